From an optimization exercise on the open Yosys and OpenROAD flow, aimed at small area and a short achievable clock period; shortcuts taken in it are not production practice.
The RTL was checked by simulation tests, not by an equivalence proof against the original design.
Order is by start time. A run may have started before the one above it ended, and the first run may already hold edits.
The series may have gaps, and a smaller design here may also do less where the tests do not look.
Power figures rest on the tool's default switching activity, not on a simulated workload.

==> flow/config.mk <==
export PLATFORM = sky130hd
export DESIGN_NAME = mips_core
export DESIGN_NICKNAME = mips_core
export VERILOG_FILES = /design/flow/design.v
export SDC_FILE = /design/flow/constraint.sdc
export NUM_CORES = 4
export LEC_CHECK = 0
export CAP_MARGIN = 20
export CORE_MARGIN = 2
export CORE_UTILIZATION = 40
export SLEW_MARGIN = 20
==> flow/constraint.sdc <==
create_clock -name core_clock -period 7.0 [get_ports {clk}]
set_input_delay 1.4000 -clock core_clock [delete_from_list [all_inputs] [get_ports {clk}]]
set_output_delay 1.4000 -clock core_clock [all_outputs]
set_load 0.01 [all_outputs]
==> flow/design.v <==
module adder (out, in1, in2);
    input [31:0] in1 , in2;
    output [31:0] out;
    assign out = in1 + in2;
endmodule
module mux (out, in1 , in2, sel);
    input sel;
    input [31:0] in1,in2;
    output reg [31:0] out;
    always@(sel or in1 or in2)
    case (sel)
      0: out = in1;
      1: out = in2;
    endcase
endmodule
module miniMux (out, in1 , in2, sel);
    input sel;
    input [4:0] in1,in2;
    output reg [4:0] out;
    always@(sel or in1 or in2)
    case (sel)
      0: out = in1;
      1: out = in2;
    endcase
endmodule
module sign_extend(out, in);
    input [15:0] in;
    output reg [31:0] out;
    integer i;
    always@(in)
    begin
      for(i = 16 ; i < 32 ; i = i+1)
      begin
        out[i] = in[15];
      end
      out[15:0] = in;
    end
endmodule
module alu(out, zeroFlag, in1, in2, shamt, aluControl);
    input[31: 0] in1, in2;
    input[4: 0] shamt;
    input[3: 0] aluControl;
    output reg[31: 0] out;
    output reg zeroFlag;
    always @(in1, in2, shamt, aluControl)
    begin
        out = 0;
        zeroFlag = (in1 == in2);
        case (aluControl) 
        4'b 0000: out = in1 & in2  ;  
        4'b 0001: out = in1 | in2  ;   
        4'b 0010: out = in1 + in2  ;  
        4'b 0110: out = in1 - in2  ;  
        4'b 1000: begin out = in1 - in2; if (in1 == in2)   begin zeroFlag = 1;
                    end
                else  zeroFlag = 0; end    
        4'b 0111: out = ($signed(in1) < $signed(in2)) ? 1 : 0  ;  
        4'b 1111: out =  in2 << shamt;   
        4'b 1110: out = in2 >> shamt;     
        4'b 1011: begin out = in1 - in2; if (in1 == in2)   begin zeroFlag = 0;
                    end
                else zeroFlag = 1; end  
        default: out = 0;
        endcase 
    end 
endmodule
module alu_control(funct, AluOp, outp);
    input [5:0] funct;
    input [2:0] AluOp;
    output [3:0] outp;
    reg [3:0] outp;
    always @(funct or AluOp)
    begin
        case (AluOp)
        3'b000: outp = 4'b0010 ; 
        3'b001: outp = 4'b1000 ; 
        3'b010 : if (funct ==  6'b100000) begin  
                    outp=4'b0010 ;
                end
            else if ( funct== 6'b100010) begin  
                    outp=4'b0110 ;
                end
            else if ( funct==6'b100100) begin  
                    outp=4'b0000;
                end
            else if( funct== 6'b100101) begin  
                    outp=4'b0001;
               end
            else  if( funct==6'b101010) begin  
                 outp=4'b0111;  
                end
          else   if( funct==6'b 000000) begin     
                 outp= 4'b 1111; 
               end
         else if ( funct==6'b 000010) begin  
                outp= 4'b 1110;  
                end
         else outp = 4'b 0010;  
         3'b011: outp = 4'b1011 ;    
         3'b100: outp = 4'b0000 ;    
         3'b101: outp = 4'b0001 ;    
        default: outp = 4'b0010;
        endcase
    end
endmodule
module Control (RegDest, Branch, MemRead, MemtoReg, ALUOp, MemWrite, ALUSrc, RegWrite, OpCode);
output reg RegDest;
output reg Branch;
output reg MemRead;
output reg MemtoReg;
output reg MemWrite;
output reg ALUSrc;
output reg RegWrite;
output reg [2:0] ALUOp;
input [5:0] OpCode;
always @(OpCode)
begin
case(OpCode)
6'b000000 : begin RegDest= 1; Branch=0; MemRead=0; MemtoReg=0; MemWrite=0; ALUSrc=0; RegWrite=1; ALUOp=3'b010; end  
6'b001000 : begin RegDest= 0; Branch=0; MemRead=0; MemtoReg=0; MemWrite=0; ALUSrc=1; RegWrite=1; ALUOp=3'b000; end  
6'b100011 : begin RegDest= 0; Branch=0; MemRead=1; MemtoReg=1; MemWrite=0; ALUSrc=1; RegWrite=1; ALUOp=3'b000; end  
6'b101011 : begin RegDest= 0; Branch=0; MemRead=0; MemtoReg=1; MemWrite=1; ALUSrc=1; RegWrite=0; ALUOp=3'b000; end  
6'b001100 : begin RegDest= 0; Branch=0; MemRead=0; MemtoReg=0; MemWrite=0; ALUSrc=1; RegWrite=1; ALUOp=3'b100; end  
6'b001101 : begin RegDest= 0; Branch=0; MemRead=0; MemtoReg=0; MemWrite=0; ALUSrc=1; RegWrite=1; ALUOp=3'b101; end  
6'b000100 : begin RegDest= 0; Branch=1; MemRead=0; MemtoReg=0; MemWrite=0; ALUSrc=0; RegWrite=0; ALUOp=3'b001; end  
6'b000101 : begin RegDest= 0; Branch=1; MemRead=0; MemtoReg=0; MemWrite=0; ALUSrc=0; RegWrite=0; ALUOp=3'b011; end  
default   : begin RegDest= 0; Branch=0; MemRead=0; MemtoReg=0; MemWrite=0; ALUSrc=0; RegWrite=0; ALUOp=3'b000; end  
endcase
end
endmodule
module IDIFreg (instout, pcout, instruction, pc, reset, clock);
output reg[31:0] instout, pcout;
input  [31:0] instruction,pc;
input reset, clock;
always@(posedge clock)
begin
if (reset) instout<=32'b0; else instout<=instruction;
pcout<=pc;
end
endmodule
module IDEXreg ( pcOut, reg1Out, reg2Out, offsetOut, rtOut, rdOut, RegDestOut, ALUOpOut, ALUSrcOut, BranchOut, MemReadOut, MemWriteOut, RegWriteOut,MemtoRegOut, pc, reg1, reg2, offset, rt, rd, RegDest, ALUOp, ALUSrc, Branch, MemRead, MemWrite, RegWrite,MemtoReg, reset, clock);
output reg [31:0] pcOut, reg1Out, reg2Out, offsetOut;
output reg [4:0] rtOut, rdOut;
output reg [2:0] ALUOpOut;
output reg RegDestOut, ALUSrcOut, BranchOut, MemReadOut, MemWriteOut, RegWriteOut,MemtoRegOut; 
input [31:0] pc, reg1, reg2, offset;
input [4:0] rt, rd;
input [2:0] ALUOp;
input RegDest, ALUSrc, Branch, MemRead, MemWrite, RegWrite,MemtoReg, reset, clock; 
always@(posedge clock)
begin
pcOut<=pc;
reg1Out<=reg1;
reg2Out<=reg2;
offsetOut<=offset;
rtOut<=rt;
rdOut<=rd;
ALUOpOut<=ALUOp;
RegDestOut<=RegDest;
ALUSrcOut<=ALUSrc;
MemtoRegOut<=MemtoReg;
if (reset) begin
BranchOut<=0;
MemReadOut<=0;
MemWriteOut<=0;
RegWriteOut<=0;
end else begin
BranchOut<=Branch;
MemReadOut<=MemRead;
MemWriteOut<=MemWrite;
RegWriteOut<=RegWrite;
end
end
endmodule
module EXMEMreg (brachAdrOut, zeroOut, ALUresOut, RegValueOut, writeRegOut,BranchOut, MemReadOut, MemWriteOut, RegWriteOut,MemtoRegOut,brachAdr, zero, ALUres, RegValue, writeReg,Branch, MemRead, MemWrite, RegWrite,MemtoReg, reset, clock);
output reg[31:0] brachAdrOut, ALUresOut, RegValueOut; 
output reg[4:0] writeRegOut; 
output reg zeroOut,BranchOut, MemReadOut, MemWriteOut, RegWriteOut,MemtoRegOut;
input [31:0] brachAdr, ALUres, RegValue; 
input [4:0] writeReg; 
input zero,Branch, MemRead, MemWrite, RegWrite,MemtoReg, reset, clock;
always@(posedge clock)
begin
brachAdrOut<=brachAdr;
ALUresOut<=ALUres;
RegValueOut<=RegValue;
writeRegOut<=writeReg;
zeroOut<=zero;
MemtoRegOut<=MemtoReg;
if (reset) begin
BranchOut<=0;
MemReadOut<=0;
MemWriteOut<=0;
RegWriteOut<=0;
end else begin
BranchOut<=Branch;
MemReadOut<=MemRead;
MemWriteOut<=MemWrite;
RegWriteOut<=RegWrite;
end
end
endmodule
module MEMWBreg(ALUresOut, writeRegOut, RegWriteOut,MemtoRegOut, ALUres, writeReg, RegWrite,MemtoReg, reset, clock);
output  reg[31:0] ALUresOut;
output  reg[4:0] writeRegOut;
output  reg RegWriteOut,MemtoRegOut;
input [31:0] ALUres;
input [4:0] writeReg;
input RegWrite,MemtoReg, reset, clock;
always@(posedge clock)
begin
ALUresOut<=ALUres;
writeRegOut<=writeReg;
MemtoRegOut<=MemtoReg;
if (reset) RegWriteOut<=0; else RegWriteOut<=RegWrite;
end
endmodule
module register_file(clk, rs, rt, rd, regWrite, writeData, readData1, readData2);
input regWrite, clk;
input [4:0] rs, rt, rd;
input [31:0] writeData;
output reg [31:0] readData1, readData2;
reg [31:0] registers [31:0];
always @(*)
begin
     readData1 = (rs==0)? 32'b0:registers[rs];
     readData2 = (rt==0)? 32'b0:registers[rt];   
end
always @(posedge clk)
begin
    if(regWrite)
        registers[rd] <= writeData;
end
endmodule
module fetch(pc, pc_out, pcSrc, reset, clk, pc_branched );
input wire clk, reset, pcSrc; 
input wire [31:0] pc_branched;
wire [31:0] pcOut_mux, mux_pc;
wire [31:0] input_4 = 32'd4;
output reg [31:0] pc;
output wire [31:0] pc_out; 
always@(posedge clk) if (reset) pc <= 0; else pc <= mux_pc;
assign pc_out = pcOut_mux;
mux mux(mux_pc,pcOut_mux, pc_branched, pcSrc);
adder add(pcOut_mux, pc, input_4);
endmodule
module decode (clk, reset, pc, instructionIn, WriteReg, WriteData, RegWriteIn, RegDest, Branch, MemRead, MemtoReg, ALUOp, 
	MemWrite,ALUSrc,RegWriteOut, pcOut, readData1, readData2, signExtendOut, instruction2016, instruction1511);
input clk, reset, RegWriteIn;
input [31:0] pc, instructionIn, WriteData;
input [4:0] WriteReg;
output RegDest, Branch, MemRead, MemtoReg, MemWrite, ALUSrc, RegWriteOut;
output [2:0] ALUOp;
output [31:0] pcOut, readData1, readData2, signExtendOut;
output [4:0] instruction2016, instruction1511;
wire [31:0] instruction;
IDIFreg if_id(instruction, pcOut, instructionIn, pc, reset, clk);
Control ctrl(RegDest, Branch, MemRead, MemtoReg, ALUOp, MemWrite, ALUSrc, RegWriteOut, instruction[31:26]);
register_file rf(clk, instruction[25:21], instruction[20:16], WriteReg, RegWriteIn, WriteData, readData1, readData2);
sign_extend se(signExtendOut, instruction[15:0]);
assign instruction2016= instruction[20:16];
assign instruction1511= instruction[15:11];
endmodule
module ex (brachAdr,zero, ALUres, reg21, writeReg,BranchOut, MemReadOut, MemWriteOut, RegWriteOut,MemtoRegOut,pc, reg1, reg2, offset, rt, rs, RegDest, ALUOp, ALUSrc, Branch, MemRead, MemWrite, RegWrite,MemtoReg, reset, clock);
output [31:0] brachAdr,ALUres,reg21;
output [4:0] writeReg;
output zero,BranchOut, MemReadOut, MemWriteOut, RegWriteOut,MemtoRegOut;
input [31:0] pc, reg1, reg2, offset;
input [4:0] rt, rs;
input [2:0] ALUOp;
input RegDest, ALUSrc, Branch, MemRead, MemWrite, RegWrite,MemtoReg, reset, clock;
wire [4:0] rt1, rs1;
wire [5:0] func;
wire [2:0] ALUOp1;
wire [3:0] aluControl;
wire [31:0] mulof,aluin,immin,pc1, reg11, reg21, offset1;
wire RegDest1, ALUSrc1;
IDEXreg regesters(pc1, reg11, reg21, offset1, rt1, rs1, RegDest1, ALUOp1, ALUSrc1, BranchOut, MemReadOut, MemWriteOut, RegWriteOut,MemtoRegOut,pc, reg1, reg2, offset, rt, rs, RegDest, ALUOp, ALUSrc, Branch, MemRead, MemWrite, RegWrite,MemtoReg, reset, clock);
assign mulof=offset1*4;
adder addBrachAdress(brachAdr,pc1,mulof);
assign immin = ALUOp1[2] ? {16'b0, offset1[15:0]} : offset1;
mux m1(aluin,reg21,immin,ALUSrc1);
assign func=offset1[5:0];
alu_control c1(func, ALUOp1, aluControl);
alu alu1(ALUres, zero, reg11, aluin, offset1[10:6], aluControl);
miniMux m2(writeReg,rt1,rs1,RegDest1);
endmodule
module memory(ALUres_out, writeData_out, memRead_out, memWrite_out, rd_out, WB_out, branch, branchAddr_out, branch_in, memWrite, memRead, regWrite, memToReg, branchAddr, zero, ALUres, writeData, rd, reset, clk);
input branch_in, memWrite, memRead, regWrite, memToReg, zero, reset, clk;
input [31:0] branchAddr, ALUres, writeData;
input [4:0] rd;
output wire [31:0] ALUres_out, branchAddr_out, writeData_out;
output wire [4:0] rd_out;
output wire [1:0] WB_out;
output wire branch, memWrite_out, memRead_out;
wire branch_out, PCSrc_out, memToReg_out, zero_out, regWrite_out;
assign WB_out = {regWrite_out, memToReg_out};
EXMEMreg mem(branchAddr_out, zero_out, ALUres_out, writeData_out, rd_out, branch_out, memRead_out, memWrite_out, regWrite_out,memToReg_out,
                branchAddr, zero, ALUres, writeData, rd, branch_in, memRead, memWrite, regWrite, memToReg, reset, clk);
assign branch = zero_out & branch_out;
endmodule
module writeback(writeData, rd_out, regWrite, ALUres, readData, rd, regWrite_out, memToReg, reset, clk);
input clk, reset, regWrite, memToReg;
input [31:0] readData, ALUres;
input [4:0] rd;
wire [31:0] ALUres_out;
wire memToReg_out;
output wire [4:0] rd_out;
output wire regWrite_out;
output wire [31:0] writeData;
MEMWBreg wb(ALUres_out, rd_out, regWrite_out, memToReg_out, ALUres, rd, regWrite, memToReg, reset, clk);
mux m (writeData, ALUres_out, readData, memToReg_out);
endmodule
module mips_core(clk, rst, imem_addr, imem_rdata, dmem_addr, dmem_wdata, dmem_we, dmem_re, dmem_rdata);
input clk, rst;
output [31:0] imem_addr;
input [31:0] imem_rdata;
output [31:0] dmem_addr, dmem_wdata;
output dmem_we, dmem_re;
input [31:0] dmem_rdata;
wire[31:0] pc_out_fetch, pc_out_IDIF, pc_branched,writeData,pc_out_to_ex,readData1, readData2,signExtendOut,branchAddr,
    ALUres, writeData_to_mem, ALUres_out_toWB;
wire[4:0] WriteReg,instruction2016, instruction1511,rd_out_toWB, writeReg_to_mem;
wire [2:0] ALUOp;
wire [1:0] WB_out;
wire pcSrc, RegDest, Branch, MemRead, MemtoReg, MemWrite, ALUSrc, RegWriteOut_toEx, zero, branch_out_to_mem, memRead_to_mem,
    memWrite_to_mem, RegWriteOut_toMem, memToReg, regWrite_wb_to_decode;
fetch fet(imem_addr, pc_out_fetch, pcSrc, rst, clk, pc_branched);
decode dec(clk, rst, pc_out_fetch, imem_rdata, WriteReg, writeData, regWrite_wb_to_decode, RegDest, Branch, MemRead, MemtoReg, ALUOp, 
	MemWrite,ALUSrc,RegWriteOut_toEx, pc_out_to_ex, readData1, readData2, signExtendOut, instruction2016, instruction1511);
ex ex(branchAddr,zero, ALUres, writeData_to_mem, writeReg_to_mem,branch_out_to_mem, memRead_to_mem, memWrite_to_mem, 
RegWriteOut_toMem,memToReg,pc_out_to_ex, readData1, readData2, signExtendOut, instruction2016, instruction1511, RegDest, ALUOp, ALUSrc, Branch, 
MemRead, MemWrite, RegWriteOut_toEx,MemtoReg, rst, clk);
memory mem(dmem_addr, dmem_wdata, dmem_re, dmem_we, rd_out_toWB, WB_out, pcSrc, pc_branched, branch_out_to_mem, memWrite_to_mem, 
memRead_to_mem, RegWriteOut_toMem, memToReg, branchAddr, zero, ALUres, writeData_to_mem, writeReg_to_mem, rst, clk);
writeback wb(writeData, WriteReg, WB_out[1], dmem_addr, dmem_rdata, rd_out_toWB, regWrite_wb_to_decode, WB_out[0], rst, clk);
endmodule
==> flow/run.sh <==
#!/bin/bash
# synth_recipe.tcl (not shown) runs the flow's synth.tcl, then flattens the netlist and writes it again
# the make line also repeats each setting of config.mk as NAME=value (left out here)
make -C /OpenROAD-flow-scripts/flow DESIGN_CONFIG=/design/flow/config.mk WORK_HOME=/design/flow/orfs CLKGATE_MAP_FILE= SYNTH_SCRIPT=/design/flow/synth_recipe.tcl finish
==> impl_results.md, run 1 <==
- Outcome: finished clean
- Worst-Margin Slew: 1.181 ns
- GRT Total Usage: 26.71%
- WL/cell: 32.81 um
- GR Overflow Total: 0
- Root buf cell: clkbuf_16
- Ys Warns: 12
- Type of the worst min-delay path: flop to flop
- Tot Pwr: 22.05 mW
- Area of placed instances: 70930 sq um
- Hold slack: around 0.32 ns
- Post-synth EDFFs: 1024
- Final setup fails: 0
- Area leader, netlist: edfxtp_1
- I/O pin total: 164
- Multi-input gate area: 27100 sq um
- Post-synth top area share: 46.11%
- Dominant synthesized flop cell: edfxtp_1
- Clk slew on worst S/H paths: roughly 0.07 ns
- Worst-Skew Late Latency: 0.80 ns
- Fin crit share: 71.82%
- RSZ-0062 raised after global routing: false
- Synth-to-Final Area Change: 13.44%
- Number of global-route vias before repair: 43.72k
- DR vias/cell: 6.371
- Postcts setup bufs: 0
- CTS tree: yes
- Most common cell in the netlist: edfxtp_1
- Post-synthesis cell count: 4605
- Worst clock skew: roughly 0.042 ns
- PortBufs: 163
- Max_slew headroom: 20.53%
- Register area share after synthesis: 57.19%
- Critical-path cell list: buf_4 -> mux2_2 -> inv_1 -> ha_1 -> nand3_1 -> o31ai_1 -> a41o_1 -> nor4b_1 -> o41a_1 -> mux2i_1 -> o311ai_1
- Number of fill cells in the layout: between 10k and 15k
- Min Tclk post-route: 5.028 ns
- Crit Path Max Fanout: 47
- Clock Sinks: 1393
- Core area: about 170000 sq um
- Largest net degree at the start of global routing: between 100 and 150
- DR vias: 44.60k
- Mean post-synth cell area: 14.48 sq um
- Post-cts gate resize count: 0
- Die Area: 170000 sq um
- Post-DP HPWL: 138.6 mm
- H-tree Lvls: 4
- Final nets: 4882
- 1st-iter DRT viols: about 5.7k
- Ratio of cells with drive above 1 in the final layout: 20.92%
- Core Rows: 149
- Delay of the slowest critical-path stage: 0.78 ns
- PwrDens: approximately 290 nW/um^2
- DR DRC count: 0
- First-pass GRT wire length: 323.7 mm
- Path type of the worst setup path: flop to flop
- Hold Path Stages: 0
- # hold bufs at CTS: 0
- Distinct cells, synth: between 80 and 90
- Total routed wirelength: approximately 230 mm
- FF+latch count, synth: 1393
- Deepest clock path buffer count: 3
- FF-to-FF path depth: 11
- Worst path required time: 7.65 ns
- Arr. time, crit path: approximately 5.7 ns
- Max Freq: slightly below 200 MHz
- Mapped Area: about 67000 sq um
- Nature of the critical path endpoint: flop
- Slew Limit Fails: 0
- Die W: about 410 um
- Startpoint types: flop
- GP Congestion: 0.9785
- CTS Buf Count: 147
- Sum Neg Setup Slack: 0 ns
- Initial core utilization: 40.37%
- Initial antenna violation count: 20
- Synth cell count leaders: 1024 x edfxtp_1, 445 x mux4_2, 369 x dfxtp_1
- Max VDD drop: 0.0002559 V
- Die Y: 412.3 um
- MaxCap Viol Count: 0
- Async set or reset register ratio after synthesis: 0%
- Flip-flop and latch area: 38180 sq um
- ANT nets after route: 0
- Slowest stage cell, crit path: dfxtp_2
- Final hold vios: 0
- Top cells by area, synth: edfxtp_1 46%, mux4_2 15%, dfxtp_1 11%
- Final Cell Area: roughly 76000 sq um
- P_leak: 25.19 nW
- DR pass1 iterations: 5
## registers in the layout (all words and copies together), names as in the netlist, 3 cells and up
name	cells
ex.regesters.reg2Out	32
ex.regesters.reg1Out	32
dec.rf.registers	1024
ex.regesters.rtOut	5
mem.mem.brachAdrOut	32
ex.regesters.pcOut	32
ex.regesters.ALUOpOut	3
dec.if_id.instout	32
mem.mem.ALUresOut	32
ex.regesters.rdOut	4
fet.pc	32
wb.wb.ALUresOut	32
mem.mem.RegValueOut	32
mem.mem.writeRegOut	5
ex.regesters.offsetOut	12
dec.if_id.pcout	32
wb.wb.writeRegOut	5
## per-layer routing
layer,track usage (%),wire length [um]
met1,35.64,90630
met2,42.10,106200
met3,6.130,22510
met4,11.01,10270
met5,0,57
## critical path: cells and delay by family, from the launching register on
family | cells | cell delay, ns
fa+ha+maj | 1 | 0.37
compound gates | 4 | 1.52
mux | 2 | 0.63
simple gates | 2 | 0.84
flops | 1 | 0.78
buf+inv | 2 | 0.71
## cell families (layout without fill, tap and decap cells)
family | after synthesis | in the layout | share of synthesized area (%)
mux | 887 | 887 | 21.97
fa+ha+maj | 129 | 129 | 2.454
buf+inv | 443 | 646 | 2.616
flops | 1393 | 1393 | 57.19
other cells | 0 | 3 | 0
simple gates | 830 | 830 | 5.873
compound gates | 854 | 854 | 8.988
xor+xnor | 69 | 69 | 0.9063
## cells in the final DEF, fill, tap and decap left out, drive strengths merged, types with 10 or more instances in the layout
cell,count
a211o,33
a211oi,83
a21o,25
a21oi,181
a221o,17
a221oi,76
a31oi,13
and2,10
and3,18
buf,102
clkbuf,197
clkdlybuf4s50,162
clkinv,61
dfxtp,369
edfxtp,1024
ha,126
inv,117
mux2,149
mux2i,292
mux4,446
nand2,158
nand2b,39
nand3,55
nand4,14
nor2,309
nor2b,62
nor3,96
nor4,11
o211ai,47
o21ai,99
o21bai,20
o221ai,63
o22ai,87
or3,15
xnor2,48
xor2,21
## layout make-up
type	count	area share (%)
Sequential cell	1393	50.48
Multi-Input combinational cell	2769	35.83
Clock buffer	197	5.408
Tap cell	2189	3.621
Timing Repair Buffer	264	3.305
Clock inverter	73	0.7857
Inverter	112	0.5558
Antenna cell	3	0.009925
## path summary, 6_finish.rpt
| kind | startpoint | end | slack, ns |
|---|---|---|---|
| worst max-delay path | ex.regesters.ALUSrcOut | mem.mem.ALUresOut[28] | 1.97 |
| worst min-delay path | dec.if_id.pcout[18] | ex.regesters.pcOut[18] | 0.32 |
| worst max register to register | ex.regesters.ALUSrcOut | mem.mem.ALUresOut[28] | 1.97 |
| worst min register to register | dec.if_id.pcout[18] | ex.regesters.pcOut[18] | 0.32 |
## report_power, final
part	internal, mW	switching, mW	leakage, nW
Sequential	10.0	0.480	12.3
Clock	4.31	3.32	2.30
Combinational	1.29	2.64	10.6
## stage by stage
stage | setup WS (ns) | util [%] | std cells
4_1_cts | 2.195 | 45.78 | 6997
5_1_grt | 1.814 | 45.79 | 6997
6_report | 1.972 | 45.79 | 7000
3_5_place_dp | 2.222 | 42.94 | 6727
2_1_floorplan | 2.819 | - | 4605
3_3_place_gp | 2.229 | 42.94 | 6727
==> inputs of run 2 (changes only) <==
==> flow/design.v (replaced) <==
module mips_core(clk, rst, imem_addr, imem_rdata, dmem_addr, dmem_wdata, dmem_we, dmem_re, dmem_rdata);
input clk, rst;
output [31:0] imem_addr;
input [31:0] imem_rdata;
output [31:0] dmem_addr, dmem_wdata;
output dmem_we, dmem_re;
input [31:0] dmem_rdata;
integer k;
genvar i;
reg  [31:2] pc;
wire [31:2] pc_inc = pc + 30'd1;
reg  [31:0] m_res;
reg         m_take;
always @(posedge clk)
    if (rst) pc <= 30'd0;
    else if (m_take) pc <= m_res[31:2];
    else pc <= pc_inc;
assign imem_addr = {pc, 2'b00};
reg [31:0] d_ins;
reg [31:2] d_pc4;
reg        d_v;
reg [31:1] d_rs_oh, d_rt_oh;
always @(posedge clk)
    for (k = 1; k < 32; k = k + 1) begin
        d_rs_oh[k] <= imem_rdata[25:21] == k;
        d_rt_oh[k] <= imem_rdata[20:16] == k;
    end
always @(posedge clk) begin
    d_ins <= imem_rdata;
    d_pc4 <= pc_inc;
    d_v   <= ~rst;
end
wire [5:0] op    = d_ins[31:26];
wire [4:0] rs    = d_ins[25:21];
wire [4:0] rt    = d_ins[20:16];
wire [4:0] rd    = d_ins[15:11];
wire [4:0] shamt = d_ins[10:6];
wire [5:0] funct = d_ins[5:0];
wire [15:0] imm  = d_ins[15:0];
wire is_r    = op == 6'b000000;
wire is_addi = op == 6'b001000;
wire is_andi = op == 6'b001100;
wire is_ori  = op == 6'b001101;
wire is_lw   = op == 6'b100011;
wire is_sw   = op == 6'b101011;
wire is_beq  = op == 6'b000100;
wire is_bne  = op == 6'b000101;
wire is_br   = is_beq | is_bne;
wire f_sub = funct == 6'b100010;
wire f_and = funct == 6'b100100;
wire f_or  = funct == 6'b100101;
wire f_slt = funct == 6'b101010;
wire f_sll = funct == 6'b000000;
wire f_srl = funct == 6'b000010;
wire r_and = is_r & f_and;
wire r_or  = is_r & f_or;
wire r_slt = is_r & f_slt;
wire r_sub = is_r & f_sub;
wire r_sh  = is_r & (f_sll | f_srl);
wire r_srl = is_r & f_srl;
wire sel_and = r_and | is_andi;
wire sel_or  = r_or  | is_ori;
wire sel_add = ~(sel_and | sel_or | r_slt | r_sh);
wire inv_b   = r_sub | r_slt;
wire use_imm = is_addi | is_andi | is_ori | is_lw | is_sw;
wire zext    = is_andi | is_ori;
wire regwrite = is_r | is_addi | is_andi | is_ori | is_lw;
wire [4:0] wreg = is_r ? rd : rt;
reg  [31:0] w_res;
reg  [4:0]  w_wr;
reg         w_rw, w_lw;
wire [31:0] wd = w_lw ? dmem_rdata : w_res;
wire [31:0] rs_acc [0:31];
wire [31:0] rt_acc [0:31];
assign rs_acc[0] = 32'd0;
assign rt_acc[0] = 32'd0;
generate for (i = 1; i < 32; i = i + 1) begin : g_rf
    reg [31:0] q;
    always @(posedge clk)
        if (w_rw && w_wr == i) q <= wd;
    assign rs_acc[i] = rs_acc[i-1] | ({32{d_rs_oh[i]}} & q);
    assign rt_acc[i] = rt_acc[i-1] | ({32{d_rt_oh[i]}} & q);
end endgenerate
wire [31:0] rs_val = rs_acc[31];
wire [31:0] rt_val = rt_acc[31];
wire [31:0] sext = {{16{imm[15]}}, imm};
wire [31:0] immx = zext ? {16'd0, imm} : sext;
wire [31:0] opa = is_br ? {d_pc4, 2'b00} : rs_val;
wire [31:0] opb = is_br ? {sext[29:0], 2'b00} :
                  use_imm ? immx :
                  inv_b ? ~rt_val : rt_val;
wire [31:0] opd = is_br ? (rs_val ^ rt_val) : rt_val;
wire [4:0]  shn = r_srl ? (5'd0 - shamt) : shamt;
reg [31:0] e_a, e_b, e_d;
reg [4:0]  e_sh, e_wr;
reg        e_srl, e_cin, e_add, e_and, e_or, e_slt, e_shf;
reg        e_rw, e_lw, e_sw, e_beq, e_bne;
always @(posedge clk) begin
    e_a   <= opa;
    e_b   <= opb;
    e_d   <= opd;
    e_sh  <= shn;
    e_wr  <= wreg;
    e_srl <= r_srl;
    e_cin <= inv_b;
    e_add <= sel_add;
    e_and <= sel_and;
    e_or  <= sel_or;
    e_slt <= r_slt;
    e_shf <= r_sh;
    if (rst) begin
        e_rw <= 1'b0; e_lw <= 1'b0; e_sw <= 1'b0; e_beq <= 1'b0; e_bne <= 1'b0;
    end else begin
        e_rw  <= d_v & regwrite;
        e_lw  <= d_v & is_lw;
        e_sw  <= d_v & is_sw;
        e_beq <= d_v & is_beq;
        e_bne <= d_v & is_bne;
    end
end
wire [32:0] sum1 = {e_a, 1'b1} + {e_b, e_cin};
wire [31:0] sum = sum1[32:1];
wire lt = (e_a[31] == e_b[31]) ? e_a[31] : sum[31];
reg [31:0] rot;
always @(*) begin
    rot = e_b;
    if (e_sh[0]) rot = {rot[30:0], rot[31]};
    if (e_sh[1]) rot = {rot[29:0], rot[31:30]};
    if (e_sh[2]) rot = {rot[27:0], rot[31:28]};
    if (e_sh[3]) rot = {rot[23:0], rot[31:24]};
    if (e_sh[4]) rot = {rot[15:0], rot[31:16]};
end
reg [31:0] mask;
always @(*)
    for (k = 0; k < 32; k = k + 1)
        mask[k] = e_srl ? (e_sh == 5'd0 || k < e_sh) : (k >= e_sh);
wire [31:0] res = ({32{e_add}} & sum) |
                  ({32{e_and}} & (e_a & e_b)) |
                  ({32{e_or}}  & (e_a | e_b)) |
                  {31'd0, e_slt & lt} |
                  ({32{e_shf}} & rot & mask);
wire eq = ~|e_d;
wire take = (e_beq & eq) | (e_bne & ~eq);
reg [31:0] m_sd;
reg [4:0]  m_wr;
reg        m_rw, m_lw, m_sw;
always @(posedge clk) begin
    m_res <= res;
    m_sd  <= e_d;
    m_wr  <= e_wr;
    if (rst) begin
        m_rw <= 1'b0; m_lw <= 1'b0; m_sw <= 1'b0; m_take <= 1'b0;
    end else begin
        m_rw <= e_rw; m_lw <= e_lw; m_sw <= e_sw; m_take <= take;
    end
end
assign dmem_addr  = m_res;
assign dmem_wdata = m_sd;
assign dmem_we    = m_sw;
assign dmem_re    = m_lw;
always @(posedge clk) begin
    w_res <= m_res;
    w_wr  <= m_wr;
    w_lw  <= m_lw;
    w_rw  <= rst ? 1'b0 : m_rw;
end
endmodule
--- a/flow/config.mk
+++ b/flow/config.mk
@@ -7,5 +7,7 @@
 export LEC_CHECK = 0
 export CAP_MARGIN = 20
 export CORE_MARGIN = 2
-export CORE_UTILIZATION = 40
+export CORE_UTILIZATION = 50
+export PLACE_DENSITY = 0.55
+export SETUP_SLACK_MARGIN = 4.3
 export SLEW_MARGIN = 20
==> run 2 against run 1 <==
Core utilization is 13 points higher. Sequential power is essentially flat. Cell count down 12%. Highest routed layer unchanged.
==> impl_results.md, run 2 <==
- Post-synthesis cell count: between 4k and 5k
- Gr busiest metal: met2
- Ratio of cells with drive above 1 in the final layout: between 10% and 20%
- RSZ-0062 raised after global routing: true
- Critical-path cell list: buf_6 -> a22o_1 -> a221oi_1 -> nand3_1 -> or4_1 -> nand2_1 -> xnor2_1
- Ys Warns: 1
- GR Overflow Total: 0
- PwrDens: between 300 and 400 nW/um^2
- Final nets: 4704
- Die Area: 116600 sq um
- GRT Total Usage: 44.84%
- FF+latch count, synth: 1372
- Worst-Margin Slew: 1.183 ns
- Post-DP HPWL: 140.2 mm
- Main combinational cell family by area after synthesis: compound AO/OA/AOI/OAI gates
- Max VDD drop: 0.0002381 V
- Mean post-synth cell area: 13.05 sq um
- P_leak: ~23 nW
- Max_slew headroom: a little over a fifth
- Most common cell after layout, fill and taps aside: edfxtp_1
- Post-synth EDFFs: 992
- Worst Setup SP: d_rs_oh[18]
- Delay of the slowest critical-path stage: 0.79 ns
- Hold slack: between 0.3 and 0.4 ns
- Worst path required time: 7.69 ns
- GP Congestion: about 0.96
- Path type of the worst setup path: flop to flop
- Final hold vios: 0
- Number of global-route vias before repair: 43.70k
- WL/cell: ~43 um
- Top cells by area, synth: edfxtp_1 52%, dfxtp_1 13%, a22oi_1 8.4%
- Slowest stage cell, crit path: or4_1
- Number of flip-flops in the largest register: 992
- Final setup fails: 0
- Clk slew on worst S/H paths: 0.06 ns
- Deepest clock path buffer count: 3
- Distinct cells, synth: 73
- Startpoint types: flop
- MaxCap Viol Count: 0
- Commonest non-fill, non-tap cells in the layout: 992 x edfxtp_1, 638 x a22oi_1, 241 x nor2_1
- Xor/xnor cell area share of the yosys netlist: 1.893%
- Area of placed instances: 60480 sq um
- Critical hold path startpoint: e_wr[3]
- # hold bufs at CTS: 0
- Worst clock skew: about 0.03 ns
- Largest Register: g_rf.q
- Die W: 341.4 um
- Post-synth top area share: 52.34%
- Met3 usage: 17.14%
- Synth-to-Final Area Change: 16.72%
- Compound-Gate Fraction of Synth Area: 16.86%
- DR pass1 iterations: 10
- Outcome: finished clean
- ANT nets after route: 0
- DR vias: 46.16k
- Min Tclk post-route: 2.777 ns
- Reg2reg start: d_rs_oh[18]
- DR DRC count: 0
- Worst-Skew Late Latency: between 0.7 and 0.8 ns
- Post-synthesis mux area share: between 2 and 3%
- H-tree Lvls: 4
- Max Freq: 360.1 MHz
- Slew Limit Fails: 0
- Sum Neg Setup Slack: 0 ns
- Routing usage on met2: 66.01%
- Dominant synthesized flop cell: edfxtp_1
- Tot Pwr: 21.54 mW
- Initial core utilization: 50.52%
- DR vias/cell: 7.460
- CTS Buf Count: 143
- Synth cell count leaders: 992 x edfxtp_1, 638 x a22oi_1, 380 x dfxtp_1
- Mapped Area: 56920 sq um
- Placed Cells: slightly below 6k
- Type of the worst min-delay path: flop to flop
- CTS tree: yes
- Arr. time, crit path: 3.47 ns
- Core Rows: 123
- Fin crit share: approximately two fifths
- Largest net degree at the start of global routing: 72
- 1st-iter DRT viols: 8707
- PortBufs: 161
- Crit Path Max Fanout: 25
- Async set or reset register ratio after synthesis: 0%
- I/O pin total: between 150 and 200
- Final Cell Area: 66430 sq um
- Total routed wirelength: about 270 mm
- Area leader, netlist: edfxtp_1
- Root buf cell: clkbuf_16
- Die Y: 341.4 um
- Met1 usage: between 50% and 60%
- Non-Filler Instances: 6187
- Synth Area in Simple Gates: 8.707%
- Clock Sinks: 1372
- Most common cell in the netlist: edfxtp_1
- Adder-cell share of the synthesized area: 1.486%
- Initial antenna violation count: 4
- First-pass GRT wire length: ~360 mm
- Core area: 112700 sq um
- Nature of the critical path endpoint: flop
- Register area share after synthesis: 65.70%
run 2: changes by cell type after synthesis, sizes merged, moves of 68 or more:
cell	before	now
a211oi	83	8
a21oi	181	96
a22o	8	132
a22oi	9	638
buf	121	53
mux2	149	39
mux2i	292	44
mux4	446	32
nand2	158	241
nand3	55	225
o22ai	87	7
run 2: per-layer routing:
metal  up-vias  part of all wire, %
met5         -               0.0079
met2      4559                   42
met3      1202                   16
met4         4                  7.9
li1      17780                    -
met1     22610                   34
run 2: repair_timing:
| action | 4_1_cts | 5_1_grt |
|---|---|---|
| buffers inserted | 55 | 26 |
| resized for setup | 581 | 110 |
| pin swaps | 21 | 30 |
| setup endpoints to repair | 276 | 147 |
| hold endpoints to repair | 0 | 0 |
run 2: worst paths after layout:
path / endpoint / slack (ns) / depth (start not counted)
worst max register to register: e_d[21] / 4.22 / 7
worst min register to register: m_wr[3] / 0.33 / 0
worst min-delay path: m_wr[3] / 0.33 / 0
worst max-delay path: e_d[21] / 4.22 / 7
run 2: cell type report:
| cell class | count | area [sq um] |
|---|---|---|
| sequential | 1372 | 37720 |
| inverter | 86 | 337.8 |
| clock inverter | 80 | 903.4 |
| multi-input combinational | 2614 | 18770 |
| tap | 1500 | 1877 |
| fill | 9081 | 46220 |
| timing repair buffer | 354 | 2945 |
| antenna | 4 | 10.01 |
| clock buffer | 177 | 3872 |
run 2: worst max-delay path, delay by kind of cell, from the launching register on:
kind,cells,cell delay (ns)
AND/OR/NAND/NOR,3,1.11
AO/OA/AOI/OAI,2,0.56
flip-flops,1,0.50
buffers and inverters,1,0.37
XOR/XNOR,1,0.13
run 2: kinds of logic (layout without fill, tap and decap cells):
| logic type | count (synthesis) | after routing |
|---|---|---|
| flops | 1372 | 1372 |
| buf+inv | 375 | 697 |
| xor+xnor | 123 | 123 |
| fa+ha+maj | 67 | 67 |
| simple gates | 1034 | 1034 |
| compound gates | 1273 | 1273 |
| other cells | 1 | 6 |
| mux | 115 | 115 |
run 2: power breakdown:
| group | switching (mW) | leakage (nW) | internal, mW |
|---|---|---|---|
| registers | 0.382 | 12.1 | 10.0 |
| clock network | 3.33 | 2.33 | 4.54 |
| logic | 2.29 | 8.51 | 0.997 |
run 2: per-stage QoR:
step | setup WS, ns | utilization, %
3_5_place_dp | 3.829 | 53.69
5_1_grt | 4.196 | 58.96
3_3_place_gp | 3.691 | 53.66
4_1_cts | 4.116 | 58.45
2_1_floorplan | 4.408 | -
6_report | 4.223 | 58.97
==> inputs of run 3 (changes only) <==
--- a/flow/config.mk
+++ b/flow/config.mk
@@ -8,6 +8,8 @@
 export CAP_MARGIN = 20
 export CORE_MARGIN = 2
 export CORE_UTILIZATION = 50
+export CTS_CLUSTER_DIAMETER = 80
+export CTS_CLUSTER_SIZE = 20
 export PLACE_DENSITY = 0.55
 export SETUP_SLACK_MARGIN = 4.3
 export SLEW_MARGIN = 20
==> run 3 against run 2 <==
Still clean on timing, DRC and antenna. Power is 13% lower. Via count is 0.25% lower. Global-route usage is 0.30 points lower. Flip-flop and latch count stayed put. Sequential share of layout area is 2.0 points higher.
==> impl_results.md, run 3 <==
- Type of the worst min-delay path: flop to flop
- RSZ-0062 raised after global routing: true
- Slew Limit Fails: 0
- Critical-path cell list: buf_12 -> a22o_1 -> a221oi_1 -> nand3_1 -> or4_1 -> xor2_1 -> nand2_1 -> a21oi_1
- Final hold vios: 0
- Synth Area in Simple Gates: under 10%
- Reg2reg start: d_rt_oh[18]
- Worst path required time: approximately 7.6 ns
- Top cells by area, synth: edfxtp_1 52%, dfxtp_1 13%, a22oi_1 8.4%
- Post-synth top area share: 52.34%
- GP Congestion: 0.9610
- H-tree Lvls: 3
- Arr. time, crit path: roughly 3.3 ns
- Worst clock skew: 0.04518 ns
- Worst path depth: 8
- Largest Register: g_rf.q
- CTS Buf Count: 82
- Distinct cells, synth: between 70 and 80
- I/O pin total: 164
- WL/cell: about 44 um
- Post-synthesis mux area share: 2.812%
- First-pass GRT wire length: 355.5 mm
- Nature of the critical path endpoint: flop
- Xor/xnor cell area share of the yosys netlist: under 10%
- 1st-iter DRT viols: just under 9k
- Number of flip-flops in the largest register: roughly 990
- Startpoint types: flop
- Crit Path Max Fanout: 21
- Placed Cells: 5845
- Path type of the worst setup path: flop to flop
- Final nets: approximately 4.7k
- Main combinational cell family by area after synthesis: compound AO/OA/AOI/OAI gates
- Post-synthesis cell count: about 4.4k
- Commonest non-fill, non-tap cells in the layout: 992 x edfxtp_1, 638 x a22oi_1, 241 x nor2_1
- Ys Warns: 1
- Critical hold path startpoint: e_wr[0]
- PwrDens: 291.0 nW/um^2
- Initial antenna violation count: 5
- DR DRC count: 0
- GR Overflow Total: 0
- Synth cell count leaders: 992 x edfxtp_1, 638 x a22oi_1, 380 x dfxtp_1
- Fin crit share: 39.18%
- DR vias/cell: 7.591
- Max Freq: 364.6 MHz
- Register area share after synthesis: between 60% and 70%
- Clk slew on worst S/H paths: 0.09 ns
- Number of fill cells in the layout: 9309
- Area of placed instances: 60480 sq um
- PortBufs: 161
- Core Rows: 123
- Buf/Inv on CP: 1
- DR vias: about 46k
- Flip-flop and latch area: 37720 sq um
- ANT nets after route: 0
- FF+latch count, synth: roughly 1.4k
- Core area: 112700 sq um
- Post-synth EDFFs: 992
- Multi-input gate area: 18800 sq um
- Crit path max-delay family: simple AND/OR/NAND/NOR gates
- Post-DP HPWL: 140.2 mm
- Deepest clock path buffer count: 3
- Dominant synthesized flop cell: edfxtp_1
- Worst Setup SP: d_rt_oh[18]
- Async set or reset register ratio after synthesis: 0%
- Synth-to-Final Area Change: 12.85%
- Clock Sinks: around 1.4k
- Mean post-synth cell area: 13.05 sq um
- Worst-Margin Slew: 1.147 ns
- Die W: 341.4 um
- Ratio of cells with drive above 1 in the final layout: 16.28%
- Hold slack: 0.3353 ns
- Most common cell after layout, fill and taps aside: edfxtp_1
- Outcome: finished clean
- Min Tclk post-route: roughly 2.7 ns
- DR pass1 iterations: 9
- CTS tree: yes
- Largest net degree at the start of global routing: just over 70
- Max_slew headroom: 23.55%
- Sum Neg Setup Slack: 0 ns
- Final Cell Area: 64230 sq um
- Die Y: 341.4 um
- FF-to-FF path depth: 8
- Adder-cell share of the synthesized area: 1.486%
- Die Area: 116600 sq um
- Slowest stage cell, crit path: or4_1
- GRT Total Usage: 44.54%
- Compound-Gate Fraction of Synth Area: 16.86%
- Mapped Area: 56920 sq um
- Most common cell in the netlist: edfxtp_1
- Max VDD drop: about 0.00026 V
- Number of global-route vias before repair: 43.09k
- Delay of the slowest critical-path stage: ~0.67 ns
- Final setup fails: 0
- Non-Filler Instances: 6065
- P_leak: 21.78 nW
- Worst-Skew Late Latency: 0.73 ns
- Area leader, netlist: edfxtp_1
- Root buf cell: clkbuf_16
- Initial core utilization: 50.52%
- Hold Path Stages: 0
- MaxCap Viol Count: 0
- Total routed wirelength: between 200 and 300 mm
run 3: cell count changes in the layout (fill, tap and decap cells not counted), moves of 15 or more:
cell / change
clkdlybuf4s15_1: +16
clkinv_2: -21
bufinv_16: -16
clkinv_1: -25
clkbuf_16: -64
buf_6: -15
buf_2: -34
clkdlybuf4s15_2: +21
run 3: where the power goes:
group,internal [mW],switching [mW]
sequential,9.99,0.372
clock,2.24,2.82
combinational,0.970,2.29
total,13.2,5.49
run 3: what timing repair did:
item                       4_1_cts  5_1_grt
hold buffers                     0        0
gates resized for setup        468      141
buffers inserted                60       31
setup endpoints to repair      279      181
pin swaps                       20       37
run 3: worst register-to-register path: cells and delay by family, from the launching register on:
kind                      cells  cell delay, ns
and+or+nand+nor               3            0.87
AOI/OAI and AO/OA             3            0.69
DFF                           1            0.49
buffers and inverters         1            0.31
xor gates and xnor gates      1            0.21
run 3: cell families after synthesis:
logic type      count (synthesis)
fa+ha+maj                      67
other cells                     1
xor+xnor                      123
flops                        1372
mux                           115
buf+inv                       375
simple gates                 1034
compound gates               1273
run 3: final timing paths:
kind / to / slack (ns)
worst max register to register: e_b[25] / 4.26
worst max-delay path: e_b[25] / 4.26
worst min-delay path: m_wr[0] / 0.34
worst min register to register: m_wr[0] / 0.34
run 3: through the flow:
step | power (mW) | setup slack, ns | util (%)
2_1_floorplan | 11.83 | 4.408 | -
3_3_place_gp | 13.40 | 3.691 | 53.66
3_5_place_dp | 13.41 | 3.829 | 53.69
4_1_cts | 18.43 | 4.184 | 56.57
5_1_grt | 19.10 | 4.211 | 57.00
6_report | 18.69 | 4.257 | 57.02
run 3: layout make-up:
| class | instances | area share, % |
|---|---|---|
| well taps | 1500 | 2.922 |
| clock inverters | 16 | 0.2747 |
| inverters | 86 | 0.5260 |
| diodes | 7 | 0.02727 |
| multi-input cells | 2614 | 29.27 |
| clock buffers | 106 | 3.417 |
| repair buffers | 364 | 4.843 |
| flip-flops and latches | 1372 | 58.73 |
run 3: layer usage:
layer	vias up	wire [um]	global-route usage, %
met1	22740	90420	55.91
met5	-	322	1.307
met3	1141	40940	16.21
met2	4554	113800	66.02
li1	17600	-	-
met4	11	19790	26.52
==> inputs of run 4 (changes only) <==
==> flow/flow/run.sh (new file) <==
#!/bin/bash
# The standard layout (standard.sh, with the standard synthesis), with two
# changes to what ORFS does by default:
#  - ports are buffered with buf_2 cells instead of the delay cells that
#    buffer_ports otherwise picks (every port still gets its own buffer);
#  - clock tree synthesis inserts no dummy load cells.
# Each tool's output goes to the logs under orfs/logs; make's own output to
# flow_make.log in this folder.
set -euo pipefail
export BUFFER_PORTS_ARGS="-buffer_cell sky130_fd_sc_hd__buf_2"
export CTS_ARGS="-sink_clustering_enable -repair_clock_nets -dont_use_dummy_load -sink_clustering_size 20 -sink_clustering_max_diameter 80"
bash standard.sh > flow_make.log 2>&1
==> flow/standard.sh (new file) <==
#!/bin/bash
# synth_recipe.tcl (not shown) runs the flow's synth.tcl, then flattens the netlist and writes it again
# the make line also repeats each setting of config.mk as NAME=value (left out here)
make -C /OpenROAD-flow-scripts/flow DESIGN_CONFIG=/design/flow/config.mk WORK_HOME=/design/flow/orfs CLKGATE_MAP_FILE= SYNTH_SCRIPT=/design/flow/synth_recipe.tcl "${@:-finish}"
removed: flow/run.sh
==> run 4 against run 3 <==
Area after synthesis unchanged. Die area unchanged. Synthesized cell count unchanged. Still clean. Via count decreased by 2.1%. Global-route usage decreased by 0.37 points. Non-clock buffer count decreased by 46. Critical path type unchanged. Largest cell class unchanged. Flip-flop and latch count unchanged. Sequential share of layout area increased by 1.1 points. Maximum frequency decreased by 4.9%. First-iteration DRC count decreased by 0.10%.
==> impl_results.md, run 4 <==
- Outcome: finished clean
- Deepest clock path buffer count: 3
- Synth cell count leaders: 992 x edfxtp_1, 638 x a22oi_1, 380 x dfxtp_1
- Final setup fails: 0
- CTS Buf Count: 80
- Switching pwr: 5.246 mW
- Synth-to-Final Area Change: 10.49%
- MaxCap Viol Count: 0
- Commonest non-fill, non-tap cells in the layout: 992 x edfxtp_1, 638 x a22oi_1, 266 x dfxtp_1
- Largest net degree at the start of global routing: just over 70
- Register area share after synthesis: 65.70%
- Fin crit share: 41.21%
- Mapped Area: between 50000 and 60000 sq um
- Sequential power share: 57.1%
- 1st-iter DRT viols: 8917
- Crit Path Max Fanout: 7
- Die W: 341.4 um
- Die Y: 341.4 um
- P_leak: 21.39 nW
- Arr. time, crit path: about 3.4 ns
- # hold bufs at CTS: 0
- Cell Int Power: 12.85 mW
- Path type of the worst setup path: flop to flop
- Final nets: 4605
- Clock Sinks: 1372
- Post-DP HPWL: 142.6 mm
- Number of global-route vias before repair: 42.73k
- Synth Area in Simple Gates: 8.707%
- Distinct cells, synth: 73
- Sum Neg Setup Slack: 0 ns
- Final hold vios: 0
- Adder-cell share of the synthesized area: 1.486%
- Startpoint types: flop
- Final Cell Area: 62890 sq um
- DR DRC count: 0
- Root buf cell: clkbuf_16
- Max_slew headroom: ~17%
- Worst clock skew: about 0.068 ns
- Post-synth top area share: about 52%
- First-pass GRT wire length: 352.5 mm
- Number of flip-flops in the largest register: between 900 and 1k
- Ys Warns: 1
- Ratio of cells with drive above 1 in the final layout: roughly 16%
- H-tree Lvls: 3
- Clk slew on worst S/H paths: 0.09 ns
- CTS tree: yes
- Xor/xnor cell area share of the yosys netlist: between 1.5 and 2%
- Slew Limit Fails: 0
- PwrDens: 287.7 nW/um^2
- Area leader, netlist: edfxtp_1
- GR Overflow Total: 0
- Reg2Reg Setup Slack: 4.12 ns
- Async set or reset register ratio after synthesis: 0%
- Post-synthesis cell count: 4360
- DR pass1 iterations: 10
- Compound-Gate Fraction of Synth Area: 16.86%
- WL/cell: 44.10 um
- DR vias: 45.05k
- Total routed wirelength: 263.4 mm
- Nature of the critical path endpoint: flop
- Worst path required time: 7.53 ns
- I/O pin total: 164
- Largest Register: g_rf.q
- RSZ-0062 raised after global routing: true
- Core Rows: 123
- Clock Power Share: 25.8%
- ANT nets after route: 0
- Worst-Margin Slew: 1.243 ns
- Max VDD drop: 0.0001694 V
- GRT Total Usage: 44.17%
- Initial antenna violation count: 8
- DR vias/cell: 7.544
- Worst-Skew Late Latency: 0.71 ns
- Max Freq: between 300 and 400 MHz
- Comb pwr share: 17.1%
- Min Tclk post-route: 2.885 ns
- Post-synthesis mux area share: about 2.8%
- Most common cell in the netlist: edfxtp_1
- Most common cell after layout, fill and taps aside: edfxtp_1
- Dominant synthesized flop cell: edfxtp_1
- Area of placed instances: 59670 sq um
- Initial core utilization: 50.52%
- Core area: 112700 sq um
- GP Congestion: about 0.96
- PortBufs: 161
- Switching power share of the total: 29.00%
- FF+latch count, synth: 1372
- Mean post-synth cell area: 13.05 sq um
- Top cells by area, synth: edfxtp_1 52%, dfxtp_1 13%, a22oi_1 8.4%
- Post-synth EDFFs: 992
- Die Area: 116600 sq um
- Main combinational cell family by area after synthesis: compound AO/OA/AOI/OAI gates
- Type of the worst min-delay path: flop to flop
[run 4: cell types whose count changed in the layout (fill, tap and decap cells not counted), moves of 16 or more]
cell	previous run	this run
dfxtp_1	226	266
clkdlybuf4s50_1	64	0
clkdlybuf4s15_1	16	0
buf_2	45	161
dfxtp_4	52	26
clkbuf_1	21	0
buf_4	163	113
clkdlybuf4s15_2	21	0
[run 4: repair_timing]
item / in CTS / in global routing
endpoints found under the setup margin: 179 / 110
pin swaps: 13 / 27
gates cloned: 0 / 1
resized for setup: 103 / 129
endpoints found under the hold margin: 0 / 0
setup buffers: 16 / 27
[run 4: metal layers]
metal	track usage, %	vias up	wire, um
met1	56.35	22140	90040
met5	0	-	33
met3	15.04	1139	41200
met4	24.98	4	20050
met2	65.97	4329	112000
li1	-	17450	-
[run 4: area by class of cell]
class                   count  area [sq um]
clock buffers              80          2002
diodes                      2         5.005
well taps                1500          1877
repair buffers            318          2256
multi-input cells        2614         18810
fillers                  9458         49760
inverters                  86         331.6
flip-flops and latches   1372         37600
[run 4: path summary, 6_finish.rpt]
kind	startpoint	to	cells after the start
setup / recovery	e_b[0]	m_res[0]	11
hold / removal	e_wr[0]	m_wr[0]	0
setup reg to reg	e_b[0]	m_res[0]	11
hold reg to reg	e_wr[0]	m_wr[0]	0
[run 4: cell families after synthesis]
logic type	after synthesis
AO/OA/AOI/OAI	1273
AND/OR/NAND/NOR	1034
other	1
flip-flops	1372
multiplexers	115
buffers and inverters	375
adder cells (fa/ha/maj)	67
XOR/XNOR	123
[run 4: stage by stage]
step / instances / util [%] / total power [mW] / setup slack (ns) / hold WS (ns)
2_1_floorplan: 4361 / - / 11.83 / 4.408 / 0.3096
3_3_place_gp: 5846 / 52.97 / 13.23 / 3.872 / 0.3149
3_5_place_dp: 5846 / 52.97 / 13.24 / 3.840 / 0.3132
4_1_cts: 5942 / 55.17 / 17.79 / 4.160 / 0.3363
5_1_grt: 5970 / 55.82 / 18.50 / 4.036 / 0.3427
6_report: 5972 / 55.83 / 18.09 / 4.115 / 0.3337
[run 4: power groups by stage]
stage                     registers (mW)  clock network (mW)  logic [mW]
final                               10.3                4.67        3.09
after global routing                10.4                4.93        3.21
after CTS                           10.3                4.66        2.80
after detailed placement            10.5                   0        2.74
after global placement              10.5                   0        2.73
after floorplan                     10.3                   0        1.52
[run 4: worst max-delay path: stages, from the launching register on]
cell and delay, ns:
dfxtp_4 0.40, fa_1 0.30, a21oi_4 0.10, o211a_4 0.28, nor4_4 0.35, o21ai_4 0.15
a211oi_4 0.23, buf_4 0.16, nand3_4 0.09, a31oi_4 0.25, a211oi_2 0.10, a311o_1 0.32
==> inputs of run 5 (changes only) <==
==> flow/run.sh (new file) <==
#!/bin/bash
# synth_recipe.tcl (not shown) runs the flow's synth.tcl, then flattens the netlist and writes it again
# the make line also repeats each setting of config.mk as NAME=value (left out here)
make -C /OpenROAD-flow-scripts/flow DESIGN_CONFIG=/design/flow/config.mk WORK_HOME=/design/flow/orfs CLKGATE_MAP_FILE= SYNTH_SCRIPT=/design/flow/synth_recipe.tcl finish
--- a/flow/config.mk
+++ b/flow/config.mk
@@ -11,5 +11,5 @@
 export CTS_CLUSTER_DIAMETER = 80
 export CTS_CLUSTER_SIZE = 20
 export PLACE_DENSITY = 0.55
-export SETUP_SLACK_MARGIN = 4.3
+export SETUP_SLACK_MARGIN = 4.2
 export SLEW_MARGIN = 20
removed: flow/flow/run.sh
removed: flow/standard.sh
==> run 5 against run 4 <==
Still clean. Power up 2.2%. Clock power rose by 8.4%. Sequential share of layout area is 0.49 points lower. Setup slack improved by 0.042 ns. Via count grew 1.6%. Clock-buffer cell count grew 26. Critical path depth is 4 lower. Cell count increased by 0.35%. Sequential power about the same. Die area stayed put. Clock skew decreased by 0.025 ns.
==> impl_results.md, run 5 <==
- Outcome: finished clean
- # hold bufs at CTS: 0
- Comb pwr share: 16.6%
- Min Tclk post-route: roughly 2.8 ns
- Clock Sinks: 1372
- Most common cell in the netlist: edfxtp_1
- Synth cell count leaders: 992 x edfxtp_1, 638 x a22oi_1, 380 x dfxtp_1
- Post-synth EDFFs: 992
- WL/cell: 44.04 um
- GR Overflow Total: 0
- Initial core utilization: 50.52%
- Max_slew headroom: 23.32%
- Max Freq: around 350 MHz
- Nature of the critical path endpoint: flop
- Worst-Skew Late Latency: around 0.73 ns
- Startpoint types: flop
- Sequential power share: 56.1%
- Ratio of cells with drive above 1 in the final layout: 11.88%
- H-tree Lvls: 3
- I/O pin total: 164
- Largest Register: g_rf.q
- Slew Limit Fails: 0
- Dominant synthesized flop cell: edfxtp_1
- Fin crit share: between 40 and 50%
- Placed Cells: 5845
- GP Congestion: roughly 0.96
- Initial antenna violation count: 5
- Area leader, netlist: edfxtp_1
- Final setup fails: 0
- Worst clock skew: 0.04228 ns
- Met3 usage: 15.59%
- Routing usage on met2: 65.80%
- Top cells by area, synth: edfxtp_1 52%, dfxtp_1 13%, a22oi_1 8.4%
- Final hold vios: 0
- Post-DP HPWL: 140.2 mm
- Die Y: roughly 340 um
- Synth-to-Final Area Change: 11.56%
- Path type of the worst setup path: flop to flop
- Max VDD drop: 0.0002579 V
- PwrDens: 291.3 nW/um^2
- Most common cell after layout, fill and taps aside: edfxtp_1
- PortBufs: between 150 and 200
- CTS tree: yes
- Switching pwr: 5.411 mW
- Hold slack: about 0.34 ns
- 1st-iter DRT viols: slightly below 9k
- Type of the worst min-delay path: flop to flop
- Arr. time, crit path: between 3 and 4 ns
- RSZ-0062 raised after global routing: true
- Deepest clock path buffer count: 3
- Mapped Area: 56920 sq um
- FF+latch count, synth: 1372
- Non-Filler Instances: roughly 6.0k
- Die W: 341.4 um
- Ys Warns: 1
- Final nets: 4581
- Clock Power Share: 27.4%
- Root buf cell: clkbuf_16
- Worst path required time: 7.61 ns
- DR vias/cell: 7.640
- Cell Int Power: around 13 mW
- DR vias: 45.78k
- Crit Path Max Fanout: 23
- DR pass1 iterations: 10
- Commonest non-fill, non-tap cells in the layout: 992 x edfxtp_1, 638 x a22oi_1, 248 x dfxtp_1
- First-pass GRT wire length: approximately 350 mm
- Largest net degree at the start of global routing: 72
- Register area share after synthesis: 65.70%
- Met1 usage: a little under three fifths
- GRT Total Usage: 44.33%
- Die Area: 116600 sq um
- Number of global-route vias before repair: 42.70k
- Core area: 112700 sq um
- Clk slew on worst S/H paths: around 0.09 ns
- MaxCap Viol Count: 0
- Gr busiest metal: met2
- Number of flip-flops in the largest register: ~1000
- ANT nets after route: 0
- Async set or reset register ratio after synthesis: 0%
- CTS Buf Count: 82
- DR DRC count: 0
- Mean post-synth cell area: ~13 sq um
- Core Rows: 123
- P_leak: 21.54 nW
- Post-synth top area share: 52.34%
- Sum Neg Setup Slack: 0 ns
- Total routed wirelength: 263.9 mm
- Number of fill cells in the layout: between 9k and 10k
- Distinct cells, synth: 73
- Switching power share of the total: between 20% and 30%
- Post-synthesis cell count: 4360
- Worst-Margin Slew: 1.150 ns
run 5: cell counts after synthesis:
No cell type changed its count.
run 5: cells by family after synthesis:
group / share of synthesized area [%]
compound gates: 16.86
other cells: 0.006589
buf+inv: 2.535
flops: 65.70
fa+ha+maj: 1.486
mux: 2.812
xor+xnor: 1.893
simple gates: 8.707
run 5: critical path: stages (launching register included):
cell,delay (ns)
dfxtp_2,0.50
buf_4,0.43
a22o_1,0.30
a221oi_1,0.25
nand3_1,0.10
or4_1,0.75
nand2_1,0.20
xnor2_2,0.16
run 5: final timing paths:
path | slack, ns | to | cells after the start | start
max | 4.16 | e_d[17] | 7 | d_rs_oh[24]
min | 0.34 | m_wr[3] | 0 | e_wr[3]
max reg2reg | 4.16 | e_d[17] | 7 | d_rs_oh[24]
min reg2reg | 0.34 | m_wr[3] | 0 | e_wr[3]
run 5: per-stage QoR:
step,total power [mW],worst slack [ns],util (%),instance area [sq um]
2_1_floorplan,11.83,4.408,-,56920
3_3_place_gp,13.40,3.691,53.66,60450
3_5_place_dp,13.41,3.829,53.69,60480
4_1_cts,18.29,4.184,56.08,63170
5_1_grt,18.91,4.096,56.35,63480
6_report,18.50,4.157,56.36,63500
run 5: area by class of cell:
class	count	area (sq um)	share of cell area [%]
multi-input combinational	2614	18600	29.30
clock buffer	106	2195	3.456
clock inverter	16	176.4	0.2778
antenna	7	17.52	0.02759
tap	1500	1877	2.956
timing repair buffer	292	2648	4.170
inverter	86	327.8	0.5163
sequential	1372	37650	59.30
run 5: layer usage:
layer | vias up | share of wire, %
met2 | 4743 | 42
met3 | 1307 | 16
met5 | - | 0.086
met1 | 22280 | 34
met4 | 6 | 8.0
li1 | 17450 | -
run 5: power groups by stage:
| stage | clock network (mW) | registers, mW | logic (mW) |
|---|---|---|---|
| 5_1_grt | 5.34 | 10.4 | 3.18 |
| 4_1_cts | 5.05 | 10.4 | 2.87 |
| 3_3_place_gp | 0 | 10.5 | 2.88 |
| 2_1_floorplan | 0 | 10.3 | 1.52 |
| 3_5_place_dp | 0 | 10.5 | 2.90 |
| 6_report | 5.06 | 10.4 | 3.07 |
run 5: what timing repair did:
| item | 4_1_cts | 5_1_grt |
|---|---|---|
| resized for setup | 233 | 78 |
| setup buffers | 12 | 7 |
| setup endpoints to repair | 191 | 111 |
| pin swaps | 11 | 10 |
==> inputs of run 6 (changes only) <==
==> flow/flow/run.sh (new file) <==
#!/bin/bash
# The standard layout (standard.sh, with the standard synthesis), except that
# ports are buffered with buf_2 cells instead of the delay cells that
# buffer_ports otherwise picks (every port still gets its own buffer).
# Each ORFS step writes its full log under orfs/logs; make's own output goes
# to flow_make.log in this folder.
set -euo pipefail
export BUFFER_PORTS_ARGS="-buffer_cell sky130_fd_sc_hd__buf_2"
bash standard.sh > flow_make.log 2>&1
==> flow/standard.sh (new file) <==
#!/bin/bash
# synth_recipe.tcl (not shown) runs the flow's synth.tcl, then flattens the netlist and writes it again
# the make line also repeats each setting of config.mk as NAME=value (left out here)
make -C /OpenROAD-flow-scripts/flow DESIGN_CONFIG=/design/flow/config.mk WORK_HOME=/design/flow/orfs CLKGATE_MAP_FILE= SYNTH_SCRIPT=/design/flow/synth_recipe.tcl "${@:-finish}"
removed: flow/run.sh
==> run 6 against run 5 <==
First-iteration DRC count shrank 0.96%. Setup slack worse by 0.034 ns. Routed wire length fell by 0.95%. Clock skew fell by 0.00088 ns. Non-clock buffer count up 18. Hold slack about the same. Clock power fell by 3%. Via count shrank 1.5%. Cell count grew 0.28%. Largest cell class unchanged. Highest routed layer is now met4.
==> impl_results.md, run 6 <==
- Outcome: finished clean
- Worst clock skew: 0.04140 ns
- Largest net degree at the start of global routing: 72
- CTS tree: yes
- Clock Sinks: 1372
- Worst-Skew Late Latency: 0.71 ns
- DR DRC count: 0
- Post-synthesis cell count: 4360
- Synth-to-Final Area Change: 10.15%
- Core area: between 100000 and 150000 sq um
- WL/cell: about 43 um
- Cell Int Power: 12.93 mW
- Min Tclk post-route: 2.877 ns
- Synth cell count leaders: 992 x edfxtp_1, 638 x a22oi_1, 380 x dfxtp_1
- I/O pin total: ~160
- Final nets: between 4k and 5k
- Mean post-synth cell area: around 13 sq um
- Arr. time, crit path: 3.46 ns
- GP Congestion: about 0.96
- Clk slew on worst S/H paths: 0.08 ns
- Register area share after synthesis: between 60% and 70%
- MaxCap Viol Count: 0
- Number of global-route vias before repair: between 40k and 50k
- PwrDens: 290.6 nW/um^2
- GR Overflow Total: 0
- Area leader, netlist: edfxtp_1
- Slew Limit Fails: 0
- Ys Warns: 1
- Ratio of cells with drive above 1 in the final layout: 14.61%
- Distinct cells, synth: 73
- Comb pwr share: between 15 and 20%
- PortBufs: 161
- Top cells by area, synth: edfxtp_1 52%, dfxtp_1 13%, a22oi_1 8.4%
- Switching pwr: about 5.3 mW
- Clock Power Share: a little over a quarter
- Post-DP HPWL: 142.6 mm
- Die W: 341.4 um
- Final hold vios: 0
- Max_slew headroom: approximately 20%
- Dominant synthesized flop cell: edfxtp_1
- Mapped Area: 56920 sq um
- Commonest non-fill, non-tap cells in the layout: 992 x edfxtp_1, 638 x a22oi_1, 291 x dfxtp_1
- Fin crit share: between 40 and 50%
- Sequential power share: 56.6%
- Sum Neg Setup Slack: 0 ns
- # hold bufs at CTS: 0
- DR top layer: met4
- ANT nets after route: 0
- FF+latch count, synth: 1372
- Initial antenna violation count: 4
- Switching power share of the total: 29.03%
- Worst path required time: 7.58 ns
- Type of the worst min-delay path: flop to flop
- RSZ-0062 raised after global routing: true
- Largest Register: g_rf.q
- Post-synth EDFFs: 992
- DR pass1 iterations: 9
- Met3 routed WL: 39.25 mm
- Most common cell after layout, fill and taps aside: edfxtp_1
- DR vias: 45.11k
- Final setup fails: 0
- First-pass GRT wire length: ~350 mm
- Area of placed instances: 59670 sq um
- Initial core utilization: 50.52%
- 1st-iter DRT viols: slightly below 9k
- Die Y: 341.4 um
- WL met2: 112.4 mm
- Path type of the worst setup path: flop to flop
- Worst-Margin Slew: 1.205 ns
- Max VDD drop: about 0.00017 V
- Max Freq: 347.6 MHz
- P_leak: 21.42 nW
- Most common cell in the netlist: edfxtp_1
- Post-route setup slack: 4.123 ns
- DR vias/cell: 7.505
- M1 WL: 91.54 mm
- Async set or reset register ratio after synthesis: 0%
- DP Worst Slack: around 3.8 ns
- Total routed wirelength: 261.4 mm
- Crit Path Max Fanout: 32
- Nature of the critical path endpoint: flop
- Die Area: roughly 120000 sq um
- CTS Buf Count: 80
- H-tree Lvls: 3
- Startpoint types: flop
- Number of flip-flops in the largest register: approximately 1000
- Final Cell Area: 62700 sq um
- GRT Total Usage: a little over two fifths
- Core Rows: 123
- Post-synth top area share: 52.34%
- Root buf cell: clkbuf_16
- Deepest clock path buffer count: 3
[run 6: final timing paths]
check	from	endpoint	slack [ns]	depth (start not counted)
hold / removal	e_wr[0]	m_wr[0]	0.34	0
setup / recovery	d_rs_oh[28]	e_a[24]	4.12	7
hold reg to reg	e_wr[0]	m_wr[0]	0.34	0
setup reg to reg	d_rs_oh[28]	e_a[24]	4.12	7
[run 6: routing by layer]
metal / GRT usage, % / vias up
li1: - / 17490
met1: 56.15 / 22360
met2: 65.13 / 4230
met3: 15.77 / 1028
met4: 24.79 / 0
met5: 0.2451 / -
[run 6: worst max-delay path, cell delays in order (launching register included)]
cell	delay, ns
dfxtp_2	0.32
buf_4	0.38
a22o_1	0.36
a221oi_1	0.30
nand3_1	0.17
or4_1	0.78
nor2_1	0.27
nor2_1	0.06
[run 6: repair_timing]
action,4_1_cts,5_1_grt
setup endpoints to repair,64,126
resized for setup,46,76
pin swaps,9,16
buffers inserted,9,27
[run 6: area by class of cell]
| cell class | count | area (sq um) |
|---|---|---|
| Fill cell | 9495 | 49960 |
| Sequential cell | 1372 | 37540 |
| Multi-Input combinational cell | 2614 | 18590 |
| Clock buffer | 109 | 2153 |
| Timing Repair Buffer | 310 | 2073 |
| Tap cell | 1500 | 1877 |
| Inverter | 86 | 329.1 |
| Clock inverter | 13 | 113.9 |
| Antenna cell | 6 | 15.01 |
[run 6: stage by stage]
stage                     std cells  total power [mW]  hold WS (ns)  utilization (%)
after global routing           6004             18.68        0.3448            55.64
after detailed placement       5846             13.24        0.3132            52.97
after floorplan                4361             11.83        0.3096                -
after global placement         5846             13.23        0.3149            52.97
final                          6010             18.22        0.3360            55.65
after CTS                      5977             18.02        0.3389            55.19
[run 6: cells by family after synthesis]
group,count (synthesis),share of synthesized area [%]
AOI/OAI and AO/OA,1273,16.86
xor gates and xnor gates,123,1.893
adders and majority gates,67,1.486
buffers and inverters,375,2.535
DFF,1372,65.70
muxes,115,2.812
other,1,0.006589
and+or+nand+nor,1034,8.707
[run 6: power groups by stage]
| stage | Combinational [mW] | Clock, mW | Sequential (mW) |
|---|---|---|---|
| after CTS | 2.78 | 4.92 | 10.3 |
| after global placement | 2.73 | 0 | 10.5 |
| final | 2.98 | 4.92 | 10.3 |
| after floorplan | 1.52 | 0 | 10.3 |
| after detailed placement | 2.74 | 0 | 10.5 |
| after global routing | 3.12 | 5.21 | 10.3 |
==> inputs of run 7 (changes only) <==
==> flow/run.sh (new file) <==
#!/bin/bash
# synth_recipe.tcl (not shown) runs the flow's synth.tcl, then flattens the netlist and writes it again
# the make line also repeats each setting of config.mk as NAME=value (left out here)
make -C /OpenROAD-flow-scripts/flow DESIGN_CONFIG=/design/flow/config.mk WORK_HOME=/design/flow/orfs CLKGATE_MAP_FILE= SYNTH_SCRIPT=/design/flow/synth_recipe.tcl finish
--- a/flow/config.mk
+++ b/flow/config.mk
@@ -11,5 +11,5 @@
 export CTS_CLUSTER_DIAMETER = 80
 export CTS_CLUSTER_SIZE = 20
 export PLACE_DENSITY = 0.55
-export SETUP_SLACK_MARGIN = 4.2
+export SETUP_SLACK_MARGIN = 4.4
 export SLEW_MARGIN = 20
removed: flow/flow/run.sh
removed: flow/standard.sh
==> run 7 against run 6 <==
Still clean. Register-to-register slack gained 0.16 ns. Hold slack lost 0.0032 ns. Routed wire length grew 1.8%. Cell count grew 1.4%. Combinational power grew 15%. Flip-flop and latch count is the same. Maximum frequency grew 5.9%. Synthesized cell count is the same. Via count grew 1.9%. Non-clock buffer count grew 87. First-iteration DRC count grew 4.4%. Sequential power is essentially flat. Critical path type unchanged.
==> impl_results.md, run 7 <==
- Most common cell in the netlist: edfxtp_1
- Initial antenna violation count: 2
- Total routed wirelength: roughly 270 mm
- Distinct cells, synth: 73
- Sum Neg Setup Slack: 0 ns
- DP Worst Slack: 3.829 ns
- Die Y: roughly 340 um
- Crit Path Max Fanout: 4
- Hold slack: 0.3327 ns
- Final setup fails: 0
- Final hold vios: 0
- Dominant synthesized flop cell: edfxtp_1
- Compound-Gate Fraction of Synth Area: roughly 17%
- Initial core utilization: between 50 and 60%
- Post-synth top area share: 52.34%
- Flip-flop and latch area: approximately 38000 sq um
- DR vias: 45.95k
- Post-synthesis cell count: ~4.4k
- FF+latch count, synth: ~1.4k
- Number of flip-flops in the largest register: between 900 and 1k
- DR vias/cell: 7.536
- Switching pwr: ~5.5 mW
- Largest Register: g_rf.q
- Worst clock skew: 0.04283 ns
- Startpoint types: flop
- Synth Area in Simple Gates: between 8 and 9%
- DR pass1 iterations: 9
- Comb pwr share: a little under a fifth
- Xor/xnor cell area share of the yosys netlist: 1.893%
- Outcome: finished clean
- Nature of the critical path endpoint: flop
- First-pass GRT wire length: 356.2 mm
- Clock Sinks: 1372
- CTS Buf Count: 82
- Register area share after synthesis: ~66%
- WL/cell: 43.65 um
- GR Overflow Total: 0
- I/O pin total: 164
- Async set or reset register ratio after synthesis: 0%
- Die Area: roughly 120000 sq um
- Main combinational cell family by area after synthesis: compound AO/OA/AOI/OAI gates
- Final nets: between 4k and 5k
- Path type of the worst setup path: flop to flop
- Largest net degree at the start of global routing: slightly above 70
- Adder-cell share of the synthesized area: 1.486%
- Type of the worst min-delay path: flop to flop
- GP Congestion: a little under 1
- Min Tclk post-route: ~2.7 ns
- Ratio of cells with drive above 1 in the final layout: between 10% and 20%
- Mean post-synth cell area: 13.05 sq um
- Switching power share of the total: approximately 29%
- Max_slew headroom: between 20 and 25%
- Mapped Area: 56920 sq um
- Root buf cell: clkbuf_16
- DR DRC count: 0
- Max Freq: 367.9 MHz
- Worst-Margin Slew: 1.165 ns
- Post-synthesis mux area share: 2.812%
- Sequential power share: 55.0%
- Number of global-route vias before repair: 43.25k
- Post-DP HPWL: 140.2 mm
- 1st-iter DRT viols: 9236
- Post-route setup slack: 4.282 ns
- Slew Limit Fails: 0
- H-tree Lvls: 3
- Area leader, netlist: edfxtp_1
- # hold bufs at CTS: 0
- MaxCap Viol Count: 0
- CTS tree: yes
- Fin crit share: 38.83%
- Deepest clock path buffer count: 3
- Worst path required time: approximately 7.6 ns
- Die W: 341.4 um
- Most common cell after layout, fill and taps aside: edfxtp_1
- Cell Int Power: around 13 mW
- Worst-Skew Late Latency: 0.73 ns
- Multi-input gate area: around 19000 sq um
- Core area: 112700 sq um
- Synth-to-Final Area Change: 14.17%
- Number of fill cells in the layout: about 9.2k
- Synth cell count leaders: 992 x edfxtp_1, 638 x a22oi_1, 380 x dfxtp_1
- Reg2Reg Setup Slack: 4.28 ns
- RSZ-0062 raised after global routing: true
- GRT Total Usage: 44.66%
- PwrDens: 290.3 nW/um^2
- Clock Power Share: 26.9%
- Commonest non-fill, non-tap cells in the layout: 992 x edfxtp_1, 638 x a22oi_1, 240 x nand2_1, 240 x nor2_1, 224 x dfxtp_1
- Ys Warns: 1
- ANT nets after route: 0
- Arr. time, crit path: 3.30 ns
- Max VDD drop: 0.0002577 V
- Core Rows: 123
- Top cells by area, synth: edfxtp_1 52%, dfxtp_1 13%, a22oi_1 8.4%
- P_leak: 22.16 nW
- PortBufs: 161
- Clk slew on worst S/H paths: 0.09 ns
- Post-synth EDFFs: 992
[run 7: cell counts after synthesis]
No cell type changed its count.
[run 7: final timing paths]
| path | cells past startpoint | to | start |
|---|---|---|---|
| max | 11 | m_res[0] | e_b[1] |
| min | 0 | m_wr[3] | e_wr[3] |
| max reg2reg | 11 | m_res[0] | e_b[1] |
| min reg2reg | 0 | m_wr[3] | e_wr[3] |
[run 7: kinds of logic (layout without fill, tap and decap cells)]
logic type / Yosys count / count (layout)
xor gates and xnor gates: 123 / 123
AOI/OAI and AO/OA: 1273 / 1273
buffers and inverters: 375 / 605
other: 1 / 8
DFF: 1372 / 1372
muxes: 115 / 115
adders and majority gates: 67 / 67
and+or+nand+nor: 1034 / 1034
[run 7: what timing repair did]
item / 4_1_cts / 5_1_grt
pin swaps: 18 / 25
cloned: 0 / 1
endpoints found under the setup margin: 360 / 312
resized for setup: 667 / 169
buffers inserted: 77 / 46
[run 7: metrics by stage]
step / util [%] / instances / power, mW / area [sq um]
global route: 57.67 / 6091 / 19.28 / 64970
finish: 57.68 / 6097 / 18.87 / 64980
floorplan: - / 4361 / 11.83 / 56920
detailed placement: 53.69 / 5845 / 13.41 / 60480
global placement: 53.66 / 5844 / 13.40 / 60450
CTS: 56.77 / 6044 / 18.57 / 63960
[run 7: area by class of cell]
cell class                      instances  area share [%]
Multi-Input combinational cell       2614           29.15
Antenna cell                            6         0.02311
Timing Repair Buffer                  397           5.686
Sequential cell                      1372           58.08
Inverter                               86          0.5237
Tap cell                             1500           2.888
Clock buffer                          106           3.377
Clock inverter                         16          0.2715
[run 7: layer usage]
metal / track usage (%) / routed length (um) / vias to the layer above
li1: - / - / 17670
met1: 56.19 / 89820 / 22520
met2: 66.02 / 113300 / 4529
met3: 15.72 / 41840 / 1224
met4: 27.53 / 20990 / 4
met5: 1.307 / 219 / -
[run 7: power groups by stage]
stage                     clock network [mW]  registers [mW]  logic (mW)
final                                   5.07            10.4        3.43
after detailed placement                   0            10.5        2.90
after CTS                               5.05            10.4        3.15
after floorplan                            0            10.3        1.52
after global routing                    5.34            10.4        3.55
after global placement                     0            10.5        2.88
[run 7: critical path, stage by stage, from the launching register on]
cell,delay (ns)
dfxtp_4,0.38
inv_4,0.04
ha_4,0.28
a21oi_4,0.06
o211a_1,0.28
nor4_4,0.38
o21ai_4,0.15
a211oi_4,0.26
nand3_2,0.16
a31oi_4,0.25
a211oi_2,0.09
a311o_1,0.27
==> inputs of run 8 (changes only) <==
==> flow/flow/run.sh (new file) <==
#!/bin/bash
# The standard layout (standard.sh, with the standard synthesis), except that
# ports are buffered with buf_2 cells instead of the delay cells that
# buffer_ports otherwise picks (every port still gets its own buffer).
# Each ORFS step writes its full log under orfs/logs; make's own output goes
# to flow_make.log in this folder.
set -euo pipefail
export BUFFER_PORTS_ARGS="-buffer_cell sky130_fd_sc_hd__buf_2"
bash standard.sh > flow_make.log 2>&1
==> flow/standard.sh (new file) <==
#!/bin/bash
# synth_recipe.tcl (not shown) runs the flow's synth.tcl, then flattens the netlist and writes it again
# the make line also repeats each setting of config.mk as NAME=value (left out here)
make -C /OpenROAD-flow-scripts/flow DESIGN_CONFIG=/design/flow/config.mk WORK_HOME=/design/flow/orfs CLKGATE_MAP_FILE= SYNTH_SCRIPT=/design/flow/synth_recipe.tcl "${@:-finish}"
--- a/flow/config.mk
+++ b/flow/config.mk
@@ -11,5 +11,5 @@
 export CTS_CLUSTER_DIAMETER = 80
 export CTS_CLUSTER_SIZE = 20
 export PLACE_DENSITY = 0.55
-export SETUP_SLACK_MARGIN = 4.4
+export SETUP_SLACK_MARGIN = 4.3
 export SLEW_MARGIN = 20
removed: flow/run.sh
==> run 8 against run 7 <==
Power decreased by 2.7%. Via count shrank 1.7%. Synthesized cell count stayed put. Clock power fell by 3%. Area after synthesis unchanged. Sequential power barely moved. Core utilization decreased by 1.6 points. Maximum frequency is 0.62% lower. Highest routed layer unchanged.
==> impl_results.md, run 8 <==
- Outcome: finished clean
- Core Rows: 123
- Total routed wirelength: 262.7 mm
- Arr. time, crit path: 3.30 ns
- Register area share after synthesis: 65.70%
- Number of flip-flops in the largest register: 992
- Most common cell in the netlist: edfxtp_1
- Max VDD drop: approximately 0.00017 V
- Nature of the critical path endpoint: flop
- Die Area: 116600 sq um
- Clk slew on worst S/H paths: 0.09 ns
- Non-Filler Instances: 6016
- WL/cell: 43.66 um
- Number of global-route vias before repair: 42.87k
- Mean post-synth cell area: 13.05 sq um
- GP Congestion: between 0.9 and 1
- DR vias: 45.16k
- Post-synthesis cell count: 4360
- GR Overflow Total: 0
- WL met2: approximately 110 mm
- Max Freq: 365.6 MHz
- Commonest non-fill, non-tap cells in the layout: 992 x edfxtp_1, 638 x a22oi_1, 258 x dfxtp_1
- Min Tclk post-route: 2.735 ns
- Final core occ: 56.07%
- Max_slew headroom: 21.20%
- First-pass GRT wire length: about 350 mm
- Fin crit share: 39.07%
- Type of the worst min-delay path: flop to flop
- P_leak: 21.50 nW
- Ratio of cells with drive above 1 in the final layout: 16.29%
- DR top layer: met5
- Worst-Margin Slew: 1.182 ns
- Root buf cell: clkbuf_16
- Async set or reset register ratio after synthesis: 0%
- Final nets: ~4.6k
- Initial antenna violation count: 6
- 1st-iter DRT viols: 8907
- H-tree Lvls: 3
- Dominant synthesized flop cell: edfxtp_1
- Core area: 112700 sq um
- Worst clock skew: 0.03718 ns
- CTS tree: yes
- GRT Total Usage: ~44%
- PwrDens: 290.5 nW/um^2
- Mapped Area: about 57000 sq um
- Final setup fails: 0
- Path type of the worst setup path: flop to flop
- Final hold vios: 0
- Startpoint types: flop
- Post-synth top area share: 52.34%
- Sum Neg Setup Slack: 0 ns
- CTS Buf Count: 80
- I/O pin total: 164
- RSZ-0062 raised after global routing: true
- Worst path required time: 7.57 ns
- Post-synth EDFFs: 992
- Ys Warns: 1
- MaxCap Viol Count: 0
- ANT nets after route: 0
- Largest net degree at the start of global routing: a little over 70
- Slew Limit Fails: 0
- Worst-Skew Late Latency: 0.71 ns
- DR DRC count: 0
- Met3 routed WL: 40.38 mm
- Synth-to-Final Area Change: 10.98%
- Synth cell count leaders: 992 x edfxtp_1, 638 x a22oi_1, 380 x dfxtp_1
- Largest Register: g_rf.q
- Top cells by area, synth: edfxtp_1 52%, dfxtp_1 13%, a22oi_1 8.4%
- Most common cell after layout, fill and taps aside: edfxtp_1
- PortBufs: 161
- Post-DP HPWL: about 140 mm
- DR pass1 iterations: 11
- Area leader, netlist: edfxtp_1
- Die Y: 341.4 um
- DR vias/cell: 7.506
- Distinct cells, synth: 73
- Crit Path Max Fanout: 5
- Die W: 341.4 um
- FF+latch count, synth: about 1.4k
- Placed Cells: 5846
- Deepest clock path buffer count: 3
- Clock Sinks: 1372
- M1 WL: 90.76 mm
- # hold bufs at CTS: 0
- Number of fill cells in the layout: ~9.4k
- Initial core utilization: approximately half
-- run 8: changes by cell type in the layout (fill, tap and decap cells not counted), moves of 30 or more --
cell,before,now
buf_2,51,161
dfxtp_4,61,31
buf_6,83,29
buf_4,166,113
clkdlybuf4s50_1,64,0
dfxtp_1,224,258
-- run 8: worst paths after layout --
check,cells after the start,startpoint,endpoint,slack (ns)
setup reg to reg,11,e_b[3],m_res[0],4.27
hold reg to reg,0,e_wr[0],m_wr[0],0.34
setup / recovery,11,e_b[3],m_res[0],4.27
hold / removal,0,e_wr[0],m_wr[0],0.34
-- run 8: layer usage --
layer	up-vias	GRT usage (%)
met4	2	25.76
met1	22220	56.29
met5	-	0.1225
li1	17510	-
met3	1081	15.51
met2	4345	65.63
-- run 8: area by class of cell --
cell class / count / area (sq um) / area share, %
multi-input cells: 2614 / 18790 / 29.75
clock inverters: 13 / 113.9 / 0.1803
diodes: 4 / 10.01 / 0.01585
inverters: 86 / 326.6 / 0.5170
flip-flops and latches: 1372 / 37630 / 59.57
repair buffers: 318 / 2268 / 3.591
clock buffers: 109 / 2153 / 3.409
well taps: 1500 / 1877 / 2.971
-- run 8: through the flow --
step / power (mW) / worst slack, ns / hold slack, ns / cell area, sq um
after detailed placement: 13.24 / 3.840 / 0.3132 / 59670
after global placement: 13.23 / 3.872 / 0.3149 / 59670
final: 18.35 / 4.265 / 0.3357 / 63170
after floorplan: 11.83 / 4.408 / 0.3096 / 56920
after global routing: 18.79 / 4.191 / 0.3448 / 63160
after CTS: 18.09 / 4.244 / 0.3389 / 62610
-- run 8: critical path, cell delays in order, from the launching register on --
cell and delay (ns):
dfxtp_4 0.37, inv_1 0.06, ha_4 0.30, nand2_4 0.07, o211a_4 0.25, nor4_4 0.35
o21ai_4 0.15, a211oi_4 0.28, nand3_2 0.15, a31oi_4 0.24, a211oi_2 0.09, a311o_1 0.28
-- run 8: report_power, final --
part | total [mW] | switching [mW] | leakage (nW) | internal [mW]
registers | 10.3 | 0.382 | 12.1 | 9.95
clock network | 4.93 | 2.74 | 1.10 | 2.19
logic | 3.08 | 2.22 | 8.28 | 0.863
total | 18.3 | 5.34 | 21.5 | 13.0
-- run 8: cells by family (layout without fill, tap and decap cells) --
kind of cell / Yosys count / after routing / share of synthesized area [%]
multiplexers: 115 / 115 / 2.812
AO/OA/AOI/OAI: 1273 / 1273 / 16.86
adder cells (fa/ha/maj): 67 / 67 / 1.486
flip-flops: 1372 / 1372 / 65.70
buffers and inverters: 375 / 526 / 2.535
AND/OR/NAND/NOR: 1034 / 1034 / 8.707
XOR/XNOR: 123 / 123 / 1.893
other: 1 / 6 / 0.006589
-- run 8: what timing repair did --
action                     in CTS  in global routing
setup buffers                  26                 17
cloned                          0                  1
resized for setup             125                119
pin swaps                      24                 31
setup endpoints to repair     173                 92
==> inputs of run 9 (changes only) <==
--- a/flow/config.mk
+++ b/flow/config.mk
@@ -11,5 +11,5 @@
 export CTS_CLUSTER_DIAMETER = 80
 export CTS_CLUSTER_SIZE = 20
 export PLACE_DENSITY = 0.55
-export SETUP_SLACK_MARGIN = 4.3
+export SETUP_SLACK_MARGIN = 4.35
 export SLEW_MARGIN = 20
==> run 9 against run 8 <==
Still clean on timing, DRC and antenna. Power grew 0.58%. Via count grew 0.21%. Critical endpoint unchanged. Critical path depth is the same. Hold slack about the same. Sequential power barely moved. Combinational power rose by 3%.
==> impl_results.md, run 9 <==
- Post-route setup slack: 4.245 ns
- DR pass1 iterations: 9
- Top cells by area, synth: edfxtp_1 52%, dfxtp_1 13%, a22oi_1 8.4%
- Initial antenna violation count: 5
- H-tree Lvls: 3
- Synth-to-Final Area Change: 11.64%
- FF+latch count, synth: 1372
- Most common cell after layout, fill and taps aside: edfxtp_1
- Max_slew headroom: between 15 and 20%
- Non-Filler Instances: ~6k
- P_leak: 21.64 nW
- Core area: 112700 sq um
- Synth cell count leaders: 992 x edfxtp_1, 638 x a22oi_1, 380 x dfxtp_1
- Sum Neg Setup Slack: 0 ns
- Crit Path Max Fanout: 4
- Commonest non-fill, non-tap cells in the layout: 992 x edfxtp_1, 638 x a22oi_1, 240 x nor2_1
- Mapped Area: 56920 sq um
- Final nets: 4623
- Final core occ: ~56%
- Most common cell in the netlist: edfxtp_1
- Number of global-route vias before repair: 42.89k
- MaxCap Viol Count: 0
- Register area share after synthesis: between 60% and 70%
- Post-synthesis cell count: 4360
- GR Overflow Total: 0
- Path type of the worst setup path: flop to flop
- Die Y: 341.4 um
- Worst-Skew Late Latency: ~0.71 ns
- Worst clock skew: about 0.037 ns
- Hold slack: 0.3358 ns
- DP Worst Slack: ~3.8 ns
- DR vias: 45.25k
- Fin crit share: 39.35%
- I/O pin total: 164
- Clock Sinks: about 1.4k
- Worst path required time: ~7.6 ns
- Ratio of cells with drive above 1 in the final layout: 17.40%
- Post-synth EDFFs: a little under 1k
- Diode count: 0
- Root buf cell: clkbuf_16
- Outcome: finished clean
- First-pass GRT wire length: about 350 mm
- Arr. time, crit path: 3.32 ns
- Slew Limit Fails: 0
- PwrDens: a little under 300 nW/um^2
- Delay of the slowest critical-path stage: 0.37 ns
- Initial core utilization: 50.52%
- CTS Buf Count: 80
- Dominant synthesized flop cell: edfxtp_1
- WL/cell: 43.86 um
- Startpoint types: flop
- 1st-iter DRT viols: 8676
- Max VDD drop: 0.0001731 V
- # hold bufs at CTS: 0
- GRT Total Usage: between 40% and 50%
- Largest Register: g_rf.q
- Core Rows: ~120
- Ys Warns: 1
- Slowest stage cell, crit path: dfxtp_4
- Worst-Margin Slew: 1.224 ns
- Mean post-synth cell area: 13.05 sq um
- Critical-path cell list: inv_1 -> ha_4 -> a21oi_4 -> o211a_4 -> nor4_4 -> o21ai_4 -> a211oi_4 -> nand3_2 -> a31oi_4 -> a211oi_2 -> a311o_1
- CTS tree: yes
- Number of fill cells in the layout: around 9.4k
- Post-DP HPWL: 142.6 mm
- Deepest clock path buffer count: 3
- Die Area: roughly 120000 sq um
- Async set or reset register ratio after synthesis: 0%
- Total routed wirelength: ~260 mm
- GP Congestion: between 0.9 and 1
- Final hold vios: 0
- Die W: 341.4 um
- Type of the worst min-delay path: flop to flop
- Distinct cells, synth: 73
- Post-synth top area share: 52.34%
- Placed Cells: ~6k
- DR DRC count: 0
- Clk slew on worst S/H paths: 0.09 ns
- Area leader, netlist: edfxtp_1
- Final setup fails: 0
- Max Freq: 363.0 MHz
- Min Tclk post-route: between 2 and 3 ns
- Nature of the critical path endpoint: flop
- Largest net degree at the start of global routing: 72
- DR vias/cell: between 7 and 8
- ANT nets after route: 0
- RSZ-0062 raised after global routing: true
- Number of flip-flops in the largest register: 992
- PortBufs: 161
run 9: layout make-up:
cell class	count	area [sq um]	share of cell area, %
Inverter	86	331.6	0.5218
Clock inverter	13	113.9	0.1792
Clock buffer	109	2153	3.389
Timing Repair Buffer	336	2520	3.966
Tap cell	1500	1877	2.954
Multi-Input combinational cell	2614	18850	29.66
Sequential cell	1372	37700	59.33
run 9: worst max-delay path, delay by kind of cell, from the launching register on:
kind | cells | cell delay [ns]
buffers and inverters | 1 | 0.06
adders and majority gates | 1 | 0.30
and+or+nand+nor | 2 | 0.50
DFF | 1 | 0.37
AOI/OAI and AO/OA | 7 | 1.40
run 9: through the flow:
| step | power [mW] | cell area, sq um |
|---|---|---|
| 3_3_place_gp | 13.23 | 59670 |
| 3_5_place_dp | 13.24 | 59670 |
| 4_1_cts | 18.16 | 62870 |
| 2_1_floorplan | 11.83 | 56920 |
| 5_1_grt | 18.87 | 63540 |
| 6_report | 18.45 | 63540 |
run 9: per-layer routing:
| layer | GRT usage, % | vias up | wire length [um] |
|---|---|---|---|
| li1 | - | 17540 | - |
| met1 | 56.39 | 22320 | 91600 |
| met2 | 66.07 | 4300 | 113400 |
| met3 | 15.51 | 1097 | 40180 |
| met4 | 25.61 | 2 | 19240 |
| met5 | 0 | - | 20 |
run 9: report_power, final:
part	switching (mW)	total, mW	leakage (nW)	internal (mW)
combinational	2.26	3.17	8.41	0.912
clock	2.75	4.94	1.10	2.19
sequential	0.374	10.3	12.1	9.97
total	5.38	18.5	21.6	13.1
run 9: worst paths after layout:
check	from	to	slack (ns)	cells past startpoint
hold / removal	e_wr[0]	m_wr[0]	0.34	0
setup reg to reg	e_b[1]	m_res[0]	4.25	11
setup / recovery	e_b[1]	m_res[0]	4.25	11
hold reg to reg	e_wr[0]	m_wr[0]	0.34	0
run 9: timing repair:
item | 4_1_cts | 5_1_grt
pin swaps | 24 | 24
gates resized for setup | 187 | 127
endpoints found under the setup margin | 238 | 107
cloned | 0 | 2
setup buffers | 40 | 20
run 9: cells by family (layout without fill, tap and decap cells):
group,Yosys count,count (layout),share of synthesized area (%)
and+or+nand+nor,1034,1034,8.707
DFF,1372,1372,65.70
AOI/OAI and AO/OA,1273,1273,16.86
buffers and inverters,375,544,2.535
muxes,115,115,2.812
other,1,2,0.006589
xor gates and xnor gates,123,123,1.893
adders and majority gates,67,67,1.486
==> inputs of run 10 (changes only) <==
--- a/flow/config.mk
+++ b/flow/config.mk
@@ -11,5 +11,5 @@
 export CTS_CLUSTER_DIAMETER = 80
 export CTS_CLUSTER_SIZE = 20
 export PLACE_DENSITY = 0.55
-export SETUP_SLACK_MARGIN = 4.35
+export SETUP_SLACK_MARGIN = 4.4
 export SLEW_MARGIN = 20
==> run 10 against run 9 <==
Synthesized cell count stayed put. Cell count increased by 0.93%. Critical endpoint is now m_res[26]. Still clean on timing, DRC and antenna. Critical path depth is 2 higher. Power increased by 0.99%. Die area is the same. Via count rose by 0.71%. Register-to-register slack improved by 0.06 ns. Global-route usage increased by 0.16 points. Setup slack improved by 0.059 ns. Maximum frequency up 2.2%.
==> impl_results.md, run 10 <==
- Deepest clock path buffer count: 3
- Total routed wirelength: about 270 mm
- DR vias: 45.58k
- RSZ-0062 raised after global routing: true
- Type of the worst min-delay path: flop to flop
- Sequential power share: between 50% and 60%
- Worst-Skew Late Latency: 0.71 ns
- Post-route setup slack: 4.305 ns
- H-tree Lvls: 3
- Dominant synthesized flop cell: edfxtp_1
- Arr. time, crit path: roughly 3.3 ns
- Commonest non-fill, non-tap cells in the layout: 992 x edfxtp_1, 638 x a22oi_1, 238 x nand2_1, 238 x nor2_1, 224 x dfxtp_1
- CTS Buf Count: 80
- Initial core utilization: 50.52%
- Root buf cell: clkbuf_16
- Max Freq: ~370 MHz
- Min Tclk post-route: between 2 and 3 ns
- Comb pwr share: 18.0%
- Outcome: finished clean
- Nature of the critical path endpoint: flop
- P_leak: 22.03 nW
- Distinct cells, synth: 73
- Switching power share of the total: 29.07%
- 1st-iter DRT viols: 8795
- Max_slew headroom: approximately a fifth
- Top cells by area, synth: edfxtp_1 52%, dfxtp_1 13%, a22oi_1 8.4%
- Slew Limit Fails: 0
- Die Y: 341.4 um
- Number of flip-flops in the largest register: roughly 990
- Final hold vios: 0
- Switching pwr: 5.418 mW
- I/O pin total: 164
- Cell Int Power: 13.22 mW
- Post-synth top area share: 52.34%
- Max VDD drop: 0.0001762 V
- Crit Path Max Fanout: 4
- Final Cell Area: around 64000 sq um
- Synth-to-Final Area Change: 13.02%
- Final nets: approximately 4.7k
- Clk slew on worst S/H paths: 0.09 ns
- DP Worst Slack: 3.840 ns
- Register area share after synthesis: 65.70%
- Clock Sinks: 1372
- CTS tree: yes
- MaxCap Viol Count: 0
- First-pass GRT wire length: between 300 and 400 mm
- PortBufs: 161
- Worst clock skew: 0.04045 ns
- Fin crit share: 38.50%
- DR DRC count: 0
- Initial antenna violation count: 4
- Post-synth EDFFs: around 990
- DR pass1 iterations: 13
- Largest Register: g_rf.q
- Post-synthesis cell count: 4360
- Async set or reset register ratio after synthesis: 0%
- Path type of the worst setup path: flop to flop
- PwrDens: ~290 nW/um^2
- # hold bufs at CTS: 0
- Worst-Margin Slew: 1.181 ns
- GRT Total Usage: between 40% and 50%
- ANT nets after route: 0
- Sum Neg Setup Slack: 0 ns
- Core area: 112700 sq um
- Most common cell after layout, fill and taps aside: edfxtp_1
- Area of placed instances: 59670 sq um
- DR vias/cell: approximately 7.5
- Clock Power Share: 26.4%
- Mapped Area: around 57000 sq um
- Synth cell count leaders: 992 x edfxtp_1, 638 x a22oi_1, 380 x dfxtp_1
- Ys Warns: 1
- Mean post-synth cell area: between 10 and 15 sq um
- GP Congestion: 0.9590
- Area leader, netlist: edfxtp_1
- Startpoint types: flop
- Largest net degree at the start of global routing: just over 70
- GR Overflow Total: 0
- Worst path required time: 7.62 ns
- Most common cell in the netlist: edfxtp_1
- Die Area: 116600 sq um
- Die W: 341.4 um
- Post-DP HPWL: about 140 mm
- FF+latch count, synth: 1372
- Number of global-route vias before repair: 43.34k
- Ratio of cells with drive above 1 in the final layout: 19.11%
- Core Rows: 123
- Final setup fails: 0
- WL/cell: ~44 um
==> run 10: cell counts after synthesis <==
No cell type changed its count.
==> run 10: what timing repair did <==
item	4_1_cts	5_1_grt
gates resized for setup	278	126
buffers inserted	86	28
endpoints found under the setup margin	270	156
gates cloned	0	3
pin swaps	38	27
==> run 10: routing by layer <==
metal / share of wire, % / GRT usage (%)
met1: 34 / 56.77
met2: 43 / 66.02
met3: 15 / 15.60
met4: 7.5 / 25.86
met5: 0 / 0
==> run 10: path summary, 6_finish.rpt <==
kind                start   endpoint  slack (ns)  cells after the start
setup / recovery   e_b[2]  m_res[26]        4.30                     13
hold / removal    e_wr[0]    m_wr[0]        0.34                      0
setup reg to reg   e_b[2]  m_res[26]        4.30                     13
hold reg to reg   e_wr[0]    m_wr[0]        0.34                      0
==> run 10: kinds of logic (layout without fill, tap and decap cells) <==
| kind of cell | after synthesis | after routing | synth area share (%) |
|---|---|---|---|
| AND/OR/NAND/NOR | 1034 | 1034 | 8.707 |
| AO/OA/AOI/OAI | 1273 | 1273 | 16.86 |
| multiplexers | 115 | 115 | 2.812 |
| adder cells (fa/ha/maj) | 67 | 67 | 1.486 |
| other | 1 | 3 | 0.006589 |
| buffers and inverters | 375 | 599 | 2.535 |
| XOR/XNOR | 123 | 123 | 1.893 |
| flip-flops | 1372 | 1372 | 65.70 |
==> run 10: cell type report <==
class | instances | area (sq um)
Antenna cell | 1 | 2.502
Clock buffer | 109 | 2153
Clock inverter | 13 | 113.9
Fill cell | 9351 | 48330
Inverter | 86 | 331.6
Multi-Input combinational cell | 2614 | 18940
Sequential cell | 1372 | 37730
Tap cell | 1500 | 1877
Timing Repair Buffer | 391 | 3169
==> run 10: per-stage QoR <==
| stage | std cells | power, mW | hold WS, ns | util (%) |
|---|---|---|---|---|
| floorplan | 4361 | 11.83 | 0.3096 | - |
| global placement | 5846 | 13.23 | 0.3149 | 52.97 |
| detailed placement | 5846 | 13.24 | 0.3132 | 52.97 |
| CTS | 6054 | 18.36 | 0.3389 | 56.43 |
| global route | 6085 | 19.08 | 0.3448 | 57.10 |
| finish | 6086 | 18.64 | 0.3367 | 57.10 |
==> run 10: power groups by stage <==
| stage | registers, mW | clock network (mW) | logic, mW |
|---|---|---|---|
| floorplan | 10.3 | 0 | 1.52 |
| global placement | 10.5 | 0 | 2.73 |
| detailed placement | 10.5 | 0 | 2.74 |
| CTS | 10.3 | 4.92 | 3.10 |
| global route | 10.4 | 5.21 | 3.49 |
| finish | 10.3 | 4.93 | 3.36 |
==> run 10: worst max-delay path, stage by stage (launching register included) <==
cell and delay [ns]:
dfxtp_4 0.38, inv_2 0.05, ha_4 0.25, a21o_1 0.17, a21oi_2 0.17, o21ai_4 0.09, a31oi_4 0.23, o31ai_4 0.07
buf_6 0.14, a2111oi_4 0.40, o31a_1 0.30, buf_4 0.16, nand4_1 0.09, nand4_1 0.13

separate check: timing with driven ports:
No port has a modelled driver above. Below, the same layouts with a new extraction and two added sets of constraints.
Step 1 (the two cells are an assumption about what drives the block):
set clk [get_ports {clk}]
set_driving_cell -lib_cell sky130_fd_sc_hd__clkbuf_16 $clk
set_driving_cell -lib_cell sky130_fd_sc_hd__buf_2 [delete_from_list [all_inputs] $clk]
Step 2 also shifts input and output timing later by t, the mid clock arrival at the registers, as if the neighbouring blocks saw the same clock.
Slacks: ideal ports / drivers / drivers and shift; pairs: ideal ports / drivers.
run | t (ns) | slack for setup (ns) | worst hold slack (ns)
run 1 | 0.867 | 1.972 / 1.972 / 1.972 | 0.321 / 0.321 / 0.321
run 2 | 0.837 | 4.223 / 4.223 / 3.880 | 0.328 / 0.328 / 0.328
run 3 | 0.782 | 4.257 / 4.249 / 3.897 | 0.335 / 0.335 / 0.335
run 4 | 0.747 | 4.115 / 4.115 / 4.115 | 0.334 / 0.334 / 0.334
run 5 | 0.780 | 4.157 / 4.154 / 3.916 | 0.336 / 0.336 / 0.336
run 6 | 0.761 | 4.123 / 4.123 / 4.123 | 0.336 / 0.336 / 0.336
run 7 | 0.781 | 4.282 / 4.282 / 3.941 | 0.333 / 0.333 / 0.333
run 8 | 0.760 | 4.265 / 4.257 / 4.265 | 0.336 / 0.336 / 0.336
run 9 | 0.761 | 4.245 / 4.245 / 4.245 | 0.336 / 0.336 / 0.336
run 10 | 0.759 | 4.305 / 4.291 / 4.305 | 0.337 / 0.337 / 0.337
After both steps every run listed still meets setup and hold. The setup slack of run 3, which loses most, moves by -0.008 ns with the drivers and by -0.360 ns with both steps.
